Context: an optimization exercise on an open-source flow, tuned for small area and a short achievable clock period. The choices shown serve that exercise and are no tape-out recipe.
Function was checked by simulation only, so behaviour that the tests miss may differ from the original.
Runs are listed by start time; runs that overlapped did not see each other's results, and the first one shown may already differ from the original design.
Some runs may be left out. An edit can pass the tests and still lose a function that they never use.
No activity file was given, so power comes from the tool's default toggle rates.

==> design/flow/design.v <==
`timescale 1ns / 1ps
module ALU( input wire [31:0] in1,input [31:0] in2 , output reg [31:0] out, input wire [5:0] opcode
    );
always@(in1 or in2 or opcode)
begin
	case (opcode)
		6'b000000: out<=in2;  
		6'b000100: if (in1 == in2)begin out <= 32'b1;end else begin out<= 32'b0; end 
		6'b000101: if ($signed(in1) != $signed(in2))begin out <= 32'b1;end else begin out<= 32'b0; end 
		6'b000110: if ($signed(in1) < $signed(in2))begin out <= 32'b1;end else begin out<= 32'b0; end 
		6'b000111: if ($signed(in1) >= $signed(in2))begin out <= 32'b1;end else begin out<= 32'b0; end 
		6'b001000: if (in1 < in2)begin out <= 32'b1;end else begin out<= 32'b0; end 
		6'b001001: if (in1 >= in2)begin out <= 32'b1;end else begin out<= 32'b0; end 
		6'b001010: out<= in1+in2; 
		6'b001011: out<= in1+in2; 
		6'b001100: out<= in1+in2; 
		6'b001101: out<= in1+in2; 
		6'b001110: out<= in1+in2; 
		6'b001111: out<= in1+in2; 
		6'b010000: out<= in1+in2; 
		6'b010001: out<= in1+in2; 
		6'b010010: out<= in1+in2; 
		6'b010011: out<= $signed(in1)<$signed(in2); 
		6'b010100: out<= in1<in2; 
		6'b010101: out<= in1^in2; 
		6'b010110: out<= in1|in2; 
		6'b010111: out<= in1&in2; 
		6'b011000: out<= in1<<in2; 
		6'b011001: out<= in1>>in2; 
		6'b011010: out<= $signed(in1) >>> in2; 
		6'b011011: out<= in1+in2; 
		6'b011100: out<= in1-in2; 
		6'b011101: out<= in1<<in2; 
		6'b011110: out<= $signed(in1)<$signed(in2); 
		6'b011111: out<= in1<in2; 
		6'b100000: out<= in1^in2; 
		6'b100001: out<= in1>>in2; 
		6'b100010: out<= $signed(in1) >>> in2; 
		6'b100011: out<= in1|in2; 
		6'b100100: out<= in1&in2; 
		default out<=0;
	endcase
end
endmodule
`timescale 1ns / 1ps
module decoder(input wire[31:0]instr, output reg[5:0] opcode, output reg[4:0] rs1,output reg[4:0]rs2,output reg[31:0]imm,
output reg[4:0] rd );
always @(*)
begin
if (instr[6:0]== 7'b0110111 )  
begin 
	rd<=instr[11:7];rs1<=5'b0;rs2<=5'b0;
	imm <= instr & 32'hfffff000;
	opcode<= 6'b000000;
end
else if (instr[6:0]== 7'b0010111 )  
begin 
	rd<=instr[11:7];rs1<=5'b0;rs2<=5'b0;
	imm <= instr & 32'hfffff000;
	opcode<= 6'b000001;
end
else if (instr[6:0]== 7'b1101111 )  
begin 
	rd<=instr[11:7];rs1<=5'b0;rs2<=5'b0;
	imm <= {{12{instr[31]}},instr[19:12],instr[20],instr[30:21],1'b0};
	opcode<= 6'b000010;
end
else if (instr[6:0]== 7'b1100111 && instr[14:12]==3'b000)  
begin 
	rd<=instr[11:7]; rs1<=instr[19:15];rs2<=5'b0;
	imm <= {{20{instr[31]}},instr[31:20]};
	opcode<= 6'b000011;
end
else if (instr[6:0]== 7'b1100011 && instr[14:12]==3'b000 )  
begin 
	rs2<=instr[24:20];rs1<=instr[19:15];rd<=5'b0;
	imm <= {{19{instr[31]}},instr[31],instr[7],instr[30:25],instr[11:8],1'b0};
	opcode<= 6'b000100;
end
else if (instr[6:0]== 7'b1100011 && instr[14:12]==3'b001 )  
begin 
	rs2<=instr[24:20];rs1<=instr[19:15];rd<=5'b0;
	imm <= {{20{instr[31]}},instr[7],instr[30:25],instr[11:8],1'b0};
	opcode<= 6'b000101;
end
else if (instr[6:0]== 7'b1100011 && instr[14:12]==3'b100 )  
begin 
	rs2<=instr[24:20];rs1<=instr[19:15];rd<=5'b0;
	imm <= {{20{instr[31]}},instr[7],instr[30:25],instr[11:8],1'b0};
	opcode<= 6'b000110;
end
else if (instr[6:0]== 7'b1100011 && instr[14:12]==3'b101 )  
begin 
	rs2<=instr[24:20];rs1<=instr[19:15];rd<=5'b0;
	imm <= {{20{instr[31]}},instr[7],instr[30:25],instr[11:8],1'b0};
	opcode<= 6'b000111;
end
else if (instr[6:0]== 7'b1100011 && instr[14:12]==3'b110 )  
begin 
	rs2<=instr[24:20];rs1<=instr[19:15];rd<=5'b0;
	imm <= {{20{instr[31]}},instr[7],instr[30:25],instr[11:8],1'b0};
	opcode<= 6'b001000;
end
else if (instr[6:0]== 7'b1100011 && instr[14:12]==3'b111 )  
begin 
	rs2<=instr[24:20];rs1<=instr[19:15];rd<=5'b0;
	imm <= {{20{instr[31]}},instr[7],instr[30:25],instr[11:8],1'b0};
	opcode<= 6'b001001;
end
else if (instr[6:0]== 7'b0000011 && instr[14:12]==3'b000 )  
begin 
	rd<=instr[11:7];rs1<=instr[19:15];rs2<=5'b0;
	imm <= {{20{instr[31]}},instr[31:20]};
	opcode<= 6'b001010;
end
else if (instr[6:0]== 7'b0000011 && instr[14:12]==3'b001 )  
begin 
	rd<=instr[11:7];rs1<=instr[19:15];rs2<=5'b0;
	imm <= {{20{instr[31]}},instr[31:20]};
	opcode<= 6'b001011;
end
else if (instr[6:0]== 7'b0000011 && instr[14:12]==3'b010 )  
begin 
	rd<=instr[11:7];rs1<=instr[19:15];rs2<=5'b0;
	imm <= {{20{instr[31]}},instr[31:20]};
	opcode<= 6'b001100;
end
else if (instr[6:0]== 7'b0000011 && instr[14:12]==3'b100 )  
begin 
	rd<=instr[11:7];rs1<=instr[19:15];rs2<=5'b0;
	imm <= {{20{instr[31]}},instr[31:20]};
	opcode<= 6'b001101;
end
else if (instr[6:0]== 7'b0000011 && instr[14:12]==3'b101 )  
begin 
	rd<=instr[11:7];rs1<=instr[19:15];rs2<=5'b0;
	imm <= {{20{instr[31]}},instr[31:20]};
	opcode<= 6'b001110;
end
else if (instr[6:0]== 7'b0100011 && instr[14:12]==3'b000 )  
begin 
	rs2<=instr[24:20];rs1<=instr[19:15];rd<=5'b0;
	imm <= {{20{instr[31]}},instr[31:25],instr[11:7]};
	opcode<= 6'b001111;
end
else if (instr[6:0]== 7'b0100011 && instr[14:12]==3'b001 )  
begin 
	rs2<=instr[24:20];rs1<=instr[19:15];rd<=5'b0;
	imm <= {{20{instr[31]}},instr[31:25],instr[11:7]};
	opcode<= 6'b010000;
end
else if (instr[6:0]== 7'b0100011 && instr[14:12]==3'b010 )  
begin 
	rs2<=instr[24:20];rs1<=instr[19:15];rd<=5'b0;
	imm <= {{20{instr[31]}},instr[31:25],instr[11:7]};
	opcode<= 6'b010001;
end
else if (instr[6:0]== 7'b0010011 && instr[14:12]==3'b000 )  
begin 
	rd<=instr[11:7];rs1<=instr[19:15];rs2<=5'b0;
	imm <= {{20{instr[31]}},instr[31:20]};
	opcode<= 6'b010010;
end
else if (instr[6:0]== 7'b0010011 && instr[14:12]==3'b010 )  
begin 
	rd<=instr[11:7];rs1<=instr[19:15];rs2<=5'b0;
	imm <= {{20{instr[31]}},instr[31:20]};
	opcode<= 6'b010011;
end
else if (instr[6:0]== 7'b0010011 && instr[14:12]==3'b011 )  
begin 
	rd<=instr[11:7];rs1<=instr[19:15];rs2<=5'b0;
	imm <= {{20'b0},instr[31:20]};
	opcode<= 6'b010100;
end
else if (instr[6:0]== 7'b0010011 && instr[14:12]==3'b100 )  
begin 
	rd<=instr[11:7];rs1<=instr[19:15];rs2<=5'b0;
	imm <= {{20'b0},instr[31:20]};
	opcode<= 6'b010101;
end
else if (instr[6:0]== 7'b0010011 && instr[14:12]==3'b110 )  
begin 
	rd<=instr[11:7];rs1<=instr[19:15];rs2<=5'b0;
	imm <= {{20'b0},instr[31:20]};
	opcode<= 6'b010110;
end
else if (instr[6:0]== 7'b0010011 && instr[14:12]==3'b111 )  
begin 
	rd<=instr[11:7];rs1<=instr[19:15];rs2<=5'b0;
	imm <= {{20'b0},instr[31:20]};
	opcode<= 6'b010111;
end
else if (instr[6:0]== 7'b0010011 && instr[14:12]==3'b001 )  
begin 
	rd<=instr[11:7];rs1<=instr[19:15];rs2<=5'b0;
	imm <= {27'b0,instr[24:20]};
	opcode<= 6'b011000;
end
else if (instr[6:0]== 7'b0010011 && instr[14:12]==3'b101 && instr[31:25]==7'b0000000 )  
begin 
	rd<=instr[11:7];rs1<=instr[19:15];rs2<=5'b0;
	imm <= {27'b0,instr[24:20]};
	opcode<= 6'b011001;
end
else if (instr[6:0]== 7'b0010011 && instr[14:12]==3'b101 && instr[31:25]==7'b0100000 )  
begin 
	rd<=instr[11:7];rs1<=instr[19:15];rs2<=5'b0;
	imm <= {27'b0,instr[24:20]};
	opcode<= 6'b011010;
end
else if (instr[6:0]== 7'b0110011 && instr[14:12]==3'b000 && instr[31:25]==7'b0000000 )  
begin 
	rd<=instr[11:7];rs1<=instr[19:15];rs2 <= instr[24:20];imm<=32'b0;
	opcode<= 6'b011011;
end
else if (instr[6:0]== 7'b0110011 && instr[14:12]==3'b000 && instr[31:25]==7'b0100000 )  
begin 
	rd<=instr[11:7];rs1<=instr[19:15];rs2 <= instr[24:20];imm<=32'b0;
	opcode<= 6'b011100;
end
else if (instr[6:0]== 7'b0110011 && instr[14:12]==3'b001 && instr[31:25]==7'b0000000 )  
begin 
	rd<=instr[11:7];rs1<=instr[19:15];rs2 <= instr[24:20];imm<=32'b0;
	opcode<= 6'b011101;
end
else if (instr[6:0]== 7'b0110011 && instr[14:12]==3'b010 && instr[31:25]==7'b0000000 )  
begin 
	rd<=instr[11:7];rs1<=instr[19:15];rs2 <= instr[24:20];imm<=32'b0;
	opcode<= 6'b011110;
end
else if (instr[6:0]== 7'b0110011 && instr[14:12]==3'b011 && instr[31:25]==7'b0000000 )  
begin 
	rd<=instr[11:7];rs1<=instr[19:15];rs2 <= instr[24:20];imm<=32'b0;
	opcode<= 6'b011111;
end
else if (instr[6:0]== 7'b0110011 && instr[14:12]==3'b100 && instr[31:25]==7'b0000000 )  
begin 
	rd<=instr[11:7];rs1<=instr[19:15];rs2 <= instr[24:20];imm<=32'b0;
	opcode<= 6'b100000;
end
else if (instr[6:0]== 7'b0110011 && instr[14:12]==3'b101 && instr[31:25]==7'b0000000 )  
begin 
	rd<=instr[11:7];rs1<=instr[19:15];rs2 <= instr[24:20];imm<=32'b0;
	opcode<= 6'b100001;
end
else if (instr[6:0]== 7'b0110011 && instr[14:12]==3'b101 && instr[31:25]==7'b0100000 )  
begin 
	rd<=instr[11:7];rs1<=instr[19:15];rs2 <= instr[24:20];imm<=32'b0;
	opcode<= 6'b100010;
end
else if (instr[6:0]== 7'b0110011 && instr[14:12]==3'b110 && instr[31:25]==7'b0000000 )  
begin 
	rd<=instr[11:7];rs1<=instr[19:15];rs2 <= instr[24:20];imm<=32'b0;
	opcode<= 6'b100011;
end
else if (instr[6:0]== 7'b0110011 && instr[14:12]==3'b111 && instr[31:25]==7'b0000000 )  
begin 
	rd<=instr[11:7];rs1<=instr[19:15];rs2 <= instr[24:20];imm<=32'b0;
	opcode<= 6'b100100;
end
else begin rd<=5'b0;rs1<=5'b0;rs2<=5'b0;opcode<=6'b111111;imm<=32'b0;end
end
endmodule
`timescale 1ns / 1ps
module rf_file(input clk,input wire [4:0] rs1,input wire [4:0] rs2,input wire [4:0] rd,input we,input wire [31:0] indata,output wire [31:0] x31,rv1,rv2);
reg [31:0] rfmem[31:0]; 
assign rv1 = (rs1 == 5'd0) ? 32'b0 : rfmem[rs1];  
assign rv2 = (rs2 == 5'd0) ? 32'b0 : rfmem[rs2];
assign x31 = rfmem[31];
always @(posedge clk)  
	begin 
	if (we && (rd != 0))
		begin 
			rfmem[rd]<= indata;
		end
	end
endmodule
`timescale 1ns / 1ps
module CPU(
    input clk,
    input reset,
    output reg [31:0] iaddr,   
    input [31:0] idata,    
    output reg[31:0]  daddr,   
    input [31:0] drdata,   
    output reg[31:0] dwdata,  
    output reg[3:0] we,       
    output [31:0] x31,
    output [31:0] pc
);
wire[31:0] imm;
wire [5:0] opcode;
wire [4:0] rs1,rs2,rd;
wire [31:0] rv1;
wire [31:0] rv2;
wire[31:0] alu_out;
reg [31:0] alu_rv2;
reg we_rf;
reg[31:0]rf_win;
reg [31:0] rv2_buff;
decoder d1(.instr(idata),.rs1(rs1),.rs2(rs2),.rd(rd),.imm(imm),.opcode(opcode));
ALU a1(.in1(rv1),.in2(alu_rv2),.opcode(opcode),.out(alu_out));
rf_file rf1(.x31(x31),.clk(clk),.rs1(rs1),.rs2(rs2),.rd(rd),.we(we_rf),.indata(rf_win),.rv1(rv1),.rv2(rv2));
assign pc = iaddr;
always @(*)begin
if ((opcode>=4 && opcode <=9) || (opcode>=27) )begin alu_rv2<=rv2; end
else begin alu_rv2<= imm; end
if (idata[6:0] == 7'b1100011 || idata[6:0] == 7'b0100011) begin we_rf<= 1'b0; end
else begin we_rf<=1'b1; end
case (opcode)
6'b001111 : if (alu_out[1:0] ==2'b00 )begin we<=4'b0001;end
				else if (alu_out[1:0] ==2'b01 )begin we<=4'b0010;end
				else if (alu_out[1:0] ==2'b10 )begin we<=4'b0100;end
				else begin we<=4'b1000;end
6'b010000 : if (alu_out[1] ==1'b0 )begin we<=4'b0011;end
				else begin we<=4'b1100;end
6'b010001 : we<= 4'b1111; 				
default : we <= 4'b0;
endcase
	case(opcode)
		6'b000001 : rf_win <= iaddr + imm;
		6'b000010 : rf_win <= iaddr + 4;	
		6'b000011 : rf_win <= iaddr + 4;
		6'b001010 : if (daddr[1:0]==2'b00)rf_win <= {{24{drdata[7]}},drdata[7:0]} ;
						else if (daddr[1:0]==2'b01)rf_win <= {{24{drdata[15]}},drdata[15:8]} ;
						else if (daddr[1:0]==2'b10)rf_win <= {{24{drdata[23]}},drdata[23:16]} ;
						else rf_win <= {{24{drdata[31]}},drdata[31:24]} ;
		6'b001011 :	if (daddr[1]==1'b0)rf_win <= {{16{drdata[15]}},drdata[15:0]} ;
						else rf_win <= {{16{drdata[31]}},drdata[31:16]} ;
		6'b001100 : rf_win<= drdata;	
		6'b001101 : if (daddr[1:0]==2'b00)rf_win <= {24'b0,drdata[7:0]} ;
						else if (daddr[1:0]==2'b01)rf_win <= {24'b0,drdata[15:8]} ;
						else if (daddr[1:0]==2'b10)rf_win <= {24'b0,drdata[23:16]} ;
						else rf_win <= {24'b0,drdata[31:24]} ;
		6'b001110 :	if (daddr[1]==1'b0)rf_win <= {16'b0,drdata[15:0]} ;
						else rf_win <= {16'b0,drdata[31:16]} ;		
		default : rf_win <= alu_out;			
	endcase
case(opcode) 
	6'b001111 : rv2_buff <= {4{rv2[7:0]}};    
	6'b010000 : rv2_buff <= {2{rv2[15:0]}};   
	default : rv2_buff <= rv2 ;
endcase
dwdata<= rv2_buff; 
daddr<= alu_out; 
end
always @(posedge clk )
begin 
	if (reset == 1'b0)begin 
	case (opcode)
		6'b000010 : iaddr <= iaddr + imm;
		6'b000011 : iaddr <= rv1+ imm;
		6'b000100 : if (alu_out==32'b1)begin iaddr<= iaddr + imm;end 
						else begin iaddr<= iaddr +4;end
		6'b000101 : if (alu_out==32'b1)begin iaddr<= iaddr + imm;end 
						else begin iaddr<= iaddr +4;end
		6'b000110 : if (alu_out==32'b1)begin iaddr<= iaddr + imm;end 
						else begin iaddr<= iaddr +4;end
		6'b000111 : if (alu_out==32'b1)begin iaddr<= iaddr + imm;end 
						else begin iaddr<= iaddr +4;end
		6'b001000 : if (alu_out==32'b1)begin iaddr<= iaddr + imm;end 
						else begin iaddr<= iaddr +4;end
		6'b001001 : if (alu_out==32'b1)begin iaddr<= iaddr + imm;end 
						else begin iaddr<= iaddr +4;end
		default : iaddr <= iaddr + 4;
	endcase
	end
	else begin iaddr <= 32'b0;end
end
endmodule 
==> design/flow/run.sh <==
#!/bin/bash
# synth_recipe.tcl (not shown) runs the flow's synth.tcl, then flattens the netlist and writes it again
# the make line also repeats each setting of config.mk as NAME=value (left out here)
make -C /OpenROAD-flow-scripts/flow DESIGN_CONFIG=/design/flow/config.mk WORK_HOME=/design/flow/orfs CLKGATE_MAP_FILE= SYNTH_SCRIPT=/design/flow/synth_recipe.tcl finish
==> design/flow/config.mk <==
export PLATFORM = sky130hd
export DESIGN_NAME = CPU
export DESIGN_NICKNAME = CPU
export VERILOG_FILES = /design/flow/design.v
export SDC_FILE = /design/flow/constraint.sdc
export NUM_CORES = 4
export LEC_CHECK = 0
export CAP_MARGIN = 20
export CORE_MARGIN = 2
export CORE_UTILIZATION = 40
export SETUP_SLACK_MARGIN = 0.2
export SLEW_MARGIN = 20
==> design/flow/constraint.sdc <==
create_clock -name core_clock -period 14.0 [get_ports {clk}]
set_input_delay 2.8000 -clock core_clock [delete_from_list [all_inputs] [get_ports {clk}]]
set_output_delay 2.8000 -clock core_clock [all_outputs]
set_load 0.01 [all_outputs]
==> flow_metrics.py, run 1 <==
metrics = {
    "power_and_ir_drop": {
        "leakage_uw": 0.0325,
        "vdd_drop_max_mv": 0.111,
        "powerDensity_nw_per_um2": 89.7,
    },
    "place": {
        "port_buffers": 229,
        "dpl.hpwl_um": 344000,
        "dp_cells": 9908,
        "gp_congestion": 1.07,
    },
    "grt": {
        "grt_pass1_wl_um": 621000,
        "grt_pass1_vias": 69000,
        "grt_usage_pct": 51.3,
        "grt_max_degree": 87,
        "antenna_found_initial": 39,
        "grt-ovfl-total": 0,
    },
    "routing": {
        "via_per_inst": 7.30,
        "initialDrtViolationCount": 13100,
        "first_pass_iters": 7,
        "drt-wirelength-per-cell_um": 46.4,
        "via_count": 74300,
        "drc": 0,
        "final_antenna_net_count": 0,
        "wirelength_um": 472000,
    },
    "timing": {
        "slew_headroom_pct": 15.7,
        "tightest_slew_ns": 1.25,
        "setup_viol": 0,
        "period_needed_ns": 13.82,
        "finalCritPeriodShare_pct": 98.7,
        "rsz0062_at_grt": "no",
        "max_freq_ghz": 0.0724,
        "slew_viol_final": 0,
        "holdWs_ns": 0.618,
        "hold_viol": 0,
        "finalClockSkew_ns": 0.0948,
    },
    "critical_path": {
        "cp-startpoint": "idata[26]",
        "ff2ff_path_depth": 25,
        "max_stage_delay_ns": 0.64,
        "cp.arrival_ns": 11.02,
        "required_ns": 11.20,
        "reg2reg_slack_ns": 5.16,
        "cp-end-kind": "output pin",
        "critPathCapture": "daddr[26]",
        "r2r-start": "rf1.rfmem[31][0]$_DFFE_PP_",
        "crit_top_cell": "buf_4",
        "r2r-end": "rf1.rfmem[6][26]$_DFFE_PP_",
        "critPathLaunchType": "input port",
        "criticalPathCategory": "input port to output pin",
        "path_max_fanout": 25,
        "critPathSlowestCell": "clkdlybuf4s50_1",
    },
    "floorplanning": {
        "die-area_um2": 178000,
        "row_count": 153,
        "coreArea_um2": 173000,
        "initial_core_util_pct": 40.2,
        "io_pins": 230,
        "die_w_um": 421,
        "die_h_um": 421,
    },
    "yosys": {
        "avgSynthCellArea_um2": 10.2,
        "ys_ff_latch": 1046,
        "synthCells": 6799,
        "yosysTopAreaCell": "edfxtp_1",
        "synth_top_area_share_pct": 43.7,
        "ys_seq_area_share_pct": 44.6,
        "synth_warnings": 4,
        "synth_area_leaders": "edfxtp_1 (44%), mux2i_1 (7.1%), a21oi_1 (3.2%)",
        "synth_cell_type_count": 126,
        "synth_area_um2": 69700,
        "synth_ff_type": "edfxtp_1",
        "async_flop_share_pct": 0,
        "synth_edf_count": 1014,
    },
    "final_layout": {
        "final_nets": 7952,
        "drive_above_1_share_pct": 22.4,
        "syn2layout_area_growth_pct": 25.3,
        "stdcell_count": 10200,
        "n_fill_cell": 16000,
    },
    "cts": {
        "clk_pin_slew_ns": 0.07,
        "cts_buffers": 118,
        "clock_latency_ns": 0.87,
        "cts_tree": "built",
        "cts.sinks": 1046,
        "ctsHtreeMaxLevel": 3,
        "clock-root-buffer": "clkbuf_16",
        "cts_hold_buf": 0,
        "clockBufferDepth": 3,
    },
    "run": {
        "cap_violations": 0,
    },
    "worst_hold_path": {
        "hp-class": "flop to flop",
    },
    "outcome": {
        "status": "finished clean",
    },
}
synthesized netlist by cell type, types with 41 or more instances:
cell type  count
edfxtp_1    1014
nand2_1      537
mux2i_1      492
nor2_1       458
a21oi_1      452
o21ai_0      285
clkbuf_1     277
inv_1        186
nor3_1       177
nand3_1      174
buf_2        157
ha_1         157
a211oi_1     156
o22ai_1      124
a221oi_1     117
mux2_2       109
o211ai_1     107
a31oi_1       92
and3_1        89
a22oi_1       78
xnor2_1       71
a21o_1        69
buf_4         66
mux4_2        62
o221ai_1      57
nor4_1        55
nand2b_1      51
o21ai_1       49
nand4_1       48
nor2b_1       48
buf_1         45
o31ai_1       45
a2111oi_0     44
and2_1        42
a221o_1       41
what timing repair did:
item	in CTS	in global routing
setup endpoints to repair	15	16
gates resized for setup	25	62
cloned	0	1
pin swaps	5	16
setup buffers	4	14
state kept, by name (all words and copies together), names as in the netlist:
register   flops
iaddr         32
rf1.rfmem   1014
layout make-up:
type                            instances  area (um2)  share of cell area (%)
Clock buffer                          129        3020                    3.46
Antenna cell                           27        67.6                  0.0774
Timing Repair Buffer                 1343       11900                    13.6
Sequential cell                      1046       31100                    35.6
Inverter                              200         753                   0.863
Multi-Input combinational cell       5016       36400                    41.7
Clock inverter                         96        1130                    1.30
Tap cell                             2325        2910                    3.33
metrics by stage:
stage | util [%] | area [um2] | total power (uW) | worst slack (ns) | setup TNS, ns
final | 50.3 | 87300 | 7830 | 0.179 | 0
after detailed placement | 47.5 | 82500 | 4460 | -0.437 | -1.39
after global placement | 47.5 | 82400 | 4460 | -0.719 | -1.95
after global routing | 50.3 | 87200 | 7940 | 0.194 | 0
after CTS | 50.0 | 86800 | 7750 | 0.199 | 0
after floorplan | - | 69700 | 3920 | 1.34 | 0
cells in the final DEF, fill, tap and decap left out, types with 144 or more instances in the layout:
master,count
a21oi_1,424
inv_1,185
clkdlybuf4s50_1,214
a211oi_1,144
mux2i_1,489
edfxtp_1,1014
nor2_1,423
o21ai_0,280
nand3_1,173
ha_1,156
buf_4,1009
nand2_1,535
nor3_1,169
how the worst min path moves through the flow:
| stage | end | cells past startpoint | startpoint |
|---|---|---|---|
| floorplan | iaddr[0]$_SDFFE_PP0P_ | 2 | iaddr[0]$_SDFFE_PP0P_ |
| global route | iaddr[0]$_SDFFE_PP0P_ | 2 | iaddr[0]$_SDFFE_PP0P_ |
| CTS | iaddr[0]$_SDFFE_PP0P_ | 2 | iaddr[0]$_SDFFE_PP0P_ |
| finish | iaddr[0]$_SDFFE_PP0P_ | 2 | iaddr[0]$_SDFFE_PP0P_ |
| detailed placement | iaddr[0]$_SDFFE_PP0P_ | 2 | iaddr[0]$_SDFFE_PP0P_ |
| global placement | iaddr[0]$_SDFFE_PP0P_ | 2 | iaddr[0]$_SDFFE_PP0P_ |
cell families after synthesis:
logic type               after synthesis  synth area share (%)
AO/OA/AOI/OAI                       2236                  22.8
AND/OR/NAND/NOR                     1831                  12.7
adder cells (fa/ha/maj)              162                  2.95
other                                  1               0.00538
flip-flops                          1046                  44.6
multiplexers                         663                  10.8
XOR/XNOR                             102                  1.28
buffers and inverters                758                  4.87
worst max-delay path: cells and delay by family:
kind                       cells  cell delay [ns]
buffers and inverters         11             3.01
AOI/OAI and AO/OA             12             3.23
and+or+nand+nor                8             1.73
adders and majority gates      1             0.20
routing by layer:
metal  wire, um  track usage [%]  vias to the layer above
met3      59500             17.3                     2276
met5        457            0.323                        -
li1           -                -                    28700
met2     196000             74.6                     6910
met1     158000             58.6                    36400
met4      57800             49.4                       30
where the power goes:
part           internal [uW]  total (uW)  switching (uW)
combinational            337        1040             699
sequential              3420        3430            6.45
clock                   1890        3370            1470
total                   5650        7830            2180
==> run 2: changes to the inputs <==
==> design/flow/design.v (replaced) <==
`timescale 1ns / 1ps
module add32(input wire [31:0] a, input wire [31:0] b, output wire [31:0] s);
assign s = a + b;
endmodule
module pfx_node(input wire gi, pi, gj, pj, output wire g, p);
assign g = gi | (pi & gj);
assign p = pi & pj;
endmodule
module pfx_g(input wire gi, pi, gj, output wire g);
assign g = gi | (pi & gj);
endmodule
module pfx_pg(input wire an, b, output wire g, p);
assign g = ~an & b;
assign p = ~an ^ b;
endmodule
module add32n(input wire [31:0] an, input wire [31:0] b, output wire [31:0] s);
wire [31:0] g [0:5];
wire [31:0] p [0:5];
genvar l, i;
generate
	for (i = 0; i < 32; i = i + 1) begin : pg
		pfx_pg n(.an(an[i]), .b(b[i]), .g(g[0][i]), .p(p[0][i]));
	end
	for (l = 0; l < 5; l = l + 1) begin : lv
		for (i = 0; i < 32; i = i + 1) begin : bt
			if (i < (1 << l)) begin : pass
				assign g[l+1][i] = g[l][i];
				assign p[l+1][i] = p[l][i];
			end else if (i < (2 << l)) begin : last
				pfx_g n(.gi(g[l][i]), .pi(p[l][i]), .gj(g[l][i-(1<<l)]), .g(g[l+1][i]));
				assign p[l+1][i] = 1'b0;
			end else begin : full
				pfx_node n(.gi(g[l][i]), .pi(p[l][i]), .gj(g[l][i-(1<<l)]), .pj(p[l][i-(1<<l)]),
				           .g(g[l+1][i]), .p(p[l+1][i]));
			end
		end
	end
endgenerate
assign s = p[0] ^ {g[5][30:0], 1'b0};
endmodule
module alu_addsub(input wire [31:0] a, input wire [31:0] b, input wire sub,
                  output wire [32:0] sum);
assign sum = {1'b0, a} + {1'b0, b ^ {32{sub}}} + {32'b0, sub};
endmodule
module alu_shift(input wire [31:0] in1, input wire [31:0] rv2, input wire [31:0] instr,
                 output wire [31:0] out);
wire [2:0] f3 = instr[14:12];
wire reg_op = instr[5];
wire left = ~f3[2];
wire big = reg_op & (|rv2[31:5]);
wire [4:0] sh = reg_op ? rv2[4:0] : instr[24:20];
wire fill = f3[2] & instr[30] & in1[31];
wire [31:0] src;
wire [31:0] shr;
wire [31:0] shl;
genvar i;
generate
	for (i = 0; i < 32; i = i + 1) begin : g_rev
		assign src[i] = left ? in1[31-i] : in1[i];
		assign shl[i] = shr[31-i];
	end
endgenerate
wire [63:0] ext = {{32{fill}}, src};
wire [63:0] shifted = ext >> sh;
assign shr = big ? {32{fill}} : shifted[31:0];
assign out = left ? shl : shr;
endmodule
module ALU(input wire [31:0] in1_n, input wire [31:0] rv2_n, input wire [31:0] imm,
           input wire [31:0] instr, output reg [31:0] out, output wire br_taken);
wire [31:0] in1 = ~in1_n;
wire [31:0] rv2 = ~rv2_n;
wire [2:0] f3 = instr[14:12];
wire reg_op = instr[5];                  
wire [31:0] op2 = reg_op ? rv2 : imm;
wire sub = ~(f3 == 3'b000 && !instr[6] && !(reg_op && instr[30]));
wire [32:0] sum;
alu_addsub as(.a(in1), .b(op2), .sub(sub), .sum(sum));
wire ltu = ~sum[32];
wire lts = (in1[31] ^ op2[31]) ? in1[31] : ltu;
wire eq = (sum[31:0] == 32'b0);
reg cond;
always @(*) begin
	case (f3[2:1])
		2'b00: cond = eq;
		2'b10: cond = lts;
		default: cond = ltu;
	endcase
end
assign br_taken = cond ^ f3[0];
wire [31:0] shres;
alu_shift shf(.in1(in1), .rv2(rv2), .instr(instr), .out(shres));
always @(*) begin
	case (f3)
		3'b000: out = sum[31:0];
		3'b001: out = shres;
		3'b010: out = {31'b0, lts};
		3'b011: out = {31'b0, ltu};
		3'b100: out = in1 ^ op2;
		3'b101: out = shres;
		3'b110: out = in1 | op2;
		default: out = in1 & op2;
	endcase
end
endmodule
`timescale 1ns / 1ps
module decoder(input wire [31:0] instr,
               output wire is_lui, is_auipc, is_jal, is_jalr, is_br, is_load, is_store,
               output wire is_wr);
wire [6:0] opc = instr[6:0];
wire [2:0] f3 = instr[14:12];
wire [6:0] f7 = instr[31:25];
assign is_lui   = opc == 7'b0110111;
assign is_auipc = opc == 7'b0010111;
assign is_jal   = opc == 7'b1101111;
assign is_jalr  = opc == 7'b1100111 && f3 == 3'b000;
assign is_br    = opc == 7'b1100011 && f3[2:1] != 2'b01;
assign is_load  = opc == 7'b0000011 && f3 != 3'b011 && f3[2:1] != 2'b11;
assign is_store = opc == 7'b0100011 && (f3 == 3'b000 || f3 == 3'b001 || f3 == 3'b010);
wire is_opimm   = opc == 7'b0010011 && (f3 != 3'b101 || f7 == 7'b0000000 || f7 == 7'b0100000);
wire is_op      = opc == 7'b0110011 && (f7 == 7'b0000000 || (f7 == 7'b0100000 && (f3 == 3'b000 || f3 == 3'b101)));
assign is_wr    = is_lui | is_auipc | is_jal | is_jalr | is_load | is_opimm | is_op;
endmodule
`timescale 1ns / 1ps
module rf_aoi3(input wire [2:0] s, input wire [2:0] d, output wire qn);
assign qn = ~|(s & d);
endmodule
module rf_nand2(input wire s, input wire d, output wire qn);
assign qn = ~(s & d);
endmodule
module rf_rdbit(input wire [31:1] sel, input wire [31:1] d, output wire qn);
wire [10:0] t;
genvar j;
generate
	for (j = 0; j < 10; j = j + 1) begin : g3
		rf_aoi3 a(.s(sel[3*j+1 +: 3]), .d(d[3*j+1 +: 3]), .qn(t[j]));
	end
endgenerate
rf_nand2 a10(.s(sel[31]), .d(d[31]), .qn(t[10]));
assign qn = &t;
endmodule
module rf_file(input clk, input wire [4:0] rs1, input wire [4:0] rs2, input wire [4:0] rd,
               input we, input wire [31:0] indata, output wire [31:0] x31, rv1_n, rv2_n);
reg [32*32-1:32] rf;    
wire [31:1] sel1, sel2;
genvar i, b;
generate
	for (i = 1; i < 32; i = i + 1) begin : g_dec
		assign sel1[i] = (rs1 == i);
		assign sel2[i] = (rs2 == i);
	end
	for (i = 1; i < 32; i = i + 1) begin : g_wr
		always @(posedge clk)
			if (we && rd == i)
				rf[32*i +: 32] <= indata;
	end
	for (b = 0; b < 32; b = b + 1) begin : g_rd
		wire [31:1] col;
		for (i = 1; i < 32; i = i + 1) begin : g_col
			assign col[i] = rf[32*i + b];
		end
		rf_rdbit u1(.sel(sel1), .d(col), .qn(rv1_n[b]));
		rf_rdbit u2(.sel(sel2), .d(col), .qn(rv2_n[b]));
	end
endgenerate
assign x31 = rf[32*31 +: 32];
endmodule
`timescale 1ns / 1ps
module CPU(
    input clk,
    input reset,
    output reg [31:0] iaddr,
    input [31:0] idata,
    output [31:0] daddr,
    input [31:0] drdata,
    output [31:0] dwdata,
    output [3:0] we,
    output [31:0] x31,
    output [31:0] pc
);
wire is_lui, is_auipc, is_jal, is_jalr, is_br, is_load, is_store, is_wr;
wire [31:0] rv1_n, rv2_n, alu_out;
wire br_taken;
wire [6:0] opc = idata[6:0];
wire [2:0] f3 = idata[14:12];
decoder d1(.instr(idata), .is_lui(is_lui), .is_auipc(is_auipc), .is_jal(is_jal), .is_jalr(is_jalr),
           .is_br(is_br), .is_load(is_load), .is_store(is_store), .is_wr(is_wr));
wire [31:0] imm_i = {{20{idata[31]}}, idata[31:20]};
wire [31:0] imm_s = {{20{idata[31]}}, idata[31:25], idata[11:7]};
wire [31:0] imm_b = {{20{idata[31]}}, idata[7], idata[30:25], idata[11:8], 1'b0};
wire [31:0] imm_j = {{12{idata[31]}}, idata[19:12], idata[20], idata[30:21], 1'b0};
wire [31:0] imm_u = {idata[31:12], 12'b0};
wire [31:0] imm_ls = (opc[5] & ~opc[2]) ? imm_s : imm_i;
wire [31:0] imm_alu = (f3 == 3'b000 || f3 == 3'b010) ? imm_i : {20'b0, idata[31:20]};
wire [31:0] imm_pc = ~opc[2] ? imm_b : (opc[3] ? imm_j : imm_u);
reg [31:0] rf_win;
rf_file rf1(.x31(x31), .clk(clk), .rs1(idata[19:15]), .rs2(idata[24:20]), .rd(idata[11:7]),
            .we(is_wr), .indata(rf_win), .rv1_n(rv1_n), .rv2_n(rv2_n));
wire [31:0] rv2 = ~rv2_n;
ALU a1(.in1_n(rv1_n), .rv2_n(rv2_n), .imm(imm_alu), .instr(idata), .out(alu_out), .br_taken(br_taken));
assign pc = iaddr;
add32n u_dadd(.an(rv1_n), .b(imm_ls), .s(daddr));
assign we = !is_store ? 4'b0000 :
            f3[1] ? 4'b1111 :
            f3[0] ? (daddr[1] ? 4'b1100 : 4'b0011) :
            (4'b0001 << daddr[1:0]);
assign dwdata[7:0]   = rv2[7:0];
assign dwdata[15:8]  = (f3[1:0] == 2'b00) ? rv2[7:0] : rv2[15:8];
assign dwdata[23:16] = f3[1] ? rv2[23:16] : rv2[7:0];
assign dwdata[31:24] = f3[1] ? rv2[31:24] : (f3[0] ? rv2[15:8] : rv2[7:0]);
wire [31:0] pcrel;
add32 u_padd(.a(iaddr), .b(imm_pc), .s(pcrel));
wire [31:0] pc4 = iaddr + 32'd4;
wire [15:0] ldh = daddr[1] ? drdata[31:16] : drdata[15:0];
wire [7:0]  ldb = daddr[0] ? ldh[15:8] : ldh[7:0];
wire [31:0] ld  = f3[1] ? drdata :
                  f3[0] ? {{16{~f3[2] & ldh[15]}}, ldh} :
                          {{24{~f3[2] & ldb[7]}}, ldb};
always @(*) begin
	if (is_load) rf_win = ld;
	else if (is_lui) rf_win = imm_u;
	else if (is_auipc) rf_win = pcrel;
	else if (is_jal | is_jalr) rf_win = pc4;
	else rf_win = alu_out;
end
always @(posedge clk) begin
	if (reset) iaddr <= 32'b0;
	else if (is_jalr) iaddr <= daddr;
	else if (is_jal || (is_br && br_taken)) iaddr <= pcrel;
	else iaddr <= pc4;
end
endmodule
==> design/flow/flow/run.sh (new file) <==
#!/bin/bash
# The standard layout, except that the input and output port buffers are
# buf_4 cells instead of the delay buffers buffer_ports picks by default.
set -euo pipefail
cd "$(dirname "$0")/.."
bash standard.sh "BUFFER_PORTS_ARGS=-buffer_cell sky130_fd_sc_hd__buf_4" finish > standard_flow.log 2>&1
==> design/flow/standard.sh (new file) <==
#!/bin/bash
# synth_recipe.tcl (not shown) runs the flow's synth.tcl, then flattens the netlist and writes it again
# the make line also repeats each setting of config.mk as NAME=value (left out here)
make -C /OpenROAD-flow-scripts/flow DESIGN_CONFIG=/design/flow/config.mk WORK_HOME=/design/flow/orfs CLKGATE_MAP_FILE= SYNTH_SCRIPT=/design/flow/synth_recipe.tcl "${@:-finish}"
--- a/design/flow/config.mk
+++ b/design/flow/config.mk
@@ -9,4 +9,6 @@
 export CORE_MARGIN = 2
-export CORE_UTILIZATION = 40
-export SETUP_SLACK_MARGIN = 0.2
+export CORE_UTILIZATION = 45
+export SETUP_SLACK_MARGIN = 4
 export SLEW_MARGIN = 20
+export SYNTH_HIERARCHICAL = 1
+export TNS_END_PERCENT = 5
removed: design/flow/run.sh
==> flow_metrics.py, run 2 <==
metrics = {
    "outcome": {
        "status": "finished clean",
    },
    "worst_hold_path": {
        "hp-class": "flop to flop",
        "holdPathStages": 3,
        "worstHoldStart": "iaddr[29]$_SDFF_PP0_",
        "hold_end": "iaddr[29]$_SDFF_PP0_",
    },
    "cts": {
        "clk_pin_slew_ns": 0.08,
        "clock_latency_ns": 0.75,
        "cts_tree": "built",
        "cts_buffers": 101,
        "clock-root-buffer": "clkbuf_16",
        "clockBufferDepth": 3,
        "ctsHtreeMaxLevel": 3,
        "cts.sinks": 1024,
        "cts_hold_buf": 0,
    },
    "grt": {
        "grt_pass1_vias": 45100,
        "antenna_found_initial": 5,
        "grt_max_degree": 62,
        "grt_pass1_wl_um": 351000,
        "grt-ovfl-total": 0,
        "grt_usage_pct": 39.1,
    },
    "place": {
        "dp_cells": 6412,
        "port_buffers": 229,
        "postPlaceCellArea_um2": 61000,
        "dpl.hpwl_um": 178000,
        "gp_congestion": 1.07,
    },
    "final_layout": {
        "n_fill_cell": 10700,
        "final_cell_mix": "edfxtp_1 (992), a222oi_1 (642), buf_4 (423)",
        "drive_above_1_share_pct": 17.8,
        "stdcell_count": 6649,
        "final_nets": 5155,
        "fin_area_um2": 65000,
        "reg_top3": "rf1.rf: 992 flops, iaddr: 32 flops",
        "top_register": "rf1.rf",
        "syn2layout_area_growth_pct": 15.7,
        "layout.cells.most_common": "edfxtp_1",
        "largest_reg_flops": 992,
    },
    "timing": {
        "finalClockSkew_ns": 0.0578,
        "slew_headroom_pct": 24.6,
        "period_needed_ns": 10.25,
        "tightest_slew_ns": 1.13,
        "holdWs_ns": 0.737,
        "setup_viol": 0,
        "slew_viol_final": 0,
        "rsz0062_at_grt": "yes",
        "max_freq_ghz": 0.0976,
        "finalCritPeriodShare_pct": 73.2,
        "setup_tns_ns": 0,
        "hold_viol": 0,
    },
    "yosys": {
        "synth_area_um2": 56200,
        "synth_fa_ha_area_share_pct": 3.63,
        "synth_warnings": 10,
        "yosysTopAreaCell": "edfxtp_1",
        "synth_ff_type": "edfxtp_1",
        "ys_ff_latch": 1024,
        "synth_top_family_by_area": "compound AO/OA/AOI/OAI gates",
        "avgSynthCellArea_um2": 12.2,
        "yosysMostFrequentCell": "edfxtp_1",
        "synth-simple-area-share_pct": 11.7,
        "synth_commonest_cells": "edfxtp_1 (992), a222oi_1 (642), nor2_1 (298)",
        "yosys-mux-area-fraction_pct": 3.30,
        "synthCells": 4615,
        "synth_compound_area_share_pct": 21.8,
        "synth_cell_type_count": 112,
        "synthXorXnorAreaFrac_pct": 2.06,
        "async_flop_share_pct": 0,
        "ys_seq_area_share_pct": 54.1,
        "synth_area_leaders": "edfxtp_1 (53%), a222oi_1 (11%), ha_1 (3.6%)",
        "synth_top_area_share_pct": 53.0,
        "synth_edf_count": 992,
    },
    "floorplanning": {
        "die_h_um": 358,
        "io_pins": 230,
        "row_count": 129,
        "coreArea_um2": 124000,
        "die-area_um2": 128000,
        "die_w_um": 358,
        "initial_core_util_pct": 45.4,
    },
    "run": {
        "cap_violations": 0,
    },
    "critical_path": {
        "critPathLaunchType": "input port",
        "ff2ff_path_depth": 19,
        "criticalPathCategory": "input port to output pin",
        "required_ns": 11.20,
        "reg2reg_slack_ns": 6.75,
        "r2r-start": "rf1.rf[639]$_DFFE_PP_",
        "path_max_fanout": 32,
        "r2r-end": "rf1.rf[665]$_DFFE_PP_",
        "cp.arrival_ns": 7.45,
        "cp-end-kind": "output pin",
    },
    "routing": {
        "via_per_inst": 7.42,
        "final_antenna_net_count": 0,
        "initialDrtViolationCount": 11300,
        "via_count": 49300,
        "drt-wirelength-per-cell_um": 38.7,
        "first_pass_iters": 13,
        "drc": 0,
        "wirelength_um": 257000,
    },
    "power_and_ir_drop": {
        "vdd_drop_max_mv": 0.108,
        "powerDensity_nw_per_um2": 129,
        "leakage_uw": 0.0236,
    },
}
[run 2: Yosys stat by module (local to each module, per instance), a selection]
module / area, um2 / flip-flops and latches
rf_nand2: 3.75 / 0
add32: 1820 / 0
decoder: 200 / 0
rf_file: 30700 / 992
alu_addsub: 2200 / 0
add32n: 279 / 0
pfx_g: 7.51 / 0
rf_aoi3: 10.0 / 0
rf_rdbit: 27.5 / 0
pfx_pg: 16.3 / 0
[run 2: critical path, stage by stage]
cell and delay (ns):
buf_4 0.21, or3b_4 0.36, nor2_4 0.04, buf_4 0.31, a222oi_1 0.63, nand4_1 0.22
nor3_2 0.64, inv_1 0.14, ha_1 0.41, and2_1 0.20, and2_1 0.18, a21o_1 0.26
xor2_1 0.77, buf_4 0.25
[run 2: metrics by stage]
stage               total power, uW  utilization, %  setup WS, ns
CTS                            8320            52.3          3.89
finish                         8410            52.5          3.75
detailed placement             5640            49.3          2.60
global placement               5650            49.2          2.56
global route                   8600            52.5          3.83
floorplan                      4700               -          4.65
[run 2: area by class of cell]
cell class                      count  area (um2)  area share [%]
Antenna cell                        4        10.0          0.0154
Clock buffer                      125        2660            4.09
Clock inverter                     59         520           0.800
Inverter                          195         737            1.13
Multi-Input combinational cell   3172       25200            38.8
Sequential cell                  1024       30400            46.8
Tap cell                         1637        2050            3.15
Timing Repair Buffer              433        3410            5.24
[run 2: where the power goes]
group	leakage [uW]	switching, uW	internal [uW]
logic	0.0128	1550	675
registers	0.00926	7.91	3510
clock network	0.00155	1190	1480
total	0.0236	2750	5660
[run 2: worst max-delay path by stage]
stage                    from                      to  slack, ns  depth (start not counted)
global route        idata[15]                daddr[6]       3.83                         15
finish              idata[19]                daddr[6]       3.75                         14
global placement    idata[21]    iaddr[14]$_SDFF_PP0_       2.56                         27
floorplan           idata[20]  rf1.rf[1007]$_DFFE_PP_       4.65                         25
detailed placement  idata[21]    iaddr[16]$_SDFF_PP0_       2.60                         27
CTS                 idata[19]               daddr[20]       3.89                         17
[run 2: logic make-up after synthesis]
| logic type | count (synthesis) |
|---|---|
| adders and majority gates | 162 |
| buffers and inverters | 419 |
| xor gates and xnor gates | 132 |
| muxes | 142 |
| and+or+nand+nor | 1243 |
| DFF | 1024 |
| AOI/OAI and AO/OA | 1492 |
| other | 1 |
[run 2: repair_timing]
item                       CTS  global route
setup buffers               36            12
pin swaps                   27            15
resized for setup           50            25
setup endpoints to repair  188           284
[run 2: routing by layer]
metal	wire (um)	part of all wire [%]	global-route usage [%]	up-vias
met5	158	0.061	0.667	-
met4	19900	7.7	24.8	6
met3	34100	13	9.90	691
met2	112000	43	58.9	4148
met1	91400	36	50.2	24300
li1	-	-	-	20200
==> run 3: changes to the inputs <==
==> design/flow/run.sh (new file) <==
#!/bin/bash
# synth_recipe.tcl (not shown) runs the flow's synth.tcl, then flattens the netlist and writes it again
# the make line also repeats each setting of config.mk as NAME=value (left out here)
make -C /OpenROAD-flow-scripts/flow DESIGN_CONFIG=/design/flow/config.mk WORK_HOME=/design/flow/orfs CLKGATE_MAP_FILE= SYNTH_SCRIPT=/design/flow/synth_recipe.tcl finish
removed: design/flow/flow/run.sh
removed: design/flow/standard.sh
==> flow_metrics.py, run 3 <==
metrics = {
    "outcome": {
        "status": "finished with violations",
        "so.violations": "capacitance limit, slew limit",
    },
    "critical_path": {
        "path_max_fanout": 20,
        "critical_path.cell_chain": "buf_6, nand3b_1, buf_4, nor2_4, buf_6, a222oi_1, nand4_1, nor3_4, buf_4, inv_1, ha_1, and2_1, and2_1, and2_1, and2_1, a21o_1, xor2_4, clkdlybuf4s50_1",
        "cp.arrival_ns": 7.47,
        "critPathSlowestCell": "clkdlybuf4s50_1",
        "ff2ff_path_depth": 24,
        "crit_top_cell": "and2_1",
        "criticalPathCategory": "input port to output pin",
        "reg2reg_slack_ns": 6.85,
        "r2r-start": "rf1.rf[421]$_DFFE_PP_",
        "max_stage_delay_ns": 0.59,
        "critPathLaunchType": "input port",
        "required_ns": 11.20,
        "cp-end-kind": "output pin",
        "r2r-end": "rf1.rf[376]$_DFFE_PP_",
    },
    "yosys": {
        "ys_seq_area_share_pct": 54.1,
        "yosysMostFrequentCell": "edfxtp_1",
        "synth_warnings": 10,
        "yosysTopAreaCell": "edfxtp_1",
        "synth_commonest_cells": "edfxtp_1 (992), a222oi_1 (642), nor2_1 (298)",
        "avgSynthCellArea_um2": 12.2,
        "async_flop_share_pct": 0,
        "synth_area_um2": 56200,
        "synthCells": 4615,
        "synth_top_area_share_pct": 53.0,
        "ys_ff_latch": 1024,
        "synth_cell_type_count": 112,
        "synth_area_leaders": "edfxtp_1 (53%), a222oi_1 (11%), ha_1 (3.6%)",
        "synth_ff_type": "edfxtp_1",
        "synth_edf_count": 992,
    },
    "routing": {
        "drt-wirelength-per-cell_um": 39.8,
        "first_pass_iters": 13,
        "wl_met1_um": 93100,
        "wirelength_um": 268000,
        "via_count": 50200,
        "dr_wl_met2_um": 115000,
        "highest_layer": "met5",
        "initialDrtViolationCount": 11600,
        "drc": 0,
        "final_antenna_net_count": 0,
        "wl_met3_um": 36500,
        "via_per_inst": 7.44,
    },
    "power_and_ir_drop": {
        "switching_share_pct": 32.9,
        "leakage_uw": 0.0239,
        "switchingPower_uw": 2800,
        "powerDensity_nw_per_um2": 128,
        "seq_power_share_pct": 41.3,
        "power_frac_comb_pct": 27.5,
        "vdd_drop_max_mv": 0.103,
        "intPower_uw": 5710,
        "p_clk_share_pct": 31.2,
    },
    "floorplanning": {
        "coreArea_um2": 124000,
        "die-area_um2": 128000,
        "initial_core_util_pct": 45.4,
        "row_count": 129,
        "die_h_um": 358,
        "die_w_um": 358,
        "io_pins": 230,
    },
    "worst_hold_path": {
        "holdPathStages": 3,
        "hp-class": "flop to flop",
        "worstHoldStart": "iaddr[30]$_SDFF_PP0_",
        "hold_end": "iaddr[30]$_SDFF_PP0_",
    },
    "timing": {
        "finalClockSkew_ns": 0.0654,
        "rsz0062_at_grt": "yes",
        "slew_headroom_pct": -19.9,
        "period_needed_ns": 10.27,
        "setup_tns_ns": 0,
        "tightest_slew_ns": 1.78,
        "setup_viol": 0,
        "hold_viol": 0,
        "max_freq_ghz": 0.0974,
        "finalCritPeriodShare_pct": 73.3,
        "slew_viol_final": 3,
        "setup_slack_ns": 3.73,
    },
    "final_layout": {
        "largest_reg_flops": 992,
        "drive_above_1_share_pct": 15.8,
        "final_nets": 5243,
        "syn2layout_area_growth_pct": 18.5,
        "reg_top3": "rf1.rf: 992 flops, iaddr: 32 flops",
        "top_register": "rf1.rf",
        "layout.cells.most_common": "edfxtp_1",
        "final_cell_mix": "edfxtp_1 (992), a222oi_1 (642), buf_4 (267)",
    },
    "cts": {
        "clockBufferDepth": 3,
        "cts_buffers": 101,
        "clock_latency_ns": 0.75,
        "cts_tree": "built",
        "clock-root-buffer": "clkbuf_16",
        "clk_pin_slew_ns": 0.06,
        "cts.sinks": 1024,
        "ctsHtreeMaxLevel": 3,
    },
    "place": {
        "dpl.hpwl_um": 186000,
        "port_buffers": 229,
        "gp_congestion": 1.05,
        "preCtsSetupSlack_ns": 1.57,
    },
    "grt": {
        "grt_max_degree": 67,
        "grt_usage_pct": 40.7,
        "antenna_found_initial": 16,
        "grt-ovfl-total": 0,
        "grt_pass1_vias": 46400,
        "grt_pass1_wl_um": 364000,
    },
    "run": {
        "cap_violations": 1,
    },
}
[run 3: worst max-delay path by stage]
stage | startpoint | end | cells past startpoint
4_1_cts | idata[16] | daddr[24] | 18
3_5_place_dp | idata[18] | daddr[24] | 16
2_1_floorplan | idata[20] | rf1.rf[1007]$_DFFE_PP_ | 25
3_3_place_gp | idata[18] | daddr[24] | 16
6_report | idata[16] | daddr[24] | 18
5_1_grt | idata[19] | daddr[24] | 18
[run 3: power groups by stage]
stage          Combinational [uW]  Clock, uW  Sequential [uW]
4_1_cts                      2230       2680             3520
3_3_place_gp                 2130          0             3580
3_5_place_dp                 2120          0             3580
5_1_grt                      2400       2790             3510
6_report                     2340       2660             3520
2_1_floorplan                1120          0             3580
[run 3: kinds of logic (layout without fill, tap and decap cells)]
kind of cell | after synthesis | count (layout) | synth area share [%]
xor gates and xnor gates | 132 | 132 | 2.06
AOI/OAI and AO/OA | 1492 | 1493 | 21.8
other | 1 | 11 | 0.00667
DFF | 1024 | 1024 | 54.1
buffers and inverters | 419 | 886 | 3.40
adders and majority gates | 162 | 162 | 3.63
muxes | 142 | 142 | 3.30
and+or+nand+nor | 1243 | 1250 | 11.7
[run 3: layer usage]
metal | track usage, % | vias to the layer above
li1 | - | 20300
met1 | 50.9 | 24700
met2 | 60.8 | 4261
met3 | 11.4 | 777
met4 | 28.8 | 20
met5 | 1.15 | -
[run 3: modules after synthesis, one instance, submodules excluded, a selection]
| module | cells inside | flip-flops and latches | cell area [um2] | times used |
|---|---|---|---|---|
| pfx_node | 2 | 0 | 13.8 | 94 |
| pfx_pg | 2 | 0 | 16.3 | 32 |
| alu_addsub | 302 | 0 | 2200 | 1 |
| add32n | 32 | 0 | 279 | 1 |
| rf_file | 1162 | 992 | 30700 | 1 |
| decoder | 28 | 0 | 200 | 1 |
| ALU | 469 | 0 | 2950 | 1 |
| alu_shift | 374 | 0 | 2750 | 1 |
| rf_nand2 | 1 | 0 | 3.75 | 64 |
| add32 | 246 | 0 | 1820 | 1 |
| rf_rdbit | 4 | 0 | 27.5 | 64 |
| CPU | 760 | 32 | 4910 | 1 |
[run 3: critical path, delay by kind of cell]
family / cells / cell delay (ns)
xor+xnor: 1 / 0.29
simple gates: 8 / 1.92
compound gates: 2 / 0.62
buf+inv: 6 / 1.43
fa+ha+maj: 1 / 0.38
[run 3: through the flow]
step	power [uW]	instances	hold slack [ns]	util (%)	instance area (um2)
after floorplan	4700	4615	0.637	-	56200
after global placement	5710	6449	0.704	49.9	61800
after detailed placement	5700	6449	0.712	49.9	61800
after CTS	8420	6714	0.726	53.6	66400
after global routing	8710	6728	0.800	53.8	66600
final	8510	6737	0.728	53.9	66700
[run 3: area by class of cell]
type,instances,area (um2)
sequential,1024,30400
multi-input combinational,3180,25700
timing repair buffer,513,4560
inverter,195,737
antenna,10,25.0
fill,10600,57100
tap,1637,2050
clock buffer,115,2600
clock inverter,63,583
[run 3: repair_timing]
action                                   CTS  global route
resized for setup                        179            33
endpoints found under the setup margin  1079           392
setup buffers                             80            12
hold buffers                               0             0
gates cloned                               7             1
pin swaps                                 85            16
==> run 4: changes to the inputs <==
--- a/design/flow/design.v
+++ b/design/flow/design.v
@@ -11,5 +11,7 @@
 endmodule
-module pfx_pg(input wire an, b, output wire g, p);
+module pfx_g0(input wire an, b, output wire g);
 assign g = ~an & b;
-assign p = ~an ^ b;
+endmodule
+module pfx_p0(input wire an, b, output wire p);
+assign p = ~(an ^ b);
 endmodule
@@ -21,3 +23,4 @@
 	for (i = 0; i < 32; i = i + 1) begin : pg
-		pfx_pg n(.an(an[i]), .b(b[i]), .g(g[0][i]), .p(p[0][i]));
+		pfx_g0 ng(.an(an[i]), .b(b[i]), .g(g[0][i]));
+		pfx_p0 np(.an(an[i]), .b(b[i]), .p(p[0][i]));
 	end
@@ -40,5 +43,39 @@
 endmodule
-module alu_addsub(input wire [31:0] a, input wire [31:0] b, input wire sub,
+module alu_addsub(input wire [31:0] an, input wire [31:0] b, input wire sub,
                   output wire [32:0] sum);
-assign sum = {1'b0, a} + {1'b0, b ^ {32{sub}}} + {32'b0, sub};
+wire [31:0] bx = b ^ {32{sub}};
+wire [31:0] g [0:5];
+wire [31:0] p [0:5];
+wire [31:0] p0;
+wire g00;
+genvar l, i;
+generate
+	for (i = 0; i < 32; i = i + 1) begin : pg
+		if (i == 0) begin : b0
+			pfx_g0 ng(.an(an[0]), .b(bx[0]), .g(g00));
+		end else begin : bn
+			pfx_g0 ng(.an(an[i]), .b(bx[i]), .g(g[0][i]));
+		end
+		pfx_p0 np(.an(an[i]), .b(bx[i]), .p(p0[i]));
+	end
+endgenerate
+pfx_g ncin(.gi(g00), .pi(p0[0]), .gj(sub), .g(g[0][0]));
+assign p[0] = p0;
+generate
+	for (l = 0; l < 5; l = l + 1) begin : lv
+		for (i = 0; i < 32; i = i + 1) begin : bt
+			if (i < (1 << l)) begin : pass
+				assign g[l+1][i] = g[l][i];
+				assign p[l+1][i] = p[l][i];
+			end else if (i < (2 << l)) begin : last
+				pfx_g n(.gi(g[l][i]), .pi(p[l][i]), .gj(g[l][i-(1<<l)]), .g(g[l+1][i]));
+				assign p[l+1][i] = 1'b0;
+			end else begin : full
+				pfx_node n(.gi(g[l][i]), .pi(p[l][i]), .gj(g[l][i-(1<<l)]), .pj(p[l][i-(1<<l)]),
+				           .g(g[l+1][i]), .p(p[l+1][i]));
+			end
+		end
+	end
+endgenerate
+assign sum = {g[5][31], p0 ^ {g[5][30:0], sub}};
 endmodule
@@ -76,6 +113,6 @@
 wire [32:0] sum;
-alu_addsub as(.a(in1), .b(op2), .sub(sub), .sum(sum));
+alu_addsub as(.an(in1_n), .b(op2), .sub(sub), .sum(sum));
 wire ltu = ~sum[32];
 wire lts = (in1[31] ^ op2[31]) ? in1[31] : ltu;
-wire eq = (sum[31:0] == 32'b0);
+wire eq = (in1 == op2);
 reg cond;
==> design/flow/flow/run.sh (new file) <==
#!/bin/bash
# The standard layout, except that the input and output port buffers are
# buf_4 cells instead of the delay buffers buffer_ports picks by default.
set -euo pipefail
cd "$(dirname "$0")/.."
bash standard.sh "BUFFER_PORTS_ARGS=-buffer_cell sky130_fd_sc_hd__buf_4" finish > standard_flow.log 2>&1
==> design/flow/standard.sh (new file) <==
#!/bin/bash
# synth_recipe.tcl (not shown) runs the flow's synth.tcl, then flattens the netlist and writes it again
# the make line also repeats each setting of config.mk as NAME=value (left out here)
make -C /OpenROAD-flow-scripts/flow DESIGN_CONFIG=/design/flow/config.mk WORK_HOME=/design/flow/orfs CLKGATE_MAP_FILE= SYNTH_SCRIPT=/design/flow/synth_recipe.tcl "${@:-finish}"
--- a/design/flow/config.mk
+++ b/design/flow/config.mk
@@ -10,2 +10,4 @@
 export CORE_UTILIZATION = 45
+export CTS_CLUSTER_DIAMETER = 60
+export CTS_CLUSTER_SIZE = 30
 export SETUP_SLACK_MARGIN = 4
removed: design/flow/run.sh
==> flow_metrics.py, run 4 <==
metrics = {
    "yosys": {
        "synth_warnings": 11,
        "yosysMostFrequentCell": "edfxtp_1",
        "synth_cell_type_count": 99,
        "synth_area_um2": 57100,
        "synth_area_leaders": "edfxtp_1 (52%), a222oi_1 (11%), a21o_1 (3.7%)",
        "avgSynthCellArea_um2": 12.2,
        "ys_ff_latch": 1024,
        "yosysTopAreaCell": "edfxtp_1",
        "synth_top_area_share_pct": 52.2,
        "synthCells": 4694,
        "async_flop_share_pct": 0,
        "synth_ff_type": "edfxtp_1",
        "ys_seq_area_share_pct": 53.3,
        "synth_commonest_cells": "edfxtp_1 (992), a222oi_1 (641), nor2_1 (312)",
        "synth_edf_count": 992,
    },
    "timing": {
        "setup_tns_ns": 0,
        "slew_viol_final": 0,
        "rsz0062_at_grt": "yes",
        "tightest_slew_ns": 1.18,
        "slew_headroom_pct": 21.0,
        "setup_viol": 0,
        "holdWs_ns": 0.788,
        "setup_slack_ns": 3.77,
        "period_needed_ns": 10.23,
        "finalClockSkew_ns": 0.0282,
        "max_freq_ghz": 0.0978,
        "finalCritPeriodShare_pct": 73.1,
        "hold_viol": 0,
    },
    "floorplanning": {
        "die-area_um2": 130000,
        "die_w_um": 360,
        "coreArea_um2": 126000,
        "row_count": 130,
        "io_pins": 230,
        "initial_core_util_pct": 45.4,
        "die_h_um": 360,
    },
    "place": {
        "gp_congestion": 1.09,
        "port_buffers": 229,
        "dpl.hpwl_um": 181000,
        "preCtsSetupSlack_ns": 3.00,
    },
    "critical_path": {
        "r2r-start": "rf1.rf[624]$_DFFE_PP_",
        "critPathLaunchType": "input port",
        "critical_path.cell_chain": "buf_4, or3_1, nor2_2, a222oi_1, nand4_1, nor3_2, buf_4, xnor2_1, and2_1, and2_1, and2_1, and2_1, a21o_1, xor2_1, buf_4",
        "cp-startpoint": "idata[15]",
        "critPathCapture": "daddr[28]",
        "required_ns": 11.20,
        "cp.arrival_ns": 7.43,
        "max_stage_delay_ns": 0.96,
        "criticalPathCategory": "input port to output pin",
        "reg2reg_slack_ns": 6.77,
        "ff2ff_path_depth": 17,
        "path_max_fanout": 11,
        "critPathSlowestCell": "nor2_2",
        "crit_top_cell": "and2_1",
        "r2r-end": "rf1.rf[969]$_DFFE_PP_",
        "cp-end-kind": "output pin",
    },
    "power_and_ir_drop": {
        "leakage_uw": 0.0239,
        "powerDensity_nw_per_um2": 127,
        "p_total_uw": 8310,
        "vdd_drop_max_mv": 0.127,
    },
    "routing": {
        "initialDrtViolationCount": 11900,
        "via_per_inst": 7.43,
        "drt-wirelength-per-cell_um": 39.6,
        "final_antenna_net_count": 0,
        "wirelength_um": 267000,
        "drc": 0,
        "via_count": 50100,
        "first_pass_iters": 15,
    },
    "final_layout": {
        "n_fill_cell": 10900,
        "largest_reg_flops": 992,
        "multi_input_area_um2": 26000,
        "reg_top3": "rf1.rf: 992 flops, iaddr: 32 flops",
        "top_register": "rf1.rf",
        "syn2layout_area_growth_pct": 14.9,
        "final_util_pct": 52.2,
        "final_nets": 5182,
        "seq_area_um2": 30400,
        "drive_above_1_share_pct": 19.1,
        "layout.cells.most_common": "edfxtp_1",
        "final_cell_mix": "edfxtp_1 (992), a222oi_1 (641), buf_4 (441)",
    },
    "grt": {
        "antenna_found_initial": 10,
        "grt-ovfl-total": 0,
        "grt_pass1_wl_um": 364000,
        "grt_usage_pct": 39.7,
        "grt_max_degree": 66,
        "grt_pass1_vias": 46000,
    },
    "cts": {
        "clock_latency_ns": 0.73,
        "clockBufferDepth": 3,
        "cts_hold_buf": 0,
        "cts.sinks": 1024,
        "clk_pin_slew_ns": 0.06,
        "cts_tree": "built",
        "cts_buffers": 86,
        "ctsHtreeMaxLevel": 3,
        "clock-root-buffer": "clkbuf_16",
    },
    "worst_hold_path": {
        "hp-class": "flop to flop",
    },
    "outcome": {
        "status": "finished clean",
    },
    "run": {
        "cap_violations": 0,
    },
}
run 4: worst min path at each step:
| stage | startpoint | endpoint | slack [ns] | depth (start not counted) |
|---|---|---|---|---|
| 2_1_floorplan | iaddr[0]$_SDFFE_PP0P_ | iaddr[0]$_SDFFE_PP0P_ | 0.66 | 4 |
| 3_3_place_gp | iaddr[30]$_SDFF_PP0_ | iaddr[30]$_SDFF_PP0_ | 0.76 | 2 |
| 3_5_place_dp | iaddr[30]$_SDFF_PP0_ | iaddr[30]$_SDFF_PP0_ | 0.77 | 2 |
| 4_1_cts | iaddr[30]$_SDFF_PP0_ | iaddr[30]$_SDFF_PP0_ | 0.79 | 2 |
| 5_1_grt | iaddr[30]$_SDFF_PP0_ | iaddr[30]$_SDFF_PP0_ | 0.82 | 2 |
| 6_report | iaddr[30]$_SDFF_PP0_ | iaddr[30]$_SDFF_PP0_ | 0.79 | 2 |
run 4: metrics by stage:
step	cells	area, um2
6_report	6744	65600
5_1_grt	6743	65600
4_1_cts	6740	65500
3_5_place_dp	6533	62000
3_3_place_gp	6532	62000
2_1_floorplan	4694	57100
run 4: what timing repair did:
item / CTS / global route
cloned: 7 / 1
endpoints found under the setup margin: 64 / 498
buffers inserted: 38 / 0
pin swaps: 18 / 2
gates resized for setup: 17 / 15
run 4: layer usage:
layer  up-vias  routed length, um  global-route usage, %
li1      20400                  -                      -
met1     24600              93000                   50.3
met2      4372             114000                   58.8
met3       793              36400                   10.3
met4        10              23900                   28.8
met5         -                 69                      0
run 4: report_power, final:
part           switching (uW)  internal [uW]  total, uW
Clock                    1290           1250       2550
Sequential               7.78           3490       3500
Combinational            1560            694       2260
run 4: logic make-up (layout without fill, tap and decap cells):
logic type,count (synthesis),after routing,synth area share (%)
AO/OA/AOI/OAI,1555,1555,22.0
AND/OR/NAND/NOR,1325,1333,13.5
flip-flops,1024,1024,53.3
buffers and inverters,372,763,3.15
XOR/XNOR,203,203,3.11
multiplexers,117,117,2.79
adder cells (fa/ha/maj),97,97,2.14
other,1,2,0.00657
run 4: modules after synthesis, one instance, submodules excluded, a selection:
module / cells inside / flops+latches / cell area (um2) / copies in the design
decoder: 28 / 0 / 200 / 1
add32: 249 / 0 / 1770 / 1
rf_nand2: 1 / 0 / 3.75 / 64
rf_aoi3: 1 / 0 / 10.0 / 640
rf_file: 1162 / 992 / 30700 / 1
alu_shift: 374 / 0 / 2750 / 1
CPU: 762 / 32 / 4890 / 1
add32n: 32 / 0 / 279 / 1
alu_addsub: 69 / 0 / 639 / 1
rf_rdbit: 4 / 0 / 27.5 / 64
pfx_g: 1 / 0 / 7.51 / 62
run 4: layout make-up:
class,count,share of cell area [%]
clock buffer,88,3.33
antenna,1,0.00382
sequential,1024,46.4
clock inverter,74,1.21
multi-input combinational,3306,39.7
inverter,150,0.866
tap,1650,3.15
timing repair buffer,451,5.38
run 4: critical path, delay by kind of cell:
kind / cells / cell delay (ns)
and+or+nand+nor: 8 / 2.58
buffers and inverters: 3 / 0.59
xor gates and xnor gates: 2 / 0.96
AOI/OAI and AO/OA: 2 / 0.45
==> run 5: changes to the inputs <==
--- a/design/flow/config.mk
+++ b/design/flow/config.mk
@@ -12,5 +12,5 @@
 export CTS_CLUSTER_SIZE = 30
-export SETUP_SLACK_MARGIN = 4
+export SETUP_SLACK_MARGIN = 5
 export SLEW_MARGIN = 20
 export SYNTH_HIERARCHICAL = 1
-export TNS_END_PERCENT = 5
+export TNS_END_PERCENT = 10
==> flow_metrics.py, run 5 <==
metrics = {
    "outcome": {
        "status": "finished clean",
    },
    "yosys": {
        "synth_top_area_share_pct": 52.2,
        "ys_ff_latch": 1024,
        "async_flop_share_pct": 0,
        "synth_edf_count": 992,
        "synth_warnings": 11,
        "synth_area_um2": 57100,
        "synth_area_leaders": "edfxtp_1 (52%), a222oi_1 (11%), a21o_1 (3.7%)",
        "synth_cell_type_count": 99,
        "synthCells": 4694,
        "synth_commonest_cells": "edfxtp_1 (992), a222oi_1 (641), nor2_1 (312)",
        "avgSynthCellArea_um2": 12.2,
        "yosysTopAreaCell": "edfxtp_1",
        "yosysMostFrequentCell": "edfxtp_1",
        "synth_ff_type": "edfxtp_1",
        "ys_seq_area_share_pct": 53.3,
    },
    "grt": {
        "grt_pass1_wl_um": 379000,
        "grt_usage_pct": 41.9,
        "grt-ovfl-total": 0,
        "antenna_found_initial": 14,
        "grt_max_degree": 64,
        "grt_pass1_vias": 46500,
    },
    "critical_path": {
        "criticalPathCategory": "input port to output pin",
        "cp-end-kind": "output pin",
        "reg2reg_slack_ns": 7.24,
        "ff2ff_path_depth": 19,
        "r2r-start": "rf1.rf[152]$_DFFE_PP_",
        "critPathLaunchType": "input port",
        "r2r-end": "rf1.rf[485]$_DFFE_PP_",
        "path_max_fanout": 16,
        "required_ns": 11.20,
        "cp.arrival_ns": 6.81,
    },
    "final_layout": {
        "layout.cells.most_common": "edfxtp_1",
        "largest_reg_flops": 992,
        "final_cell_mix": "edfxtp_1 (992), a222oi_1 (641), buf_4 (515)",
        "top_register": "rf1.rf",
        "syn2layout_area_growth_pct": 21.5,
        "final_util_pct": 55.1,
        "drive_above_1_share_pct": 24.2,
        "reg_top3": "rf1.rf: 992 flops, iaddr: 32 flops",
        "final_nets": 5374,
    },
    "floorplanning": {
        "initial_core_util_pct": 45.4,
        "die_h_um": 360,
        "io_pins": 230,
        "row_count": 130,
        "coreArea_um2": 126000,
        "die-area_um2": 130000,
        "die_w_um": 360,
    },
    "timing": {
        "finalClockSkew_ns": 0.0648,
        "rsz0062_at_grt": "yes",
        "slew_headroom_pct": 10.0,
        "period_needed_ns": 9.61,
        "hold_viol": 0,
        "finalCritPeriodShare_pct": 68.6,
        "tightest_slew_ns": 1.35,
        "max_freq_ghz": 0.104,
        "setup_viol": 0,
        "slew_viol_final": 0,
        "setup_slack_ns": 4.39,
        "setup_tns_ns": 0,
    },
    "cts": {
        "clock-root-buffer": "clkbuf_16",
        "clk_pin_slew_ns": 0.06,
        "cts_hold_buf": 0,
        "clock_latency_ns": 0.75,
        "cts_buffers": 87,
        "cts.sinks": 1024,
        "ctsHtreeMaxLevel": 3,
        "cts_tree": "built",
        "clockBufferDepth": 3,
    },
    "place": {
        "dpl.hpwl_um": 189000,
        "preCtsSetupSlack_ns": 2.94,
        "port_buffers": 229,
        "gp_congestion": 1.02,
    },
    "routing": {
        "initialDrtViolationCount": 12300,
        "wl_met1_um": 99800,
        "drt-wirelength-per-cell_um": 40.9,
        "via_per_inst": 7.41,
        "dr_wl_met2_um": 124000,
        "drc": 0,
        "via_count": 51400,
        "wl_met3_um": 37800,
        "final_antenna_net_count": 0,
        "wirelength_um": 284000,
        "first_pass_iters": 11,
        "highest_layer": "met5",
    },
    "run": {
        "cap_violations": 0,
    },
    "power_and_ir_drop": {
        "power_frac_comb_pct": 29.7,
        "powerDensity_nw_per_um2": 125,
        "vdd_drop_max_mv": 0.127,
        "switchingPower_uw": 3060,
        "seq_power_share_pct": 40.4,
        "p_clk_share_pct": 30.0,
        "switching_share_pct": 35.2,
        "leakage_uw": 0.0256,
        "intPower_uw": 5620,
    },
    "worst_hold_path": {
        "hp-class": "flop to flop",
        "worstHoldStart": "iaddr[30]$_SDFF_PP0_",
        "holdPathStages": 2,
        "hold_end": "iaddr[30]$_SDFF_PP0_",
    },
}
run 5: cell counts after synthesis:
Identical to the previous run, type by type.
run 5: cells by family (layout without fill, tap and decap cells):
kind of cell,after synthesis,in the layout,synth area share (%)
AOI/OAI and AO/OA,1555,1557,22.0
adders and majority gates,97,97,2.14
DFF,1024,1024,53.3
muxes,117,118,2.79
and+or+nand+nor,1325,1336,13.5
buffers and inverters,372,948,3.15
other,1,3,0.00657
xor gates and xnor gates,203,203,3.11
run 5: metal layers:
metal	global-route usage [%]	vias up
li1	-	20800
met1	53.6	25200
met2	63.5	4609
met3	9.86	818
met4	27.5	14
met5	0	-
run 5: how the worst max path moves through the flow:
stage                         start                    end  slack [ns]  cells after the start
after CTS                 idata[23]  rf1.rf[529]$_DFFE_PP_        4.56                     25
after floorplan           idata[20]  rf1.rf[128]$_DFFE_PP_        4.92                     24
after detailed placement  idata[24]  rf1.rf[265]$_DFFE_PP_        2.94                     19
after global routing      idata[15]              daddr[31]        4.51                     17
final                     idata[16]              daddr[20]        4.39                     17
after global placement    idata[18]                  we[0]        3.06                     11
run 5: area by class of cell:
type	instances	area [um2]
Inverter	150	569
Fill cell	10600	56400
Multi-Input combinational cell	3312	27300
Sequential cell	1024	30400
Antenna cell	2	5.00
Tap cell	1650	2060
Clock inverter	73	892
Clock buffer	89	2180
Timing Repair Buffer	636	5940
run 5: per-stage QoR:
step / hold slack (ns) / area (um2) / power [uW] / instances
3_3_place_gp: 0.744 / 61900 / 5750 / 6523
6_report: 0.766 / 69300 / 8680 / 6936
5_1_grt: 0.786 / 69300 / 8860 / 6934
2_1_floorplan: 0.657 / 57200 / 4740 / 4694
3_5_place_dp: 0.748 / 62000 / 5740 / 6527
4_1_cts: 0.767 / 68300 / 8520 / 6863
run 5: modules after synthesis (local to each module, per instance), excerpt:
| module | flops+latches | cells inside | times used |
|---|---|---|---|
| rf_file | 992 | 1162 | 1 |
| CPU | 32 | 762 | 1 |
| add32 | 0 | 249 | 1 |
| add32n | 0 | 32 | 1 |
| pfx_node | 0 | 2 | 192 |
| rf_aoi3 | 0 | 1 | 640 |
| pfx_g | 0 | 1 | 62 |
run 5: timing repair:
item / 4_1_cts / 5_1_grt
gates resized for setup: 258 / 51
buffers inserted: 156 / 61
gates cloned: 18 / 6
endpoints found under the setup margin: 1085 / 1058
pin swaps: 135 / 46
run 5: critical path: stages:
cell,delay [ns]
buf_8,0.14
nand3b_1,0.20
buf_12,0.14
nor2_4,0.06
buf_12,0.17
a222oi_1,0.37
nand4_1,0.65
nor3_4,0.48
buf_6,0.19
xnor2_4,0.09
a21o_1,0.26
a21o_1,0.20
a21o_1,0.19
a21o_1,0.15
a21o_1,0.18
xor2_2,0.30
buf_4,0.19
run 5: power by group through the flow:
| stage | clock network [uW] | logic, uW | registers (uW) |
|---|---|---|---|
| 3_3_place_gp | 0 | 2180 | 3570 |
| 4_1_cts | 2610 | 2400 | 3500 |
| 5_1_grt | 2730 | 2620 | 3500 |
| 2_1_floorplan | 0 | 1160 | 3580 |
| 6_report | 2600 | 2570 | 3500 |
| 3_5_place_dp | 0 | 2170 | 3570 |
==> run 6: changes to the inputs <==
--- a/design/flow/config.mk
+++ b/design/flow/config.mk
@@ -9,8 +9,8 @@
 export CORE_MARGIN = 2
-export CORE_UTILIZATION = 45
+export CORE_UTILIZATION = 55
 export CTS_CLUSTER_DIAMETER = 60
 export CTS_CLUSTER_SIZE = 30
-export SETUP_SLACK_MARGIN = 5
+export SETUP_SLACK_MARGIN = 4
 export SLEW_MARGIN = 20
 export SYNTH_HIERARCHICAL = 1
-export TNS_END_PERCENT = 10
+export TNS_END_PERCENT = 5
==> flow_metrics.py, run 6 <==
metrics = {
    "outcome": {
        "status": "finished clean",
    },
    "floorplanning": {
        "io_pins": 230,
        "die-area_um2": 106000,
        "die_w_um": 326,
        "coreArea_um2": 103000,
        "die_h_um": 326,
        "row_count": 118,
        "initial_core_util_pct": 55.3,
    },
    "power_and_ir_drop": {
        "vdd_drop_max_mv": 0.116,
        "leakage_uw": 0.0237,
        "powerDensity_nw_per_um2": 126,
    },
    "critical_path": {
        "cp.arrival_ns": 10.77,
        "ff2ff_path_depth": 17,
        "criticalPathCategory": "input port to flop",
        "path_max_fanout": 32,
        "cp-end-kind": "flop",
        "critPathLaunchType": "input port",
        "required_ns": 14.43,
    },
    "place": {
        "dp_cells": 6261,
        "gp_congestion": 1.08,
        "port_buffers": 229,
        "preCtsSetupSlack_ns": 3.17,
        "dpl.hpwl_um": 175000,
    },
    "timing": {
        "finalCritPeriodShare_pct": 73.9,
        "max_freq_ghz": 0.0967,
        "holdWs_ns": 0.759,
        "slew_headroom_pct": 16.8,
        "setup_tns_ns": 0,
        "slew_viol_final": 0,
        "tightest_slew_ns": 1.25,
        "period_needed_ns": 10.34,
        "hold_viol": 0,
        "rsz0062_at_grt": "yes",
        "setup_viol": 0,
        "setup_slack_ns": 3.66,
        "finalClockSkew_ns": 0.0820,
    },
    "final_layout": {
        "largest_reg_flops": 992,
        "layout.cells.most_common": "edfxtp_1",
        "top_register": "rf1.rf",
        "reg_top3": "rf1.rf: 992 flops, iaddr: 32 flops",
        "stdcell_count": 6424,
        "drive_above_1_share_pct": 18.3,
        "final_nets": 5140,
        "syn2layout_area_growth_pct": 13.7,
        "final_cell_mix": "edfxtp_1 (992), a222oi_1 (641), buf_4 (412)",
    },
    "yosys": {
        "synth_warnings": 11,
        "synth_area_leaders": "edfxtp_1 (52%), a222oi_1 (11%), a21o_1 (3.7%)",
        "ys_ff_latch": 1024,
        "async_flop_share_pct": 0,
        "synth_edf_count": 992,
        "synth_commonest_cells": "edfxtp_1 (992), a222oi_1 (641), nor2_1 (312)",
        "ys_seq_area_share_pct": 53.3,
        "yosysMostFrequentCell": "edfxtp_1",
        "synth_area_um2": 57100,
        "synthCells": 4694,
        "yosysTopAreaCell": "edfxtp_1",
        "avgSynthCellArea_um2": 12.2,
        "synth_top_area_share_pct": 52.2,
        "synth_cell_type_count": 99,
        "synth_ff_type": "edfxtp_1",
    },
    "cts": {
        "clock-root-buffer": "clkbuf_16",
        "cts_tree": "built",
        "cts.sinks": 1024,
        "clock_latency_ns": 0.73,
        "cts_hold_buf": 0,
        "ctsHtreeMaxLevel": 3,
        "clk_pin_slew_ns": 0.09,
        "clockBufferDepth": 3,
        "cts_buffers": 78,
    },
    "grt": {
        "grt_usage_pct": 46.7,
        "grt_pass1_wl_um": 352000,
        "antenna_found_initial": 6,
        "grt-ovfl-total": 0,
        "grt_pass1_vias": 45900,
        "grt_max_degree": 82,
    },
    "routing": {
        "first_pass_iters": 15,
        "drt-wirelength-per-cell_um": 39.9,
        "via_per_inst": 7.83,
        "drc": 0,
        "via_count": 50300,
        "final_antenna_net_count": 0,
        "initialDrtViolationCount": 13500,
        "wirelength_um": 256000,
    },
    "worst_hold_path": {
        "hp-class": "flop to flop",
        "holdPathStages": 4,
    },
    "run": {
        "cap_violations": 0,
    },
}
[run 6: Yosys stat by module (local to each module, per instance), excerpt]
module    cell area [um2]  times used
CPU                  4890           1
add32                1770           1
add32n                279           1
decoder               200           1
pfx_g                7.51          62
pfx_g0               13.8          63
pfx_node             13.8         192
pfx_p0               8.76          64
rf_nand2             3.75          64
rf_rdbit             27.5          64
[run 6: worst paths after layout]
kind	start	slack, ns	endpoint
worst min-delay path	iaddr[0]$_SDFFE_PP0P_	0.76	iaddr[0]$_SDFFE_PP0P_
worst max register to register	rf1.rf[535]$_DFFE_PP_	6.64	rf1.rf[687]$_DFFE_PP_
worst max-delay path	idata[21]	3.66	rf1.rf[687]$_DFFE_PP_
worst min register to register	iaddr[0]$_SDFFE_PP0P_	0.76	iaddr[0]$_SDFFE_PP0P_
[run 6: critical path, cell delays in order]
cell      delay [ns]
buf_4           0.29
or2_1           0.64
nor2_4          0.06
buf_4           0.31
a222oi_1        0.66
nand4_1         0.49
nor3_2          0.52
inv_1           0.10
nor4_1          0.54
and4_1          0.32
a21o_1          0.67
o211ai_1        0.40
a22oi_1         0.52
nor2b_1         0.22
a21oi_1         0.06
a21oi_1         0.72
nor3b_1         0.28
a21oi_1         0.06
o311ai_0        0.25
a32o_1          0.29
buf_4           0.42
[run 6: logic make-up after synthesis]
family	synth area share [%]
flops	53.3
other cells	0.00657
fa+ha+maj	2.14
simple gates	13.5
xor+xnor	3.11
compound gates	22.0
buf+inv	3.15
mux	2.79
[run 6: repair_timing]
item / 4_1_cts / 5_1_grt
gates cloned: 2 / 0
setup buffers: 8 / 0
pin swaps: 6 / 3
endpoints found under the setup margin: 57 / 426
gates resized for setup: 17 / 9
[run 6: cell type report]
type / instances / area [um2]
multi-input combinational: 3300 / 26000
clock buffer: 80 / 1980
fill: 8186 / 38300
sequential: 1024 / 30400
timing repair buffer: 423 / 3340
inverter: 150 / 568
antenna: 2 / 5.00
clock inverter: 65 / 871
tap: 1380 / 1730
[run 6: power by group]
| part | total [uW] | switching (uW) | leakage, uW | internal [uW] |
|---|---|---|---|---|
| combinational | 2230 | 1530 | 0.0130 | 696 |
| clock | 2470 | 1290 | 0.00138 | 1180 |
| sequential | 3500 | 7.27 | 0.00924 | 3490 |
[run 6: routing by layer]
metal	global-route usage, %	part of all wire (%)	vias to the layer above
li1	-	-	20300
met1	58.7	33	24300
met2	69.2	43	4813
met3	12.9	15	874
met4	34.7	9.3	2
met5	0	0.0020	-
[run 6: stage by stage]
stage	area, um2	power [uW]	utilization (%)
after global placement	61600	5670	59.7
final	64900	8200	62.9
after floorplan	57100	4740	-
after CTS	64700	8090	62.7
after detailed placement	61600	5670	59.7
after global routing	64900	8360	62.9
==> run 7: changes to the inputs <==
--- a/design/flow/config.mk
+++ b/design/flow/config.mk
@@ -12,5 +12,5 @@
 export CTS_CLUSTER_SIZE = 30
-export SETUP_SLACK_MARGIN = 4
+export SETUP_SLACK_MARGIN = 5
 export SLEW_MARGIN = 20
 export SYNTH_HIERARCHICAL = 1
-export TNS_END_PERCENT = 5
+export TNS_END_PERCENT = 10
==> flow_metrics.py, run 7 <==
metrics = {
    "routing": {
        "via_per_inst": 7.86,
        "wirelength_um": 263000,
        "drc": 0,
        "initialDrtViolationCount": 13100,
        "drt-wirelength-per-cell_um": 39.6,
        "final_antenna_net_count": 0,
        "via_count": 52100,
        "first_pass_iters": 14,
    },
    "final_layout": {
        "top_register": "rf1.rf",
        "layout.cells.most_common": "edfxtp_1",
        "drive_above_1_share_pct": 23.3,
        "final_util_pct": 66.4,
        "syn2layout_area_growth_pct": 20.0,
        "largest_reg_flops": 992,
        "reg_top3": "rf1.rf: 992 flops, iaddr: 32 flops",
        "final_nets": 5341,
        "final_cell_mix": "edfxtp_1 (992), a222oi_1 (641), buf_4 (475)",
    },
    "yosys": {
        "yosysMostFrequentCell": "edfxtp_1",
        "async_flop_share_pct": 0,
        "ys_ff_latch": 1024,
        "synth_top_area_share_pct": 52.2,
        "avgSynthCellArea_um2": 12.2,
        "synth_cell_type_count": 99,
        "synth_ff_type": "edfxtp_1",
        "synth_warnings": 11,
        "synthCells": 4694,
        "ys_seq_area_share_pct": 53.3,
        "yosysTopAreaCell": "edfxtp_1",
        "synth_area_leaders": "edfxtp_1 (52%), a222oi_1 (11%), a21o_1 (3.7%)",
        "synth_commonest_cells": "edfxtp_1 (992), a222oi_1 (641), nor2_1 (312)",
        "synth_edf_count": 992,
        "synth_area_um2": 57100,
    },
    "worst_hold_path": {
        "hold_end": "iaddr[0]$_SDFFE_PP0P_",
        "hp-class": "flop to flop",
        "holdPathStages": 4,
        "worstHoldStart": "iaddr[0]$_SDFFE_PP0P_",
    },
    "timing": {
        "max_freq_ghz": 0.102,
        "setup_slack_ns": 4.21,
        "setup_viol": 0,
        "finalClockSkew_ns": 0.0500,
        "slew_viol_final": 0,
        "setup_tns_ns": 0,
        "hold_viol": 0,
        "rsz0062_at_grt": "yes",
        "slew_headroom_pct": 25.2,
        "finalCritPeriodShare_pct": 70.0,
        "period_needed_ns": 9.79,
        "tightest_slew_ns": 1.12,
    },
    "grt": {
        "use_met1_pct": 58.4,
        "grt_usage_pct": 47.5,
        "grtUsageMet2_pct": 68.7,
        "antenna_found_initial": 7,
        "grt-ovfl-total": 0,
        "grt.busiest_layer": "met2",
        "grt_max_degree": 66,
        "use_met3_pct": 15.5,
        "grt_pass1_vias": 47900,
        "grt_pass1_wl_um": 359000,
    },
    "floorplanning": {
        "row_count": 118,
        "die_h_um": 326,
        "die-area_um2": 106000,
        "initial_core_util_pct": 55.3,
        "coreArea_um2": 103000,
        "die_w_um": 326,
        "io_pins": 230,
    },
    "cts": {
        "clock_latency_ns": 0.70,
        "ctsHtreeMaxLevel": 3,
        "cts_tree": "built",
        "cts_buffers": 80,
        "cts.sinks": 1024,
        "clockBufferDepth": 3,
        "clk_pin_slew_ns": 0.08,
        "clock-root-buffer": "clkbuf_16",
    },
    "critical_path": {
        "crit_top_cell": "a21o_1",
        "path_max_fanout": 5,
        "max_stage_delay_ns": 0.82,
        "reg2reg_slack_ns": 7.22,
        "cp.arrival_ns": 6.99,
        "critPathSlowestCell": "nand4_1",
        "criticalPathCategory": "input port to output pin",
        "critPathLaunchType": "input port",
        "cp-end-kind": "output pin",
        "r2r-start": "rf1.rf[41]$_DFFE_PP_",
        "ff2ff_path_depth": 20,
        "critical_path.cell_chain": "buf_12, or3b_4, nor2_4, buf_12, buf_4, a222oi_1, nand4_1, nor3_2, buf_6, buf_4, nor2b_4, a21o_1, a21o_1, a21o_1, a21o_1, a21o_1, xor2_2, buf_4",
        "required_ns": 11.20,
        "r2r-end": "rf1.rf[622]$_DFFE_PP_",
    },
    "power_and_ir_drop": {
        "switchingPower_uw": 2950,
        "p_total_uw": 8510,
        "vdd_drop_max_mv": 0.164,
        "seq_power_share_pct": 41.1,
        "p_clk_share_pct": 29.8,
        "switching_share_pct": 34.6,
        "powerDensity_nw_per_um2": 124,
        "leakage_uw": 0.0253,
        "power_frac_comb_pct": 29.1,
        "intPower_uw": 5560,
    },
    "run": {
        "cap_violations": 0,
    },
    "place": {
        "gp_congestion": 1.08,
        "preCtsSetupSlack_ns": 3.04,
        "port_buffers": 229,
        "dpl.hpwl_um": 165000,
    },
    "outcome": {
        "status": "finished clean",
    },
}
run 7: kinds of logic after synthesis:
group | after synthesis | synth area share [%]
fa+ha+maj | 97 | 2.14
other cells | 1 | 0.00657
simple gates | 1325 | 13.5
compound gates | 1555 | 22.0
flops | 1024 | 53.3
mux | 117 | 2.79
xor+xnor | 203 | 3.11
buf+inv | 372 | 3.15
run 7: final cells by class:
class	count	area [um2]
Antenna cell	4	10.0
Clock buffer	86	2090
Clock inverter	64	877
Fill cell	7713	34700
Inverter	150	573
Multi-Input combinational cell	3311	27000
Sequential cell	1024	30400
Tap cell	1380	1730
Timing Repair Buffer	611	5790
run 7: power groups by stage:
stage	clock network (uW)	registers [uW]	logic [uW]
floorplan	0	3580	1160
global placement	0	3570	2080
detailed placement	0	3570	2080
CTS	2530	3500	2340
global route	2640	3500	2530
finish	2530	3500	2480
run 7: worst max-delay path by stage:
stage                   start                    end  depth (start not counted)
floorplan           idata[20]  rf1.rf[128]$_DFFE_PP_                         24
global placement    idata[21]  rf1.rf[649]$_DFFE_PP_                         20
detailed placement  idata[21]  rf1.rf[649]$_DFFE_PP_                         20
CTS                 idata[24]  rf1.rf[574]$_DFFE_PP_                         23
global route        idata[15]              daddr[25]                         19
finish              idata[15]              daddr[29]                         18
run 7: what timing repair did:
action / 4_1_cts / 5_1_grt
setup buffers: 164 / 24
cloned: 24 / 0
pin swaps: 202 / 22
hold buffers: 0 / 0
setup endpoints to repair: 1076 / 1058
hold endpoints to repair: 0 / 0
resized for setup: 284 / 42
run 7: metal layers:
layer,vias to the layer above,share of wire [%]
met4,10,10
met3,1164,16
met5,-,0.18
li1,20700,-
met2,5188,42
met1,25100,32
run 7: per-stage QoR:
step | cells | hold WS, ns | instance area, um2
6_report | 6630 | 0.772 | 68500
5_1_grt | 6626 | 0.802 | 68500
4_1_cts | 6597 | 0.751 | 67900
3_5_place_dp | 6259 | 0.738 | 61600
3_3_place_gp | 6258 | 0.724 | 61600
2_1_floorplan | 4694 | 0.657 | 57200
run 7: worst max-delay path: cells and delay by family:
| family | cells | cell delay [ns] |
|---|---|---|
| AO/OA/AOI/OAI | 6 | 1.38 |
| XOR/XNOR | 1 | 0.31 |
| buffers and inverters | 6 | 0.94 |
| AND/OR/NAND/NOR | 5 | 1.56 |
run 7: modules after synthesis, one instance, submodules excluded, a selection:
module / cell area [um2] / copies in the design
rf_file: 30700 / 1
CPU: 4890 / 1
ALU: 2930 / 1
add32: 1770 / 1
alu_addsub: 639 / 1
decoder: 200 / 1
pfx_g0: 13.8 / 63
pfx_node: 13.8 / 192
pfx_p0: 8.76 / 64
pfx_g: 7.51 / 62
rf_nand2: 3.75 / 64

what the ideal ports hide:
The flow's constraints put no driver on any port. The routed layouts listed below were extracted and timed again, unchanged, in two steps. Step 1 sets driving cells, clkbuf_16 on the clock port and buf_2 on the other inputs (assumed; they add their load-dependent delay and slew). Step 2 times the ports against the registers' clock, not the clock port: input delays grow and output delays shrink by t, the midpoint of the rising clock arrivals with the driver on. Three values: ideal ports, drivers, drivers and shift; two values: the first two.
| run | t (ns) | slack for setup (ns) | cell pins on the clock port's net |
|---|---|---|---|
| run 1 | 0.916 | 0.179 / 0.152 / 0.152 | 1 |
| run 2 | 0.801 | 3.749 / 3.716 / 3.169 | 1 |
| run 3 | 0.800 | 3.733 / 3.685 / 3.207 | 1 |
| run 4 | 0.800 | 3.771 / 3.677 / 3.058 | 1 |
| run 5 | 0.799 | 4.395 / 4.218 / 3.655 | 1 |
| run 6 | 0.783 | 3.660 / 3.705 / 2.941 | 1 |
| run 7 | 0.751 | 4.206 / 4.046 / 3.705 | 1 |
The setup slack of run 5, which loses most, moves by -0.177 ns with the drivers and by -0.740 ns with both steps.
